From an optimization exercise on the open Yosys and OpenROAD flow, aimed at small area; shortcuts taken in it are not production practice.
In this exercise RTL edits were held to simulation tests only and were not proved equivalent to the original.
The runs stand in the order in which they began. Some may have run side by side, so a run need not build on the results above it, and the first need not be the original design.
The series may have gaps, and a smaller design here may also do less where the tests do not look.
Power figures rest on the tool's default switching activity, not on a simulated workload.

## design/flow/design.v

```verilog
module ALU_DESIGN #(parameter DW = 8, CW = 4)(INP_VALID,OPA,OPB,CIN,CLK,RST,CMD,CE,MODE,COUT,OFLOW,RES,G,E,L,ERR);
  input [DW-1:0] OPA,OPB;
  input CLK,RST,CE,MODE,CIN;
  input [CW-1:0] CMD;
  input [1:0] INP_VALID;
  output reg [DW:0] RES;
  output reg COUT;
  output reg OFLOW;
  output reg G;
  output reg E;
  output reg L;
  output reg ERR;
  reg [DW-1:0] OPA_1, OPB_1;
  reg [DW-1:0] oprd1, oprd2;
  reg [3:0] CMD_tmp;
  reg [DW-1:0] AU_out_tmp1,AU_out_tmp2 ;
  reg [4:0] wait_counter;
  reg oprd1_valid, oprd2_valid;
  always @ (posedge CLK) begin
      if(RST) begin
        oprd1<=0;
        oprd2<=0;
        CMD_tmp<=0;
        wait_counter<=0;
        oprd1_valid<=0;
        oprd2_valid<=0;
      end
      else if (INP_VALID==2'b01)  begin    
        oprd1<=OPA;
        CMD_tmp<=CMD;
        oprd1_valid<=1;
        wait_counter<=0;
      end
      else if (INP_VALID==2'b10)  begin    
        oprd2<=OPB;
        CMD_tmp<=CMD;
        oprd2_valid<=1;
        wait_counter<=0;
      end
      else if (INP_VALID==2'b11)  begin    
        oprd1<=OPA;
        oprd2<=OPB;
        CMD_tmp<=CMD;
        oprd1_valid<=1;
        oprd2_valid<=1;
        wait_counter<=0;
      end
      else begin    
        if((oprd1_valid && !oprd2_valid) || (!oprd1_valid && oprd2_valid)) begin
          if(wait_counter < 16) begin
            wait_counter <= wait_counter + 1;
          end else begin
            wait_counter <= 16;
          end
        end
      end
    end
    always@(posedge CLK)
      begin
       if(CE)                   
        begin
         if(RST)                
          begin
            RES=9'b000000000;
            COUT=1'b0;
            OFLOW=1'b0;
            G=1'b0;
            E=1'b0;
            L=1'b0;
            ERR=1'b0;
            AU_out_tmp1<=0;
            AU_out_tmp2<=0;
          end
         else if(MODE && oprd1_valid && oprd2_valid)          
         begin
           RES=9'b000000000;
           COUT=1'b0;
           OFLOW=1'b0;
           G=1'b0;
           E=1'b0;
           L=1'b0;
           ERR=1'b0;
          case(CMD_tmp)             
    4'b0000:                   begin             
              RES=oprd1+oprd2;
              COUT=RES[8]?1:0;
            end
      4'b0001 :                begin
             OFLOW=(oprd1<oprd2)?1:0;
             RES=oprd1-oprd2;
            end
           4'h2:            
            begin
             RES=oprd1+oprd2+CIN;
             COUT=RES[8]?1:0;
            end
           4'b0011:             
           begin
            OFLOW=(oprd1<oprd2)?1:0;
            RES=oprd1-oprd2-CIN;
           end
           4'b0100:RES=oprd1;  
           4'b0101:RES=oprd1-1;    
           4'b0110:RES=oprd2-1;  
           4'b0111:RES=oprd2+1;  
           4'b1000:              
           begin
            RES=9'b000000000;
            if(oprd1==oprd2)
             begin
               E=1'b1;
               G=1'b0;
               L=1'b0;
             end
            else if(oprd1>oprd2)
             begin
               E=1'b0;
               G=1'b1;
               L=1'b0;
             end
            else 
             begin
               E=1'b0;
               G=1'b0;
               L=1'b1;
             end
           end
	   4'b1001: begin   
                    RES =AU_out_tmp1 * AU_out_tmp2;
                    AU_out_tmp1 <= oprd1 + 1;
                    AU_out_tmp2 <= oprd2 + 1;
                  end
           4'b1010: begin   
                    RES =AU_out_tmp1 - AU_out_tmp2;  
                    AU_out_tmp1 <= oprd1 << 1;
                    AU_out_tmp2 <= oprd2;
                  end
           default:   
            begin
            RES=9'b000000000;
            COUT=1'b0;
            OFLOW=1'b0;
            G=1'b0;
            E=1'b0;
            L=1'b0;
            ERR=1'b0;
           end
          endcase
         end
        else if(!MODE && oprd1_valid && oprd2_valid)          
        begin 
           RES=9'b000000000;
           COUT=1'b0;
           OFLOW=1'b0;
           G=1'b0;
           E=1'b0;
           L=1'b0;
           ERR=1'b0;
           case(CMD_tmp)    
             4'b0000:RES={1'b0,oprd1&oprd2};     
             4'b0001:RES={1'b0,~(oprd1&oprd2)};  
             4'b0010:RES={1'b0,oprd1&&oprd2};      
             4'b0011:RES={1'b0,~(oprd1|oprd2)};  
             4'b0100:RES={1'b0,oprd1^oprd2};     
             4'b0101:RES={1'b0,~(oprd1^oprd2)};  
             4'b0110:RES={1'b0,~oprd1};        
             4'b0111:RES={1'b0,~oprd2};        
             4'b1000:RES={1'b0,oprd1};      
             4'b1001:RES={1'b0,oprd1<<1};      
             4'b1010:RES={1'b0,oprd2<<1};    
             4'b1011:RES={1'b0,oprd2<<1};     
             4'b1100:                        
             begin
               if(oprd2[0])
                 OPA_1 = {oprd1[6:0], oprd1[7]};
               else
                 OPA_1 = oprd1;
               if(oprd2[1])
                 OPB_1 =  {OPA_1[5:0], OPA_1[7:6]}; 
               else
                 OPB_1= OPA_1;
               if(oprd2[2])
                 RES =  {OPB_1[3:0], OPB_1[7:4]} ;
               else
                 RES = OPB_1;
               if(oprd2[4] | oprd2[5] | oprd2[6] | oprd2[7])
                 ERR=1'b1;
             end
             4'b1101:                        
             begin
               if(oprd2[0])
                 OPA_1 = {oprd1[0], oprd1[7:1]};
               else
                 OPA_1 = oprd1;
               if(oprd2[1])
                 OPB_1 =  {OPA_1[1:0], OPA_1[7:2]}; 
               else
                 OPB_1= OPA_1;
               if(oprd2[2])
                 RES =  {OPB_1[3:0], OPB_1[7:4]} ;
               else
                 RES = OPB_1;
               if(oprd2[4] | oprd2[5] | oprd2[6] | oprd2[7])
                 ERR=1'b0;
             end
             default:   
               begin
               RES=9'b000000000;
               COUT=1'b0;
               OFLOW=1'b0;
               G=1'b0;
               E=1'b0;
               L=1'b0;
               ERR=1'b0;
               end
          endcase
     end
    end
       if(!RST && wait_counter >= 16 &&
          ((INP_VALID==2'b01 && oprd2_valid) || (INP_VALID==2'b10 && oprd1_valid)))
         ERR = 1'b1;
   end
endmodule
```

## design/flow/run.sh

```bash
#!/bin/bash
# synth_recipe.tcl (not shown) runs the flow's synth.tcl, then flattens the netlist and writes it again
# the make line also repeats each setting of config.mk as NAME=value (left out here)
make -C /OpenROAD-flow-scripts/flow DESIGN_CONFIG=/design/flow/config.mk WORK_HOME=/design/flow/orfs CLKGATE_MAP_FILE= SYNTH_SCRIPT=/design/flow/synth_recipe.tcl finish
```

## design/flow/config.mk

```make
export PLATFORM = sky130hd
export DESIGN_NAME = ALU_DESIGN
export DESIGN_NICKNAME = ALU_DESIGN
export VERILOG_FILES = /design/flow/design.v
export SDC_FILE = /design/flow/constraint.sdc
export NUM_CORES = 4
export LEC_CHECK = 0
export CAP_MARGIN = 20
export CORE_MARGIN = 2
export CORE_UTILIZATION = 40
export SLEW_MARGIN = 20
```

## design/flow/constraint.sdc

```tcl
create_clock -name core_clock -period 6.0 [get_ports {CLK}]
set_input_delay 1.2000 -clock core_clock [delete_from_list [all_inputs] [get_ports {CLK}]]
set_output_delay 1.2000 -clock core_clock [all_outputs]
set_load 0.01 [all_outputs]
```

==> flow_metrics.py, run 1 <==
metrics = {
    "run_status": {
        "status": "timing/DRC/antenna clean",
    },
    "sta": {
        "tightestPinTransition_ps": 948.0,
        "skew_ps": 12.47,
        "setup_viol": 0,
        "fin_crit_ps": 4712,
        "finalMaxSlewViolations": 0,
        "finalHoldViolations": 0,
        "slew_headroom": 0.3660,
        "rsz0062_at_grt": "false",
        "setup_slack_ps": 1288,
        "min_period_over_period": 0.7853,
        "final.setup.tns_ps": 0,
        "max_freq_ghz": 0.2122,
    },
    "floorplan": {
        "die_h_um": 139.5,
        "dieArea_sq_um": 19470,
        "io_pins": 42,
        "rows": 49,
        "start_util": 0.4090,
        "die_w_um": 139.5,
        "design.core.area_sq_um": 17960,
    },
    "global_route": {
        "grt_max_degree": 35,
        "grt_first_pass_wirelength_um": 37940,
        "grt_overflow_total": 0,
        "grtUsageTotal": 0.2512,
        "grt_pass1_vias": 6635,
        "antenna_found_initial": 0,
    },
    "clock_network": {
        "cts_buffer_depth": 2,
        "postCtsSetupBuffers": 0,
        "root_buffer": "clkbuf_16",
        "h-tree-depth": 3,
        "holdBufCountCts": 0,
        "cts_tree": "built",
        "clock_latency_ps": 350,
        "clkTransAtPathRegs_ps": 60,
        "cts_resized": 0,
        "clkSinkCount": 58,
        "cts_buffers": 9,
    },
    "layout": {
        "n_antenna_cell": 0,
        "area_delta_synth_final_pct": 12.07,
        "nFillCells": 1838,
        "fin_cells": 1174,
        "ff_latch_area_sq_um": 1461,
        "multi_input_area_sq_um": 5408,
        "final_layout_size_suffix_gt1_frac": 0.06667,
        "final_nets": 1056,
    },
    "worst_setup_path": {
        "worstPathRequired_ps": 6060,
        "startpoint": "AU_out_tmp1[3]",
        "ff2ff_setup_slack_ps": 1290,
        "crit_end": "RES[6]",
        "end_kind": "flip-flop",
        "arrival_ps": 4780,
        "crit_type": "reg2reg",
        "rr_startpoint": "AU_out_tmp1[3]",
        "path_max_fanout": 7,
        "worst_setup_path_start_kind": "flip-flop",
        "rr_endpoint": "RES[6]",
        "reg2regPathDepth": 17,
    },
    "pwr": {
        "ir_drop_mv": 0.1415,
        "power.internal_mw": 0.9951,
        "comb_power_share": 0.412,
        "swShare": 0.3802,
        "pwr-share-seq": 0.292,
        "p_leak_nw": 3.139,
        "switchingPower_mw": 0.6105,
        "powerDensity_nw_per_um2": 195.0,
        "p_clk_frac": 0.296,
    },
    "synth": {
        "yosysSeqAreaShare": 0.1989,
        "synthesis.instances": 922,
        "synth_edf_count": 30,
        "yosys_register_bits": 58,
        "syn_area_sq_um": 7347,
        "synth-async-reset-ratio": 0,
        "ys_dominant_reg_cell": "edfxtp_1",
        "ys.warnings.count": 1,
        "synth_cell_type_count": 78,
        "syn_nets": 1038,
        "synth.avg_cell_area_sq_um": 7.969,
    },
    "place": {
        "placedCellCount": 1158,
        "dp_hpwl_um": 18510,
        "dp_worst_setup_slack_ps": 1365,
        "gp_congestion": 0.9464,
        "io_buffers": 41,
    },
    "routing": {
        "drt_iter0_markers": 919,
        "vias_per_cell": 5.995,
        "postRouteAntennaNets": 0,
        "wl_per_cell_um": 20.80,
        "vias": 7038,
        "drtPass1Iterations": 6,
        "drc": 0,
        "wirelength_um": 24410,
    },
    "hold_path": {
        "worst_hold_path_type": "reg2reg",
    },
    "flow_run": {
        "maxCapViolCount": 0,
    },
}
[state kept, by name (all words and copies together), names as in the netlist]
signal        count
E                 1
AU_out_tmp2       8
L                 1
OFLOW             1
oprd1             8
wait_counter      5
oprd2             8
oprd1_valid       1
ERR               1
oprd2_valid       1
CMD_tmp           4
RES               9
AU_out_tmp1       8
COUT              1
G                 1
[how the worst min path moves through the flow]
stage                                from  slack [ps]  cells after the start         endpoint
after global routing                  ERR         520                      2              ERR
final                                 ERR         480                      2              ERR
after floorplan           wait_counter[3]         480                      2  wait_counter[3]
after global placement                ERR         470                      2              ERR
after detailed placement              ERR         460                      2              ERR
after CTS                             ERR         480                      2              ERR
[power by group through the flow]
stage	Sequential [mW]	Clock, mW	Combinational, mW
final	0.469	0.475	0.662
after global routing	0.471	0.498	0.721
after CTS	0.468	0.482	0.650
after detailed placement	0.476	0	0.646
after global placement	0.475	0	0.644
after floorplan	0.466	0	0.465
[cell type report]
cell class,count,area share
clock buffer,13,0.03039
sequential,58,0.1775
inverter,71,0.03237
timing repair buffer,59,0.06625
tap,229,0.03480
clock inverter,3,0.001975
multi-input combinational,741,0.6567
[cells in the mapped netlist, types with 14 or more instances]
cell type,number,share of area
a21oi_1,50,0.034
and2_1,15,0.013
clkbuf_1,36,0.018
dfxtp_1,28,0.076
edfxtp_1,30,0.12
fa_1,21,0.057
ha_1,68,0.12
inv_1,69,0.035
nand2_1,119,0.061
nand3_1,21,0.014
nor2_1,89,0.045
nor3_1,25,0.017
o21ai_0,47,0.032
o22ai_1,17,0.014
xnor2_1,50,0.060
xor2_1,14,0.017
[cell usage in the layout (no fill, tap or decap), types with 11 or more instances in the layout]
master	netlist	final
ha_1	68	68
o21ai_0	47	47
nand2_1	119	119
edfxtp_1	30	30
mux4_2	13	13
a22oi_1	13	13
nor2_1	89	88
mux2i_1	11	11
and2_1	15	15
nand3_1	21	21
inv_1	69	69
clkdlybuf4s50_1	0	41
dfxtp_1	28	28
o22ai_1	17	17
xor2_1	14	14
buf_4	1	18
a21oi_1	50	50
fa_1	21	21
nor3_1	25	25
xnor2_1	50	50
[routing by layer]
| metal | vias to the layer above | routed length, um | global-route usage | share of wire |
|---|---|---|---|---|
| met3 | 66 | 2433 | 0.06435 | 0.10 |
| li1 | 3314 | - | - | - |
| met2 | 365 | 10800 | 0.3854 | 0.44 |
| met5 | - | 0 | 0 | 0 |
| met1 | 3293 | 10470 | 0.3463 | 0.43 |
| met4 | 0 | 711 | 0.08187 | 0.029 |
[worst max-delay path: stages, from the launching register on]
cell and delay, ps:
edfxtp_1 470, ha_1 190, inv_1 50, fa_1 530, inv_1 40, ha_1 270
inv_1 60, fa_1 500, fa_1 550, inv_1 40, ha_1 320, a211oi_1 240
nor3_1 100, a221oi_2 200, o21ai_1 100, or4_1 490, a221oi_2 190, o22ai_1 90
[logic make-up (layout without fill, tap and decap cells)]
kind of cell | Yosys count | after routing | share of synthesized area
muxes | 27 | 27 | 0.06557
adders and majority gates | 89 | 89 | 0.1730
and+or+nand+nor | 338 | 338 | 0.2158
xor gates and xnor gates | 67 | 67 | 0.08294
buffers and inverters | 123 | 146 | 0.06625
DFF | 58 | 58 | 0.1989
AOI/OAI and AO/OA | 220 | 220 | 0.1976
[stage by stage]
step	hold WS (ps)	utilization	instance area, sq um	power [mW]
2_1_floorplan	478.2	-	7347	0.9309
3_3_place_gp	471.2	0.4431	7959	1.120
3_5_place_dp	460.0	0.4431	7959	1.122
4_1_cts	480.2	0.4579	8225	1.599
5_1_grt	519.6	0.4584	8234	1.690
6_report	478.6	0.4584	8234	1.606
==> run 2: changes to the inputs <==
==> design/flow/design.v (replaced) <==
module ALU_DESIGN #(parameter DW = 8, CW = 4)(INP_VALID,OPA,OPB,CIN,CLK,RST,CMD,CE,MODE,COUT,OFLOW,RES,G,E,L,ERR);
  input [DW-1:0] OPA,OPB;
  input CLK,RST,CE,MODE,CIN;
  input [CW-1:0] CMD;
  input [1:0] INP_VALID;
  output reg [DW:0] RES;
  output reg COUT;
  output reg OFLOW;
  output reg G;
  output reg E;
  output reg L;
  output reg ERR;
  reg [7:0] A, B;
  reg [3:0] C;
  reg VA, VB;
  reg [4:0] W;
  reg [7:0] T1, T2;
  reg TZ;
  always @(posedge CLK) begin
    if (INP_VALID[0]) A <= OPA;
    if (INP_VALID[1]) B <= OPB;
    if (|INP_VALID) C <= CMD;
    VA <= ~RST & (VA | INP_VALID[0]);
    VB <= ~RST & (VB | INP_VALID[1]);
    if (RST | (|INP_VALID)) W <= 5'd0;
    else if ((VA ^ VB) & ~W[4]) W <= W + 5'd1;
  end
  wire both = VA & VB;
  wire live = ~RST & both;
  wire upd = CE & (RST | both);
  wire [15:0] c;
  genvar k;
  generate for (k = 0; k < 16; k = k + 1) begin : dec
    assign c[k] = (C == k);
  end endgenerate
  wire pa = c[0] | c[1] | c[2] | c[3] | c[4] | c[5] | c[8] | c[9];
  wire pt = c[10];
  wire pone = c[6];
  wire qb = c[0] | c[1] | c[2] | c[3] | c[6] | c[7] | c[8];
  wire qt = c[10];
  wire qinv = c[1] | c[3] | c[5] | c[8] | c[10];
  wire ci = c[1] | (c[2] & CIN) | (c[3] & ~CIN) | c[7] | c[9] | c[10];
  wire [7:0] P = ({8{pa}} & A) | ({8{pt}} & T1) | {8{pone}};
  wire [7:0] Q = (({8{qb}} & B) | ({8{qt}} & T2)) ^ {8{qinv}};
  wire [8:0] cc;
  wire [8:0] S;
  assign cc[0] = ci;
  generate for (k = 0; k < 8; k = k + 1) begin : add
    assign S[k] = P[k] ^ Q[k] ^ cc[k];
    assign cc[k+1] = (P[k] & Q[k]) | (cc[k] & (P[k] ^ Q[k]));
  end endgenerate
  assign S[8] = cc[8] ^ (pone | qinv);
  wire F = &S[7:0];
  wire LT = S[8] & ~(~ci & F);
  wire [8:0] M;
  wire mw1;
  assign mw1 = T1[0] & T2[0];
  wire mw2;
  assign mw2 = T1[0] & T2[1];
  wire mw3;
  assign mw3 = T1[0] & T2[2];
  wire mw4;
  assign mw4 = T1[0] & T2[3];
  wire mw5;
  assign mw5 = T1[0] & T2[4];
  wire mw6;
  assign mw6 = T1[0] & T2[5];
  wire mw7;
  assign mw7 = T1[0] & T2[6];
  wire mw8;
  assign mw8 = T1[0] & T2[7];
  wire mw9;
  assign mw9 = T1[1] & T2[0];
  wire mw10;
  assign mw10 = T1[1] & T2[1];
  wire mw11;
  assign mw11 = T1[1] & T2[2];
  wire mw12;
  assign mw12 = T1[1] & T2[3];
  wire mw13;
  assign mw13 = T1[1] & T2[4];
  wire mw14;
  assign mw14 = T1[1] & T2[5];
  wire mw15;
  assign mw15 = T1[1] & T2[6];
  wire mw16;
  assign mw16 = T1[1] & T2[7];
  wire mw17;
  assign mw17 = T1[2] & T2[0];
  wire mw18;
  assign mw18 = T1[2] & T2[1];
  wire mw19;
  assign mw19 = T1[2] & T2[2];
  wire mw20;
  assign mw20 = T1[2] & T2[3];
  wire mw21;
  assign mw21 = T1[2] & T2[4];
  wire mw22;
  assign mw22 = T1[2] & T2[5];
  wire mw23;
  assign mw23 = T1[2] & T2[6];
  wire mw24;
  assign mw24 = T1[3] & T2[0];
  wire mw25;
  assign mw25 = T1[3] & T2[1];
  wire mw26;
  assign mw26 = T1[3] & T2[2];
  wire mw27;
  assign mw27 = T1[3] & T2[3];
  wire mw28;
  assign mw28 = T1[3] & T2[4];
  wire mw29;
  assign mw29 = T1[3] & T2[5];
  wire mw30;
  assign mw30 = T1[4] & T2[0];
  wire mw31;
  assign mw31 = T1[4] & T2[1];
  wire mw32;
  assign mw32 = T1[4] & T2[2];
  wire mw33;
  assign mw33 = T1[4] & T2[3];
  wire mw34;
  assign mw34 = T1[4] & T2[4];
  wire mw35;
  assign mw35 = T1[5] & T2[0];
  wire mw36;
  assign mw36 = T1[5] & T2[1];
  wire mw37;
  assign mw37 = T1[5] & T2[2];
  wire mw38;
  assign mw38 = T1[5] & T2[3];
  wire mw39;
  assign mw39 = T1[6] & T2[0];
  wire mw40;
  assign mw40 = T1[6] & T2[1];
  wire mw41;
  assign mw41 = T1[6] & T2[2];
  wire mw42;
  assign mw42 = T1[7] & T2[0];
  wire mw43;
  assign mw43 = T1[7] & T2[1];
  wire mw44;
  wire mw45;
  assign mw44 = mw2 ^ mw9;
  assign mw45 = mw2 & mw9;
  wire mw46;
  wire mw47;
  assign mw46 = mw10 ^ mw17 ^ mw3;
  assign mw47 = (mw10 & mw17) | (mw10 & mw3) | (mw17 & mw3);
  wire mw48;
  wire mw49;
  assign mw48 = mw45 ^ mw46;
  assign mw49 = mw45 & mw46;
  wire mw50;
  wire mw51;
  assign mw50 = mw11 ^ mw18 ^ mw24;
  assign mw51 = (mw11 & mw18) | (mw11 & mw24) | (mw18 & mw24);
  wire mw52;
  wire mw53;
  assign mw52 = mw4 ^ mw47 ^ mw50;
  assign mw53 = (mw4 & mw47) | (mw4 & mw50) | (mw47 & mw50);
  wire mw54;
  wire mw55;
  assign mw54 = mw49 ^ mw52;
  assign mw55 = mw49 & mw52;
  wire mw56;
  wire mw57;
  assign mw56 = mw12 ^ mw19 ^ mw25;
  assign mw57 = (mw12 & mw19) | (mw12 & mw25) | (mw19 & mw25);
  wire mw58;
  wire mw59;
  assign mw58 = mw30 ^ mw5 ^ mw51;
  assign mw59 = (mw30 & mw5) | (mw30 & mw51) | (mw5 & mw51);
  wire mw60;
  wire mw61;
  assign mw60 = mw56 ^ mw53 ^ mw58;
  assign mw61 = (mw56 & mw53) | (mw56 & mw58) | (mw53 & mw58);
  wire mw62;
  wire mw63;
  assign mw62 = mw55 ^ mw60;
  assign mw63 = mw55 & mw60;
  wire mw64;
  wire mw65;
  assign mw64 = mw13 ^ mw20 ^ mw26;
  assign mw65 = (mw13 & mw20) | (mw13 & mw26) | (mw20 & mw26);
  wire mw66;
  wire mw67;
  assign mw66 = mw31 ^ mw35 ^ mw6;
  assign mw67 = (mw31 & mw35) | (mw31 & mw6) | (mw35 & mw6);
  wire mw68;
  wire mw69;
  assign mw68 = mw57 ^ mw64 ^ mw66;
  assign mw69 = (mw57 & mw64) | (mw57 & mw66) | (mw64 & mw66);
  wire mw70;
  wire mw71;
  assign mw70 = mw59 ^ mw68 ^ mw61;
  assign mw71 = (mw59 & mw68) | (mw59 & mw61) | (mw68 & mw61);
  wire mw72;
  wire mw73;
  assign mw72 = mw63 ^ mw70;
  assign mw73 = mw63 & mw70;
  wire mw74;
  wire mw75;
  assign mw74 = mw14 ^ mw21 ^ mw27;
  assign mw75 = (mw14 & mw21) | (mw14 & mw27) | (mw21 & mw27);
  wire mw76;
  wire mw77;
  assign mw76 = mw32 ^ mw36 ^ mw39;
  assign mw77 = (mw32 & mw36) | (mw32 & mw39) | (mw36 & mw39);
  wire mw78;
  wire mw79;
  assign mw78 = mw7 ^ mw65 ^ mw67;
  assign mw79 = (mw7 & mw65) | (mw7 & mw67) | (mw65 & mw67);
  wire mw80;
  wire mw81;
  assign mw80 = mw74 ^ mw76 ^ mw69;
  assign mw81 = (mw74 & mw76) | (mw74 & mw69) | (mw76 & mw69);
  wire mw82;
  wire mw83;
  assign mw82 = mw78 ^ mw80 ^ mw71;
  assign mw83 = (mw78 & mw80) | (mw78 & mw71) | (mw80 & mw71);
  wire mw84;
  wire mw85;
  assign mw84 = mw73 ^ mw82;
  assign mw85 = mw73 & mw82;
  wire mw86;
  wire mw87;
  assign mw86 = mw15 ^ mw22 ^ mw28;
  assign mw87 = (mw15 & mw22) | (mw15 & mw28) | (mw22 & mw28);
  wire mw88;
  wire mw89;
  assign mw88 = mw33 ^ mw37 ^ mw40;
  assign mw89 = (mw33 & mw37) | (mw33 & mw40) | (mw37 & mw40);
  wire mw90;
  wire mw91;
  assign mw90 = mw42 ^ mw8 ^ mw75;
  assign mw91 = (mw42 & mw8) | (mw42 & mw75) | (mw8 & mw75);
  wire mw92;
  wire mw93;
  assign mw92 = mw77 ^ mw86 ^ mw88;
  assign mw93 = (mw77 & mw86) | (mw77 & mw88) | (mw86 & mw88);
  wire mw94;
  wire mw95;
  assign mw94 = mw79 ^ mw90 ^ mw92;
  assign mw95 = (mw79 & mw90) | (mw79 & mw92) | (mw90 & mw92);
  wire mw96;
  wire mw97;
  assign mw96 = mw81 ^ mw94 ^ mw83;
  assign mw97 = (mw81 & mw94) | (mw81 & mw83) | (mw94 & mw83);
  wire mw98;
  wire mw99;
  assign mw98 = mw85 ^ mw96;
  assign mw99 = mw85 & mw96;
  wire mw100;
  assign mw100 = mw16 ^ mw23;
  wire mw101;
  assign mw101 = mw29 ^ mw34;
  wire mw102;
  assign mw102 = mw38 ^ mw41;
  wire mw103;
  assign mw103 = mw43 ^ mw100;
  wire mw104;
  assign mw104 = mw101 ^ mw102;
  wire mw105;
  assign mw105 = mw103 ^ mw104;
  wire mw106;
  assign mw106 = mw87 ^ mw89;
  wire mw107;
  assign mw107 = mw105 ^ mw106;
  wire mw108;
  assign mw108 = mw107 ^ mw91;
  wire mw109;
  assign mw109 = mw93 ^ mw108;
  wire mw110;
  assign mw110 = mw109 ^ mw95;
  wire mw111;
  assign mw111 = mw110 ^ mw97;
  wire mw112;
  assign mw112 = mw111 ^ mw99;
  assign M[0] = mw1;
  assign M[1] = mw44;
  assign M[2] = mw48;
  assign M[3] = mw54;
  assign M[4] = mw62;
  assign M[5] = mw72;
  assign M[6] = mw84;
  assign M[7] = mw98;
  assign M[8] = mw112;
  wire m1 = live & MODE;
  wire m0 = live & ~MODE;
  wire [2:0] n = B[2:0];
  wire rr = c[12] | c[13];
  wire r = c[13];
  wire [2:0] amt = {rr & (n[2] ^ (r & (n[1] | n[0]))), rr & (n[1] ^ (r & n[0])), (rr & n[0]) | c[9]};
  wire [7:0] r1 = amt[0] ? {A[6:0], A[7]} : A;
  wire [7:0] r2 = amt[1] ? {r1[5:0], r1[7:6]} : r1;
  wire [7:0] X = amt[2] ? {r2[3:0], r2[7:4]} : r2;
  wire xa = c[8] | c[9] | c[12] | c[13];
  wire [3:0] tt;
  assign tt[3] = c[0] | c[5] | xa;
  assign tt[2] = c[1] | c[4] | c[7] | xa;
  assign tt[1] = c[1] | c[4] | c[6];
  assign tt[0] = c[1] | c[3] | c[5] | c[6] | c[7];
  wire [3:0] t = tt & {4{m0}};
  wire [3:0] t0 = t & {4{~c[9]}};
  wire sB = m0 & (c[10] | c[11]);
  wire land = m0 & c[2] & (|A) & (|B);
  wire [7:0] lg;
  assign lg[0] = (t0[3] & X[0] & B[0]) | (t0[2] & X[0] & ~B[0]) | (t0[1] & ~X[0] & B[0]) | (t0[0] & ~X[0] & ~B[0]) | land;
  generate for (k = 1; k < 8; k = k + 1) begin : lgb
    assign lg[k] = (t[3] & X[k] & B[k]) | (t[2] & X[k] & ~B[k]) | (t[1] & ~X[k] & B[k]) | (t[0] & ~X[k] & ~B[k]) | (sB & B[k-1]);
  end endgenerate
  wire selS = m1 & (c[0] | c[1] | c[2] | c[3] | c[4] | c[5] | c[6] | c[7] | (c[10] & ~TZ));
  wire selM = m1 & c[9] & ~TZ;
  wire [8:0] res_n = ({9{selS}} & S) | ({9{selM}} & M) | {1'b0, lg};
  wire cout_n = m1 & (c[0] | c[2]) & S[8];
  wire oflow_n = m1 & (c[1] | c[3]) & LT;
  wire e_n = m1 & c[8] & F;
  wire g_n = m1 & c[8] & ~S[8];
  wire l_n = m1 & c[8] & LT;
  wire err_n = m0 & c[12] & (|B[7:4]);
  wire late = ~RST & W[4] & ((INP_VALID == 2'b01 & VB) | (INP_VALID == 2'b10 & VA));
  wire tupd = m1 & CE & (c[9] | c[10]);
  always @(posedge CLK) begin
    if (upd) begin
      RES <= res_n;
      COUT <= cout_n;
      OFLOW <= oflow_n;
      G <= g_n;
      E <= e_n;
      L <= l_n;
    end
    if (late) ERR <= 1'b1;
    else if (upd) ERR <= err_n;
    if (tupd) begin
      T1 <= c[9] ? S[7:0] : {A[6:0], 1'b0};
      T2 <= c[9] ? B + 8'd1 : B;
    end
    if (CE & RST) TZ <= 1'b1;
    else if (tupd) TZ <= 1'b0;
  end
endmodule
==> flow_metrics.py, run 2 <==
metrics = {
    "hold_path": {
        "hold_end": "ERR",
        "worst_hold_path_type": "reg2reg",
        "hp-start": "ERR",
        "hold_depth": 2,
    },
    "synth": {
        "syn_area_sq_um": 5039,
        "synth_top_area_cell": "edfxtp_1",
        "yosys_register_bits": 59,
        "yosysMostFrequentCell": "nand2_1",
        "synth_cell_type_count": 62,
        "yosysTopAreaCellShare": 0.2980,
        "syn_nets": 587,
        "ys.warnings.count": 1,
        "ys_top_cells_by_area": "edfxtp_1, fa_1, nand2_1, xnor2_1, dfxtp_1",
        "synth_edf_count": 50,
        "synthesis.instances": 520,
        "ys_top_cells_by_count": "nand2_1, edfxtp_1, inv_1",
        "ys_dominant_reg_cell": "edfxtp_1",
        "yosysSeqAreaShare": 0.3337,
        "synth.avg_cell_area_sq_um": 9.690,
        "synth-async-reset-ratio": 0,
    },
    "layout": {
        "area_delta_synth_final_pct": 20.41,
        "layout_commonest_cell": "nand2_1",
        "final_nets": 635,
        "fin_cells": 741,
        "largest_reg_flops": 9,
        "post-route-util": 0.4989,
        "final_layout_size_suffix_gt1_frac": 0.1379,
        "nFillCells": 1126,
        "mostFrequentLayoutCells": "nand2_1, edfxtp_1, clkdlybuf4s50_1, inv_1, nor2_1",
        "n_antenna_cell": 0,
    },
    "worst_setup_path": {
        "worstPathRequired_ps": 6090,
        "end_kind": "flip-flop",
        "max_stage_delay_ps": 510,
        "crit_type": "in2reg",
        "cpMostUsedCell": "fa_2",
        "critPathBufInv": 3,
        "crit_chain": "dlygate4sd2_1, or2_2, a21oi_1, o21ai_1, nand2_1, fa_1, inv_1, fa_1, inv_1, fa_2, fa_2, fa_2, fa_2, fa_2, fa_2, a221oi_2, o211ai_1, mux2_2",
        "cp_slowest_cell": "fa_2",
        "path_max_fanout": 3,
        "ff2ff_setup_slack_ps": 480,
        "worst_setup_path_start_kind": "input port",
        "crit_family": "adder cells",
        "arrival_ps": 5920,
        "reg2regPathDepth": 16,
        "rr_endpoint": "RES[7]",
        "rr_startpoint": "C[2]",
    },
    "routing": {
        "drc": 0,
        "wl_per_cell_um": 19.04,
        "vias": 4295,
        "postRouteAntennaNets": 0,
        "wirelength_um": 14110,
        "drt_iter0_markers": 368,
        "drtPass1Iterations": 5,
        "vias_per_cell": 5.796,
    },
    "sta": {
        "rsz0062_at_grt": "false",
        "skew_ps": 9.581,
        "max_freq_ghz": 0.1713,
        "finalMaxSlewViolations": 0,
        "slew_headroom": 0.3500,
        "fin_crit_ps": 5837,
        "tightestPinTransition_ps": 969.2,
        "setup_viol": 0,
        "whs_ps": 501.2,
        "finalHoldViolations": 0,
        "min_period_over_period": 0.9728,
    },
    "floorplan": {
        "io_pins": 42,
        "die_w_um": 116.2,
        "dieArea_sq_um": 13510,
        "die_h_um": 116.2,
        "design.core.area_sq_um": 12160,
        "start_util": 0.4143,
        "rows": 40,
    },
    "clock_network": {
        "h-tree-depth": 3,
        "root_buffer": "clkbuf_16",
        "cts_buffers": 9,
        "clock_latency_ps": 330,
        "cts_tree": "built",
        "cts_buffer_depth": 2,
        "holdBufCountCts": 0,
        "clkTransAtPathRegs_ps": 60,
        "clkSinkCount": 59,
    },
    "place": {
        "placedCellCount": 724,
        "io_buffers": 41,
        "dp_hpwl_um": 10940,
        "gp_congestion": 1.021,
    },
    "pwr": {
        "ir_drop_mv": 0.1850,
        "p_leak_nw": 2.328,
        "powerDensity_nw_per_um2": 237.6,
    },
    "global_route": {
        "grt_max_degree": 19,
        "grt_pass1_vias": 4152,
        "grt_overflow_total": 0,
        "antenna_found_initial": 0,
        "grtUsageTotal": 0.2216,
        "grt_first_pass_wirelength_um": 22600,
    },
    "flow_run": {
        "maxCapViolCount": 0,
    },
    "run_status": {
        "status": "timing/DRC/antenna clean",
    },
}
## run 2: cell types whose count changed after synthesis, moves of 18 or more
cell,delta
a21oi_1,-23
xnor2_1,-29
nand3_1,-18
nand2_1,-57
nor2_1,-60
o21ai_0,-18
edfxtp_1,+20
dfxtp_1,-19
ha_1,-57
inv_1,-37
clkbuf_1,-22
## run 2: worst min-delay path, delay by kind of cell, from the launching register on
family          cells  cell delay (ps)
simple gates        1               50
compound gates      1               70
flops               1              330
## run 2: worst max path at each step
| stage | slack, ps | cells past startpoint | to | startpoint |
|---|---|---|---|---|
| 2_1_floorplan | 60 | 17 | RES[7] | CIN |
| 3_3_place_gp | -670 | 18 | RES[7] | CIN |
| 3_5_place_dp | -760 | 18 | RES[7] | CIN |
| 4_1_cts | 130 | 18 | RES[7] | CIN |
| 5_1_grt | 20 | 18 | RES[7] | CIN |
| 6_report | 160 | 18 | RES[7] | CIN |
## run 2: stage by stage
step	total power [mW]	area [sq um]	TNS, ps	setup WS, ps
2_1_floorplan	0.7101	5039	0	62.13
3_3_place_gp	0.8206	5688	-3522	-669.6
3_5_place_dp	0.8218	5688	-4341	-764.9
4_1_cts	1.438	6058	0	131.9
5_1_grt	1.497	6067	0	19.16
6_report	1.442	6067	0	163.1
## run 2: cell type report
cell class              count  area [sq um]  area share
clock buffers              10         239.0     0.03939
flip-flops and latches     59          1682      0.2772
inverters                  33         123.9     0.02042
clock inverters             6         112.6     0.01856
well taps                 168         210.2     0.03465
multi-input cells         399          3103      0.5114
repair buffers             66         596.8     0.09837
## run 2: cells by family (layout without fill, tap and decap cells)
kind of cell / Yosys count / after routing / synth area share
buffers and inverters: 62 / 115 / 0.05463
AO/OA/AOI/OAI: 125 / 125 / 0.1810
AND/OR/NAND/NOR: 178 / 178 / 0.1810
adder cells (fa/ha/maj): 40 / 40 / 0.1425
XOR/XNOR: 28 / 28 / 0.04867
multiplexers: 28 / 28 / 0.05836
flip-flops: 59 / 59 / 0.3337
## run 2: power breakdown
group | leakage [nW] | total, mW | switching [mW] | internal, mW
Sequential | 0.546 | 0.499 | 0.0324 | 0.467
Combinational | 1.62 | 0.333 | 0.185 | 0.148
Clock | 0.161 | 0.610 | 0.193 | 0.417
## run 2: metal layers
metal  part of all wire  vias to the layer above  routed length [um]  GRT usage
met1               0.44                     2078                6219     0.3175
met4              0.021                        0                 301    0.05714
li1                   -                     1961                   -          -
met3              0.087                       30                1225    0.05345
met2               0.45                      226                6361     0.3384
met5                  0                        -                   0          0
## run 2: timing repair
item                       CTS  global route
setup buffers                1             0
cloned                       0             0
pin swaps                    3             1
resized for setup            7             2
setup endpoints to repair    7             2
==> run 3: changes to the inputs <==
--- a/design/flow/config.mk
+++ b/design/flow/config.mk
@@ -8,4 +8,8 @@
 export CAP_MARGIN = 20
 export CORE_MARGIN = 2
 export CORE_UTILIZATION = 40
+export CTS_BUF_LIST = sky130_fd_sc_hd__clkbuf_8
+export CTS_CLUSTER_DIAMETER = 200
+export CTS_CLUSTER_SIZE = 30
+export GPL_TIMING_DRIVEN = 0
 export SLEW_MARGIN = 20
==> flow_metrics.py, run 3 <==
metrics = {
    "run_status": {
        "status": "timing/DRC/antenna clean",
    },
    "worst_setup_path": {
        "arrival_ps": 5930,
        "cp_slowest_cell": "fa_1",
        "crit_chain": "dlygate4sd2_1, or2_2, a21oi_1, o21ai_2, nand2_2, fa_1, inv_1, fa_1, inv_1, fa_2, fa_2, fa_2, fa_2, fa_2, fa_1, a221oi_2, o211ai_1, mux2_2",
        "worst_setup_path_start_kind": "input port",
        "path_max_fanout": 2,
        "crit_type": "in2reg",
        "cpMostUsedCell": "fa_2",
        "worstPathRequired_ps": 6100,
        "critPathBufInv": 3,
        "max_stage_delay_ps": 480,
        "crit_family": "adder cells",
        "end_kind": "flip-flop",
    },
    "sta": {
        "tightestPinTransition_ps": 1017,
        "min_period_over_period": 0.9718,
        "final.setup.tns_ps": 0,
        "slew_headroom": 0.3182,
        "skew_ps": 10.22,
        "fin_crit_ps": 5831,
        "finalHoldViolations": 0,
        "rsz0062_at_grt": "false",
        "whs_ps": 509.1,
        "finalMaxSlewViolations": 0,
        "max_freq_ghz": 0.1715,
        "setup_viol": 0,
    },
    "floorplan": {
        "start_util": 0.4143,
        "die_w_um": 116.2,
        "design.core.area_sq_um": 12160,
        "dieArea_sq_um": 13510,
        "die_h_um": 116.2,
        "io_pins": 42,
        "rows": 40,
    },
    "synth": {
        "synth_compound_area_frac": 0.1810,
        "synth_top_area_cell": "edfxtp_1",
        "ys_top_cells_by_area": "edfxtp_1, fa_1, nand2_1, xnor2_1, dfxtp_1",
        "synthesis.instances": 520,
        "yosysTopAreaCellShare": 0.2980,
        "ys_top_cells_by_count": "nand2_1, edfxtp_1, inv_1",
        "syn_nets": 587,
        "synth-async-reset-ratio": 0,
        "synth_top_family_by_area": "compound AO/OA/AOI/OAI gates",
        "synth.avg_cell_area_sq_um": 9.690,
        "synth_edf_count": 50,
        "ys_dominant_reg_cell": "edfxtp_1",
        "synthAdderAreaFrac": 0.1425,
        "yosysSeqAreaShare": 0.3337,
        "syn_area_sq_um": 5039,
        "yosys_register_bits": 59,
        "yosys.area_share.simple": 0.1810,
        "muxShareOfSynthArea": 0.05836,
        "synth_cell_type_count": 62,
        "ys.warnings.count": 1,
        "yosysMostFrequentCell": "nand2_1",
        "synthXorXnorAreaFrac": 0.04867,
    },
    "layout": {
        "nFillCells": 1173,
        "fin_cells": 749,
        "ff_latch_area_sq_um": 1682,
        "final_layout_size_suffix_gt1_frac": 0.1239,
        "area_delta_synth_final_pct": 17.83,
        "post-route-util": 0.4882,
        "layout_commonest_cell": "nand2_1",
        "largest_reg_flops": 9,
        "mostFrequentLayoutCells": "nand2_1, edfxtp_1, clkdlybuf4s50_1, inv_1, nor2_1",
        "n_antenna_cell": 0,
        "multi_input_area_sq_um": 3115,
        "final_nets": 643,
    },
    "clock_network": {
        "cts_buffers": 9,
        "holdBufCountCts": 0,
        "clock_latency_ps": 360,
        "root_buffer": "clkbuf_8",
        "cts_tree": "built",
        "clkSinkCount": 59,
        "h-tree-depth": 3,
        "cts_buffer_depth": 2,
        "clkTransAtPathRegs_ps": 70,
    },
    "place": {
        "io_buffers": 41,
        "gp_congestion": 0.9922,
        "placedCellCount": 729,
        "dp_hpwl_um": 11340,
    },
    "routing": {
        "wl_per_cell_um": 19.61,
        "vias_per_cell": 5.717,
        "wirelength_um": 14690,
        "postRouteAntennaNets": 0,
        "drtPass1Iterations": 5,
        "drt_iter0_markers": 450,
        "vias": 4282,
        "drc": 0,
    },
    "global_route": {
        "grt_overflow_total": 0,
        "grt_pass1_vias": 4229,
        "antenna_found_initial": 0,
        "grtUsageTotal": 0.2310,
        "grt_max_degree": 18,
        "grt_first_pass_wirelength_um": 23360,
    },
    "pwr": {
        "p_clk_frac": 0.322,
        "ir_drop_mv": 0.1482,
        "switchingPower_mw": 0.3933,
        "comb_power_share": 0.289,
        "pwr-share-seq": 0.389,
        "p_leak_nw": 2.276,
        "powerDensity_nw_per_um2": 207.9,
        "power.internal_mw": 0.8410,
        "swShare": 0.3186,
    },
    "flow_run": {
        "maxCapViolCount": 0,
    },
    "hold_path": {
        "worst_hold_path_type": "reg2reg",
    },
}
run 3: per-layer routing:
| layer | up-vias | global-route usage | share of wire |
|---|---|---|---|
| met1 | 2061 | 0.3242 | 0.44 |
| met2 | 212 | 0.3628 | 0.45 |
| li1 | 1976 | - | - |
| met4 | 0 | 0.06984 | 0.024 |
| met3 | 33 | 0.04567 | 0.078 |
| met5 | - | 0 | 0 |
run 3: what timing repair did:
action,4_1_cts,5_1_grt
setup buffers,3,1
resized for setup,9,6
endpoints found under the setup margin,8,4
pin swaps,6,4
hold endpoints to repair,0,0
run 3: worst paths after layout:
| path | end | slack [ps] | depth (start not counted) | start |
|---|---|---|---|---|
| setup / recovery | RES[7] | 170 | 18 | CIN |
| hold / removal | VA | 510 | 2 | VA |
| setup reg to reg | RES[7] | 220 | 19 | C[1] |
| hold reg to reg | VA | 510 | 2 | VA |
run 3: cell type report:
cell class / count / share of cell area
clock buffers: 9 / 0.02086
repair buffers: 45 / 0.07397
inverters: 33 / 0.02086
multi-input cells: 399 / 0.5248
clock inverters: 7 / 0.01475
well taps: 168 / 0.03541
plain buffers: 29 / 0.02613
flip-flops and latches: 59 / 0.2832
run 3: power by group through the flow:
stage	combinational, mW	clock, mW	sequential [mW]
global route	0.384	0.423	0.482
floorplan	0.225	0	0.485
CTS	0.344	0.405	0.481
finish	0.356	0.398	0.480
global placement	0.329	0	0.489
detailed placement	0.329	0	0.490
run 3: worst min-delay path, delay by kind of cell, from the launching register on:
family / cells / cell delay [ps]
flops: 1 / 330
simple gates: 2 / 140
run 3: cell families (layout without fill, tap and decap cells):
family                   after synthesis  after routing
adder cells (fa/ha/maj)               40             40
flip-flops                            59             59
AO/OA/AOI/OAI                        125            125
AND/OR/NAND/NOR                      178            178
multiplexers                          28             28
XOR/XNOR                              28             28
buffers and inverters                 62            123
run 3: through the flow:
| stage | instance area (sq um) | setup slack (ps) | power (mW) |
|---|---|---|---|
| 3_5_place_dp | 5659 | -976.7 | 0.8187 |
| 3_3_place_gp | 5659 | -1027 | 0.8184 |
| 2_1_floorplan | 5039 | 62.13 | 0.7101 |
| 5_1_grt | 5937 | 2.747 | 1.289 |
| 4_1_cts | 5912 | 4.943 | 1.229 |
| 6_report | 5937 | 169.4 | 1.234 |
==> run 4: changes to the inputs <==
==> design/flow/config.mk (replaced) <==
export PLATFORM = sky130hd
export DESIGN_NAME = ALU_DESIGN
export DESIGN_NICKNAME = ALU_DESIGN
export VERILOG_FILES = /design/flow/design.v
export SDC_FILE = /design/flow/constraint.sdc
export NUM_CORES = 4
export LEC_CHECK = 0
export CAP_MARGIN = 0
export CORE_MARGIN = 2
export CORE_UTILIZATION = 40
export CTS_BUF_LIST = sky130_fd_sc_hd__clkbuf_4
export CTS_CLUSTER_DIAMETER = 200
export CTS_CLUSTER_SIZE = 16
export GPL_TIMING_DRIVEN = 0
export SLEW_MARGIN = 0
==> flow_metrics.py, run 4 <==
metrics = {
    "run_status": {
        "status": "timing/DRC/antenna clean",
    },
    "layout": {
        "multi_input_area_sq_um": 3113,
        "largest_reg_flops": 9,
        "layout_commonest_cell": "nand2_1",
        "nFillCells": 1182,
        "post-route-util": 0.4851,
        "area_delta_synth_final_pct": 17.08,
        "ff_latch_area_sq_um": 1682,
        "n_antenna_cell": 0,
        "final_nets": 644,
        "final_layout_size_suffix_gt1_frac": 0.1289,
        "mostFrequentLayoutCells": "nand2_1, edfxtp_1, clkdlybuf4s50_1, inv_1, nor2_1",
    },
    "pwr": {
        "p_leak_nw": 2.256,
        "swShare": 0.3246,
        "power.internal_mw": 0.7956,
        "switchingPower_mw": 0.3823,
        "comb_power_share": 0.303,
        "power.total_mw": 1.178,
        "p_clk_frac": 0.290,
        "powerDensity_nw_per_um2": 199.7,
        "ir_drop_mv": 0.1301,
        "pwr-share-seq": 0.407,
    },
    "floorplan": {
        "dieArea_sq_um": 13510,
        "rows": 40,
        "die_w_um": 116.2,
        "design.core.area_sq_um": 12160,
        "start_util": 0.4143,
        "die_h_um": 116.2,
        "io_pins": 42,
    },
    "worst_setup_path": {
        "worst_setup_path_start_kind": "input port",
        "ff2ff_setup_slack_ps": 250,
        "cpMostUsedCell": "fa_2",
        "end_kind": "flip-flop",
        "rr_startpoint": "C[1]",
        "path_max_fanout": 2,
        "crit_type": "in2reg",
        "arrival_ps": 6030,
        "worstPathRequired_ps": 6170,
        "reg2regPathDepth": 19,
        "max_stage_delay_ps": 530,
        "cp_slowest_cell": "fa_1",
        "rr_endpoint": "RES[7]",
        "crit_chain": "dlygate4sd2_1, or2_2, a21oi_1, o21ai_2, nand2_1, fa_1, inv_1, fa_1, inv_1, fa_2, fa_2, fa_2, fa_2, fa_2, fa_1, a221oi_2, o211ai_1, mux2_2",
    },
    "sta": {
        "slew_headroom": 0.3212,
        "finalHoldViolations": 0,
        "setup_slack_ps": 143.0,
        "fin_crit_ps": 5857,
        "rsz0062_at_grt": "false",
        "max_freq_ghz": 0.1707,
        "final.setup.tns_ps": 0,
        "skew_ps": 19.67,
        "whs_ps": 515.0,
        "setup_viol": 0,
        "min_period_over_period": 0.9762,
        "tightestPinTransition_ps": 1012,
        "finalMaxSlewViolations": 0,
    },
    "clock_network": {
        "cts_buffers": 9,
        "cts_buffer_depth": 2,
        "clkSinkCount": 59,
        "root_buffer": "clkbuf_4",
        "clkTransAtPathRegs_ps": 100,
        "clock_latency_ps": 430,
        "h-tree-depth": 3,
        "cts_tree": "built",
    },
    "synth": {
        "synth_edf_count": 50,
        "ys_top_cells_by_count": "nand2_1, edfxtp_1, inv_1",
        "synth.avg_cell_area_sq_um": 9.690,
        "syn_area_sq_um": 5039,
        "yosysMostFrequentCell": "nand2_1",
        "synth-async-reset-ratio": 0,
        "yosys_register_bits": 59,
        "syn_nets": 587,
        "synth_cell_type_count": 62,
        "ys_dominant_reg_cell": "edfxtp_1",
        "synthesis.instances": 520,
        "synth_top_area_cell": "edfxtp_1",
        "ys.warnings.count": 1,
        "yosysSeqAreaShare": 0.3337,
        "yosysTopAreaCellShare": 0.2980,
        "ys_top_cells_by_area": "edfxtp_1, fa_1, nand2_1, xnor2_1, dfxtp_1",
    },
    "hold_path": {
        "worst_hold_path_type": "reg2reg",
        "hp-start": "VA",
        "hold_end": "VA",
        "hold_depth": 2,
    },
    "routing": {
        "drtPass1Iterations": 5,
        "drt_iter0_markers": 433,
        "drc": 0,
        "wirelength_um": 14570,
        "vias_per_cell": 5.727,
        "wl_per_cell_um": 19.42,
        "vias": 4295,
        "postRouteAntennaNets": 0,
    },
    "global_route": {
        "grt_first_pass_wirelength_um": 23360,
        "grt_overflow_total": 0,
        "grt_pass1_vias": 4205,
        "antenna_found_initial": 0,
        "grt_max_degree": 18,
        "grtUsageTotal": 0.2292,
    },
    "place": {
        "dp_hpwl_um": 11340,
        "dp_worst_setup_slack_ps": -976.7,
        "io_buffers": 41,
        "gp_congestion": 0.9922,
    },
    "flow_run": {
        "maxCapViolCount": 0,
    },
}
[run 4: cell counts after synthesis]
No cell type changed its count.
[run 4: cell families after synthesis]
kind of cell / Yosys count / synth area share
AND/OR/NAND/NOR: 178 / 0.1810
multiplexers: 28 / 0.05836
XOR/XNOR: 28 / 0.04867
flip-flops: 59 / 0.3337
buffers and inverters: 62 / 0.05463
adder cells (fa/ha/maj): 40 / 0.1425
AO/OA/AOI/OAI: 125 / 0.1810
[run 4: worst max path at each step]
stage	from	to	slack, ps	cells past startpoint
after floorplan	CIN	RES[7]	60	17
after detailed placement	CIN	OFLOW	-980	19
final	CIN	RES[7]	140	18
after global placement	CIN	OFLOW	-1030	19
after global routing	CIN	RES[7]	10	18
after CTS	C[2]	RES[7]	100	19
[run 4: stage by stage]
| stage | cell area [sq um] | instances |
|---|---|---|
| final | 5899 | 750 |
| after global routing | 5899 | 750 |
| after CTS | 5868 | 748 |
| after detailed placement | 5659 | 729 |
| after global placement | 5659 | 729 |
| after floorplan | 5039 | 520 |
[run 4: critical path, delay by kind of cell]
family	cells	cell delay, ps
AO/OA/AOI/OAI	4	770
adder cells (fa/ha/maj)	8	3120
buffers and inverters	3	420
multiplexers	1	290
AND/OR/NAND/NOR	2	250
[run 4: what timing repair did]
item,in CTS,in global routing
resized for setup,10,6
setup buffers,3,2
pin swaps,6,2
hold buffers,0,0
setup endpoints to repair,7,3
[run 4: area by class of cell]
class | count | area share
buffer | 29 | 0.02672
clock buffer | 12 | 0.01527
clock inverter | 4 | 0.01294
inverter | 33 | 0.02100
multi-input combinational | 399 | 0.5277
sequential | 59 | 0.2850
tap | 168 | 0.03563
timing repair buffer | 46 | 0.07572
[run 4: routing by layer]
layer / vias up / part of all wire / track usage
met3: 40 / 0.084 / 0.05034
met2: 226 / 0.45 / 0.3628
met4: 0 / 0.021 / 0.05556
li1: 1975 / - / -
met5: - / 0 / 0
met1: 2054 / 0.44 / 0.3219
[run 4: power by group through the flow]
stage	sequential (mW)	clock (mW)	combinational, mW
after floorplan	0.485	0	0.225
after CTS	0.480	0.348	0.344
after global routing	0.481	0.368	0.386
after detailed placement	0.490	0	0.329
final	0.480	0.341	0.357
after global placement	0.489	0	0.329
==> run 5: changes to the inputs <==
--- a/design/flow/config.mk
+++ b/design/flow/config.mk
@@ -8,8 +8,8 @@
 export CAP_MARGIN = 0
 export CORE_MARGIN = 2
 export CORE_UTILIZATION = 40
-export CTS_BUF_LIST = sky130_fd_sc_hd__clkbuf_4
-export CTS_CLUSTER_DIAMETER = 200
-export CTS_CLUSTER_SIZE = 16
+export CTS_BUF_LIST = sky130_fd_sc_hd__clkbuf_16
+export CTS_CLUSTER_DIAMETER = 500
+export CTS_CLUSTER_SIZE = 100
 export GPL_TIMING_DRIVEN = 0
 export SLEW_MARGIN = 0
==> flow_metrics.py, run 5 <==
metrics = {
    "pwr": {
        "p_clk_frac": 0.380,
        "switchingPower_mw": 0.4131,
        "comb_power_share": 0.264,
        "pwr-share-seq": 0.356,
        "power.internal_mw": 0.9375,
        "ir_drop_mv": 0.1957,
        "power.total_mw": 1.351,
        "swShare": 0.3059,
        "powerDensity_nw_per_um2": 224.0,
        "p_leak_nw": 2.319,
    },
    "synth": {
        "yosysTopAreaCellShare": 0.2980,
        "synth-async-reset-ratio": 0,
        "ys_top_cells_by_count": "nand2_1, edfxtp_1, inv_1",
        "synth_cell_type_count": 62,
        "ys.warnings.count": 1,
        "yosysSeqAreaShare": 0.3337,
        "ys_top_cells_by_area": "edfxtp_1, fa_1, nand2_1, xnor2_1, dfxtp_1",
        "synth_top_area_cell": "edfxtp_1",
        "synth.avg_cell_area_sq_um": 9.690,
        "syn_nets": 587,
        "yosysMostFrequentCell": "nand2_1",
        "yosys_register_bits": 59,
        "syn_area_sq_um": 5039,
        "ys_dominant_reg_cell": "edfxtp_1",
        "synth_edf_count": 50,
        "synthesis.instances": 520,
    },
    "routing": {
        "postRouteAntennaNets": 0,
        "wl_per_cell_um": 19.54,
        "drt_iter0_markers": 388,
        "drtPass1Iterations": 5,
        "vias_per_cell": 5.677,
        "drc": 0,
        "vias": 4252,
        "wirelength_um": 14640,
    },
    "worst_setup_path": {
        "path_max_fanout": 2,
        "crit_type": "in2reg",
        "worstPathRequired_ps": 6080,
        "worst_setup_path_start_kind": "input port",
        "end_kind": "flip-flop",
        "arrival_ps": 5880,
    },
    "clock_network": {
        "root_buffer": "clkbuf_16",
        "h-tree-depth": 3,
        "cts_buffers": 9,
        "clkTransAtPathRegs_ps": 50,
        "cts_tree": "built",
        "clock_latency_ps": 340,
        "clkSinkCount": 59,
        "cts_buffer_depth": 2,
        "holdBufCountCts": 0,
    },
    "place": {
        "io_buffers": 41,
        "gp_congestion": 0.9922,
        "dp_worst_setup_slack_ps": -976.7,
        "dp_hpwl_um": 11340,
    },
    "sta": {
        "fin_crit_ps": 5800,
        "tightestPinTransition_ps": 1053,
        "finalHoldViolations": 0,
        "setup_viol": 0,
        "rsz0062_at_grt": "false",
        "skew_ps": 8.296,
        "slew_headroom": 0.2938,
        "min_period_over_period": 0.9667,
        "finalMaxSlewViolations": 0,
        "max_freq_ghz": 0.1724,
        "setup_slack_ps": 199.6,
    },
    "floorplan": {
        "die_w_um": 116.2,
        "io_pins": 42,
        "design.core.area_sq_um": 12160,
        "rows": 40,
        "dieArea_sq_um": 13510,
        "start_util": 0.4143,
        "die_h_um": 116.2,
    },
    "hold_path": {
        "worst_hold_path_type": "reg2reg",
    },
    "layout": {
        "n_antenna_cell": 0,
        "mostFrequentLayoutCells": "nand2_1, edfxtp_1, clkdlybuf4s50_1, inv_1, nor2_1",
        "layout_commonest_cell": "nand2_1",
        "final_layout_size_suffix_gt1_frac": 0.1239,
        "post-route-util": 0.4957,
        "final_nets": 643,
        "largest_reg_flops": 9,
        "area_delta_synth_final_pct": 19.64,
    },
    "global_route": {
        "grt_pass1_vias": 4240,
        "grt_max_degree": 18,
        "grt_overflow_total": 0,
        "grt_first_pass_wirelength_um": 23400,
        "grtUsageTotal": 0.2319,
        "antenna_found_initial": 0,
    },
    "run_status": {
        "status": "timing/DRC/antenna clean",
    },
    "flow_run": {
        "maxCapViolCount": 0,
    },
}
-- run 5: cell counts after synthesis --
Identical to the previous run, type by type.
-- run 5: repair_timing --
item / 4_1_cts / 5_1_grt
endpoints found under the hold margin: 0 / 0
pin swaps: 6 / 7
gates resized for setup: 9 / 6
endpoints found under the setup margin: 8 / 4
setup buffers: 3 / 1
gates cloned: 0 / 0
-- run 5: cells by family after synthesis --
logic type / count (synthesis) / share of synthesized area
and+or+nand+nor: 178 / 0.1810
muxes: 28 / 0.05836
DFF: 59 / 0.3337
AOI/OAI and AO/OA: 125 / 0.1810
xor gates and xnor gates: 28 / 0.04867
buffers and inverters: 62 / 0.05463
adders and majority gates: 40 / 0.1425
-- run 5: worst max-delay path, cell delays in order --
cell	delay, ps
dlygate4sd2_1	260
or2_2	130
a21oi_1	70
o21ai_2	200
nand2_2	90
fa_1	420
inv_1	90
fa_1	170
inv_1	60
fa_2	400
fa_2	360
fa_2	400
fa_2	360
fa_2	400
fa_1	490
a221oi_2	360
o211ai_1	150
mux2_2	290
-- run 5: final timing paths --
kind / from / end / slack, ps / depth (start not counted)
setup / recovery: CIN / RES[7] / 200 / 18
setup reg to reg: C[1] / RES[7] / 290 / 19
hold reg to reg: VA / VA / 510 / 2
hold / removal: VA / VA / 510 / 2
-- run 5: routing by layer --
metal | up-vias | part of all wire | global-route usage
li1 | 1973 | - | -
met1 | 2062 | 0.45 | 0.3235
met2 | 191 | 0.45 | 0.3616
met3 | 26 | 0.074 | 0.05034
met4 | 0 | 0.023 | 0.07302
met5 | - | 0 | 0
-- run 5: area by class of cell --
cell class | count | area (sq um)
Clock inverter | 5 | 27.53
Sequential cell | 59 | 1682
Multi-Input combinational cell | 399 | 3115
Tap cell | 168 | 210.2
Fill cell | 1164 | 6133
Inverter | 33 | 123.9
Buffer | 29 | 155.1
Timing Repair Buffer | 45 | 439.2
Clock buffer | 11 | 275.3
-- run 5: power groups by stage --
stage          logic [mW]  clock network (mW)  registers, mW
2_1_floorplan       0.225                   0          0.485
3_3_place_gp        0.329                   0          0.489
3_5_place_dp        0.329                   0          0.490
4_1_cts             0.344               0.521          0.481
5_1_grt             0.384               0.540          0.483
6_report            0.356               0.514          0.481
-- run 5: through the flow --
step	TNS (ps)	std cells	hold WS, ps	cell area [sq um]
floorplan	0	520	463.3	5039
global placement	-6065	729	480.6	5659
detailed placement	-5463	729	503.1	5659
CTS	0	748	509.3	6003
global route	0	749	531.3	6028
finish	0	749	506.9	6028
==> run 6: changes to the inputs <==
--- a/design/flow/config.mk
+++ b/design/flow/config.mk
@@ -8,8 +8,8 @@
 export CAP_MARGIN = 0
 export CORE_MARGIN = 2
 export CORE_UTILIZATION = 40
-export CTS_BUF_LIST = sky130_fd_sc_hd__clkbuf_16
+export CTS_BUF_LIST = sky130_fd_sc_hd__clkbuf_8
 export CTS_CLUSTER_DIAMETER = 500
-export CTS_CLUSTER_SIZE = 100
+export CTS_CLUSTER_SIZE = 64
 export GPL_TIMING_DRIVEN = 0
 export SLEW_MARGIN = 0
==> flow_metrics.py, run 6 <==
metrics = {
    "floorplan": {
        "io_pins": 42,
        "dieArea_sq_um": 13510,
        "design.core.area_sq_um": 12160,
        "rows": 40,
        "start_util": 0.4143,
        "die_w_um": 116.2,
        "die_h_um": 116.2,
    },
    "pwr": {
        "pwr-share-seq": 0.389,
        "p_leak_nw": 2.276,
        "switchingPower_mw": 0.3933,
        "comb_power_share": 0.289,
        "power.internal_mw": 0.8410,
        "powerDensity_nw_per_um2": 207.9,
        "power.total_mw": 1.234,
        "swShare": 0.3186,
        "ir_drop_mv": 0.1482,
        "p_clk_frac": 0.322,
    },
    "worst_setup_path": {
        "crit_chain": "dlygate4sd2_1, or2_2, a21oi_1, o21ai_2, nand2_2, fa_1, inv_1, fa_1, inv_1, fa_2, fa_2, fa_2, fa_2, fa_2, fa_1, a221oi_2, o211ai_1, mux2_2",
        "worst_setup_path_start_kind": "input port",
        "arrival_ps": 5930,
        "crit_family": "adder cells",
        "crit_type": "in2reg",
        "path_depth": 18,
        "critPathBufInv": 3,
        "max_stage_delay_ps": 480,
        "end_kind": "flip-flop",
        "cp_slowest_cell": "fa_1",
        "worstPathRequired_ps": 6100,
        "reg2regPathDepth": 19,
        "cpMostUsedCell": "fa_2",
        "path_max_fanout": 2,
    },
    "sta": {
        "skew_ps": 10.22,
        "max_freq_ghz": 0.1715,
        "rsz0062_at_grt": "false",
        "finalHoldViolations": 0,
        "whs_ps": 509.1,
        "finalMaxSlewViolations": 0,
        "fin_crit_ps": 5831,
        "min_period_over_period": 0.9718,
        "setup_slack_ps": 169.4,
        "tightestPinTransition_ps": 1017,
        "setup_viol": 0,
        "slew_headroom": 0.3182,
    },
    "layout": {
        "post-route-util": 0.4882,
        "final_layout_size_suffix_gt1_frac": 0.1239,
        "multi_input_area_sq_um": 3115,
        "fin_cells": 749,
        "ff_latch_area_sq_um": 1682,
        "final_nets": 643,
        "largest_reg_flops": 9,
        "mostFrequentLayoutCells": "nand2_1, edfxtp_1, clkdlybuf4s50_1, inv_1, nor2_1",
        "layout_commonest_cell": "nand2_1",
        "n_antenna_cell": 0,
        "area_delta_synth_final_pct": 17.83,
        "nFillCells": 1173,
    },
    "global_route": {
        "grt_first_pass_wirelength_um": 23360,
        "grt_max_degree": 18,
        "grt_pass1_vias": 4229,
        "grt_overflow_total": 0,
        "grtUsageTotal": 0.2310,
        "antenna_found_initial": 0,
    },
    "clock_network": {
        "root_buffer": "clkbuf_8",
        "cts_buffers": 9,
        "h-tree-depth": 3,
        "cts_buffer_depth": 2,
        "clock_latency_ps": 360,
        "clkTransAtPathRegs_ps": 70,
        "clkSinkCount": 59,
        "cts_tree": "built",
    },
    "synth": {
        "syn_area_sq_um": 5039,
        "yosysSeqAreaShare": 0.3337,
        "ys_dominant_reg_cell": "edfxtp_1",
        "ys.warnings.count": 1,
        "synthesis.instances": 520,
        "yosysTopAreaCellShare": 0.2980,
        "syn_nets": 587,
        "synth-async-reset-ratio": 0,
        "ys_top_cells_by_area": "edfxtp_1, fa_1, nand2_1, xnor2_1, dfxtp_1",
        "yosys_register_bits": 59,
        "ys_top_cells_by_count": "nand2_1, edfxtp_1, inv_1",
        "synth_top_area_cell": "edfxtp_1",
        "synth_cell_type_count": 62,
        "yosysMostFrequentCell": "nand2_1",
        "synth.avg_cell_area_sq_um": 9.690,
        "synth_edf_count": 50,
    },
    "routing": {
        "drc": 0,
        "drtPass1Iterations": 5,
        "vias": 4282,
        "postRouteAntennaNets": 0,
        "vias_per_cell": 5.717,
        "drt_iter0_markers": 450,
        "wirelength_um": 14690,
        "wl_per_cell_um": 19.61,
    },
    "place": {
        "io_buffers": 41,
        "gp_congestion": 0.9922,
        "dp_worst_setup_slack_ps": -976.7,
        "placedCellCount": 729,
        "dp_hpwl_um": 11340,
    },
    "run_status": {
        "status": "timing/DRC/antenna clean",
    },
    "hold_path": {
        "worst_hold_path_type": "reg2reg",
        "hold_depth": 2,
    },
    "flow_run": {
        "maxCapViolCount": 0,
    },
}
## run 6: worst reg2reg max path, delay by kind of cell, from the launching register on
family / cells / cell delay, ps
DFF: 1 / 450
buffers and inverters: 4 / 690
adders and majority gates: 8 / 2990
and+or+nand+nor: 2 / 230
muxes: 1 / 290
AOI/OAI and AO/OA: 4 / 890
## run 6: path summary, 6_finish.rpt
kind,startpoint,endpoint,slack (ps)
worst max-delay path,CIN,RES[7],170
worst min register to register,VA,VA,510
worst max register to register,C[1],RES[7],220
worst min-delay path,VA,VA,510
## run 6: repair_timing
action / CTS / global route
pin swaps: 6 / 4
cloned: 0 / 0
resized for setup: 9 / 6
setup buffers: 3 / 1
hold buffers: 0 / 0
setup endpoints to repair: 8 / 4
## run 6: layout make-up
cell class | instances | area share
Buffer | 29 | 0.02613
Clock buffer | 9 | 0.02086
Clock inverter | 7 | 0.01475
Inverter | 33 | 0.02086
Multi-Input combinational cell | 399 | 0.5248
Sequential cell | 59 | 0.2832
Tap cell | 168 | 0.03541
Timing Repair Buffer | 45 | 0.07397
## run 6: per-layer routing
layer,GRT usage,share of wire,vias up
met5,0,0,-
met4,0.06984,0.024,0
met3,0.04567,0.078,33
met2,0.3628,0.45,212
met1,0.3242,0.44,2061
li1,-,-,1976
## run 6: kinds of logic (layout without fill, tap and decap cells)
| group | Yosys count | after routing | share of synthesized area |
|---|---|---|---|
| simple gates | 178 | 178 | 0.1810 |
| compound gates | 125 | 125 | 0.1810 |
| buf+inv | 62 | 123 | 0.05463 |
| flops | 59 | 59 | 0.3337 |
| fa+ha+maj | 40 | 40 | 0.1425 |
| xor+xnor | 28 | 28 | 0.04867 |
| mux | 28 | 28 | 0.05836 |
## run 6: metrics by stage
| step | TNS [ps] | instance area (sq um) |
|---|---|---|
| 4_1_cts | 0 | 5912 |
| 5_1_grt | 0 | 5937 |
| 2_1_floorplan | 0 | 5039 |
| 3_5_place_dp | -5463 | 5659 |
| 6_report | 0 | 5937 |
| 3_3_place_gp | -6065 | 5659 |
## run 6: power groups by stage
stage                     combinational [mW]  clock, mW  sequential (mW)
final                                  0.356      0.398            0.480
after global routing                   0.384      0.423            0.482
after CTS                              0.344      0.405            0.481
after detailed placement               0.329          0            0.490
after global placement                 0.329          0            0.489
after floorplan                        0.225          0            0.485
==> run 7: changes to the inputs <==
==> design/flow/flow/run.sh (new file) <==
#!/bin/bash
# Own layout flow: the standard flow (standard.sh) with three changes.
#  1. Synthesis is the standard flow's own script (synth_recipe.tcl, so the registers and their names are the
#     standard synthesis's), except that ABC's technology mapping uses flow/area.abc, an
#     area-oriented script, instead of ORFS's delay-oriented one.
#  2. Port buffers are sky130_fd_sc_hd__buf_1 instead of the resizer's default pick.
#  3. CTS uses clkbuf_4 only and inserts no dummy loads.
# Every tool's output goes to logs in this folder (make.log, def.log) and to ORFS's own logs
# under orfs/logs/.
set -euo pipefail
W=$(pwd)
F=$W/flow

cat > "$W/own_synth.tcl" <<EOT
proc abc {args} {
  set i [lsearch -exact \$args -script]
  if {\$i >= 0} { lset args [expr {\$i + 1}] $F/area.abc }
  yosys abc {*}\$args
}
source $W/synth_recipe.tcl
EOT

bash "$W/standard.sh" \
  SYNTH_SCRIPT="$W/own_synth.tcl" \
  BUFFER_PORTS_ARGS="-buffer_cell sky130_fd_sc_hd__buf_1" \
  CTS_ARGS="-sink_clustering_enable -repair_clock_nets -dont_use_dummy_load -buf_list sky130_fd_sc_hd__clkbuf_4" \
  finish > "$W/make.log" 2>&1
==> design/flow/flow/area.abc (new file) <==
strash
dch
map -a
topo
stime -c
==> design/flow/standard.sh (new file) <==
#!/bin/bash
# synth_recipe.tcl (not shown) runs the flow's synth.tcl, then flattens the netlist and writes it again
# the make line also repeats each setting of config.mk as NAME=value (left out here)
make -C /OpenROAD-flow-scripts/flow DESIGN_CONFIG=/design/flow/config.mk WORK_HOME=/design/flow/orfs CLKGATE_MAP_FILE= SYNTH_SCRIPT=/design/flow/synth_recipe.tcl "${@:-finish}"
--- a/design/flow/config.mk
+++ b/design/flow/config.mk
@@ -8,8 +8,5 @@
 export CAP_MARGIN = 0
 export CORE_MARGIN = 2
 export CORE_UTILIZATION = 40
-export CTS_BUF_LIST = sky130_fd_sc_hd__clkbuf_8
-export CTS_CLUSTER_DIAMETER = 500
-export CTS_CLUSTER_SIZE = 64
 export GPL_TIMING_DRIVEN = 0
 export SLEW_MARGIN = 0
removed: design/flow/run.sh
==> flow_metrics.py, run 7 <==
metrics = {
    "run_status": {
        "status": "timing/DRC/antenna clean",
    },
    "worst_setup_path": {
        "path_max_fanout": 2,
        "worstPathRequired_ps": 6140,
        "arrival_ps": 5870,
        "worst_setup_path_start_kind": "input port",
        "end_kind": "flip-flop",
        "crit_type": "in2reg",
    },
    "place": {
        "dp_hpwl_um": 9602,
        "placedCellCount": 702,
        "gp_congestion": 0.9710,
        "io_buffers": 41,
    },
    "synth": {
        "syn_area_sq_um": 4436,
        "ys_top_cells_by_count": "clkinv_1, nor2_1, nand2_1",
        "ys_dominant_reg_cell": "edfxtp_1",
        "synthAdderAreaFrac": 0.1619,
        "yosysMostFrequentCell": "clkinv_1",
        "synth.avg_cell_area_sq_um": 8.530,
        "synth_cell_type_count": 25,
        "synth_edf_count": 50,
        "ys_top_cells_by_area": "edfxtp_1, fa_1, clkinv_1, nor2_1, nand2_1",
        "ys.warnings.count": 1,
        "yosysSeqAreaShare": 0.3791,
        "synth-async-reset-ratio": 0,
        "muxShareOfSynthArea": 0,
        "synth_top_family_by_area": "simple AND/OR/NAND/NOR gates",
        "syn_nets": 587,
        "synth_top_area_cell": "edfxtp_1",
        "yosys_register_bits": 59,
        "synthXorXnorAreaFrac": 0.05134,
        "yosysTopAreaCellShare": 0.3385,
        "yosys.area_share.simple": 0.1704,
        "synth_compound_area_frac": 0.1501,
        "synthesis.instances": 520,
    },
    "layout": {
        "fin_cells": 731,
        "n_antenna_cell": 0,
        "nFillCells": 1067,
        "area_delta_synth_final_pct": 15.88,
        "final_nets": 660,
        "largest_reg_flops": 9,
        "layout_commonest_cell": "clkinv_1",
        "final_layout_size_suffix_gt1_frac": 0.1134,
        "mostFrequentLayoutCells": "clkinv_1, nand2_1, nor2_1, edfxtp_1, buf_1",
        "ff_latch_area_sq_um": 1682,
        "multi_input_area_sq_um": 2502,
    },
    "routing": {
        "wirelength_um": 12440,
        "drt_iter0_markers": 338,
        "wl_per_cell_um": 17.02,
        "drc": 0,
        "vias": 4004,
        "vias_per_cell": 5.477,
        "postRouteAntennaNets": 0,
        "drtPass1Iterations": 5,
    },
    "pwr": {
        "pwr-share-seq": 0.472,
        "swShare": 0.3556,
        "powerDensity_nw_per_um2": 197.7,
        "switchingPower_mw": 0.3614,
        "power.internal_mw": 0.6550,
        "ir_drop_mv": 0.1284,
        "p_clk_frac": 0.201,
        "p_leak_nw": 1.743,
        "power.total_mw": 1.016,
        "comb_power_share": 0.327,
    },
    "clock_network": {
        "holdBufCountCts": 0,
        "cts_tree": "built",
        "clock_latency_ps": 410,
        "cts_buffer_depth": 2,
        "clkTransAtPathRegs_ps": 80,
        "root_buffer": "clkbuf_4",
        "h-tree-depth": 3,
        "clkSinkCount": 59,
        "cts_buffers": 9,
    },
    "floorplan": {
        "rows": 38,
        "start_util": 0.4092,
        "die_w_um": 109.3,
        "io_pins": 42,
        "die_h_um": 109.3,
        "design.core.area_sq_um": 10840,
        "dieArea_sq_um": 11950,
    },
    "hold_path": {
        "worst_hold_path_type": "reg2reg",
    },
    "global_route": {
        "grt_max_degree": 27,
        "grt_first_pass_wirelength_um": 19330,
        "grt_overflow_total": 0,
        "grt_pass1_vias": 3781,
        "antenna_found_initial": 0,
        "grtUsageTotal": 0.2184,
    },
    "sta": {
        "rsz0062_at_grt": "false",
        "final.setup.tns_ps": 0,
        "max_freq_ghz": 0.1745,
        "fin_crit_ps": 5731,
        "skew_ps": 25.37,
        "finalHoldViolations": 0,
        "whs_ps": 475.7,
        "tightestPinTransition_ps": 1342,
        "min_period_over_period": 0.9552,
        "finalMaxSlewViolations": 0,
        "slew_headroom": 0.09858,
        "setup_viol": 0,
    },
    "flow_run": {
        "maxCapViolCount": 0,
    },
}
-- run 7: cell types whose count changed after synthesis, moves of 15 or more --
cell | previous run | this run
clkinv_1 | 1 | 103
nor2_1 | 29 | 68
and2_1 | 28 | 0
xnor2_1 | 21 | 6
mux2i_1 | 17 | 0
inv_1 | 32 | 0
-- run 7: power groups by stage --
| stage | Sequential [mW] | Combinational, mW | Clock (mW) |
|---|---|---|---|
| 2_1_floorplan | 0.487 | 0.192 | 0 |
| 3_3_place_gp | 0.488 | 0.273 | 0 |
| 3_5_place_dp | 0.489 | 0.277 | 0 |
| 4_1_cts | 0.480 | 0.293 | 0.214 |
| 5_1_grt | 0.483 | 0.364 | 0.232 |
| 6_report | 0.480 | 0.332 | 0.204 |
-- run 7: path summary, 6_finish.rpt --
| path | start | to | slack, ps | cells past startpoint |
|---|---|---|---|---|
| setup / recovery | CIN | L | 270 | 19 |
| hold / removal | VB | VB | 480 | 2 |
| setup reg to reg | C[0] | L | 290 | 22 |
| hold reg to reg | VB | VB | 480 | 2 |
-- run 7: routing by layer --
metal	vias up	track usage	part of all wire
li1	1912	-	-
met1	1900	0.2826	0.43
met2	156	0.3523	0.46
met3	36	0.05098	0.069
met4	0	0.09222	0.037
met5	-	0	0
-- run 7: cell type report --
type / count / area share
Tap cell: 140 / 0.03408
Multi-Input combinational cell: 358 / 0.4869
Sequential cell: 59 / 0.3272
Timing Repair Buffer: 62 / 0.06134
Clock buffer: 9 / 0.01315
Inverter: 103 / 0.07741
-- run 7: logic make-up (layout without fill, tap and decap cells) --
group	count (synthesis)	count (layout)
fa+ha+maj	40	40
compound gates	111	111
flops	59	59
buf+inv	103	174
xor+xnor	26	26
simple gates	181	181
-- run 7: what timing repair did --
item,in CTS,in global routing
hold endpoints to repair,0,0
resized for setup,19,24
pin swaps,4,9
setup endpoints to repair,8,7
setup buffers,7,13
-- run 7: worst max-delay path, cell delays in order --
cell	delay [ps]
buf_1	110
nor3_1	80
a211oi_2	150
nand4_1	170
fa_1	450
clkinv_1	90
fa_1	170
clkinv_1	90
fa_2	400
fa_2	400
fa_2	410
fa_2	410
fa_1	450
fa_1	560
inv_2	60
nor4_2	240
nand4_1	200
nor2_2	160
nor3_1	70
-- run 7: metrics by stage --
stage | setup WS [ps] | area [sq um] | util
6_report | 268.8 | 5140 | 0.4741
5_1_grt | 0.7883 | 5140 | 0.4741
4_1_cts | 8.565 | 4966 | 0.4581
3_5_place_dp | -620.2 | 4781 | 0.4410
3_3_place_gp | -551.9 | 4765 | 0.4395
2_1_floorplan | 150.6 | 4436 | -
==> run 8: changes to the inputs <==
--- a/design/flow/design.v
+++ b/design/flow/design.v
@@ -288,28 +288,25 @@
   assign M[8] = mw112;
   wire m1 = live & MODE;
   wire m0 = live & ~MODE;
-  wire [2:0] n = B[2:0];
-  wire rr = c[12] | c[13];
-  wire r = c[13];
-  wire [2:0] amt = {rr & (n[2] ^ (r & (n[1] | n[0]))), rr & (n[1] ^ (r & n[0])), (rr & n[0]) | c[9]};
-  wire [7:0] r1 = amt[0] ? {A[6:0], A[7]} : A;
-  wire [7:0] r2 = amt[1] ? {r1[5:0], r1[7:6]} : r1;
-  wire [7:0] X = amt[2] ? {r2[3:0], r2[7:4]} : r2;
   wire xa = c[8] | c[9] | c[12] | c[13];
+  wire cb = c[10] | c[11];
+  wire sh = c[9] | cb;
   wire [3:0] tt;
-  assign tt[3] = c[0] | c[5] | xa;
+  assign tt[3] = c[0] | c[5] | xa | cb;
   assign tt[2] = c[1] | c[4] | c[7] | xa;
-  assign tt[1] = c[1] | c[4] | c[6];
+  assign tt[1] = c[1] | c[4] | c[6] | cb;
   assign tt[0] = c[1] | c[3] | c[5] | c[6] | c[7];
   wire [3:0] t = tt & {4{m0}};
-  wire [3:0] t0 = t & {4{~c[9]}};
-  wire sB = m0 & (c[10] | c[11]);
+  wire [7:0] Y = ({8{t[3]}} & A & B) | ({8{t[2]}} & A & ~B) | ({8{t[1]}} & ~A & B) | ({8{t[0]}} & ~A & ~B);
+  wire [2:0] n = B[2:0];
+  wire rr = c[12] | c[13];
+  wire r = c[13];
+  wire [2:0] amt = {rr & (n[2] ^ (r & (n[1] | n[0]))), rr & (n[1] ^ (r & n[0])), (rr & n[0]) | sh};
+  wire [7:0] r1 = amt[0] ? {Y[6:0], Y[7]} : Y;
+  wire [7:0] r2 = amt[1] ? {r1[5:0], r1[7:6]} : r1;
+  wire [7:0] X = amt[2] ? {r2[3:0], r2[7:4]} : r2;
   wire land = m0 & c[2] & (|A) & (|B);
-  wire [7:0] lg;
-  assign lg[0] = (t0[3] & X[0] & B[0]) | (t0[2] & X[0] & ~B[0]) | (t0[1] & ~X[0] & B[0]) | (t0[0] & ~X[0] & ~B[0]) | land;
-  generate for (k = 1; k < 8; k = k + 1) begin : lgb
-    assign lg[k] = (t[3] & X[k] & B[k]) | (t[2] & X[k] & ~B[k]) | (t[1] & ~X[k] & B[k]) | (t[0] & ~X[k] & ~B[k]) | (sB & B[k-1]);
-  end endgenerate
+  wire [7:0] lg = {X[7:1], (X[0] & ~sh) | land};
   wire selS = m1 & (c[0] | c[1] | c[2] | c[3] | c[4] | c[5] | c[6] | c[7] | (c[10] & ~TZ));
   wire selM = m1 & c[9] & ~TZ;
   wire [8:0] res_n = ({9{selS}} & S) | ({9{selM}} & M) | {1'b0, lg};
==> design/flow/flow/area.abc (replaced) <==
strash
balance
rewrite
refactor
balance
rewrite
rewrite -z
balance
refactor -z
rewrite -z
balance
dch -f
amap
topo
==> flow_metrics.py, run 8 <==
metrics = {
    "worst_setup_path": {
        "end_kind": "flip-flop",
        "crit_chain": "clkinv_1, nand2_2, nor2_2, a211oi_4, o22ai_2, nand2_1, o21ai_2, fa_2, fa_2, clkinv_1, fa_2, fa_2, fa_1, fa_2, fa_2, fa_2, nand2_1, or4_4, o21ai_2, nor3_1",
        "ff2ff_setup_slack_ps": 250,
        "max_stage_delay_ps": 630,
        "worst_setup_path_start_kind": "flip-flop",
        "worstPathRequired_ps": 6180,
        "path_max_fanout": 5,
        "arrival_ps": 5930,
        "cp_slowest_cell": "fa_2",
        "cpMostUsedCell": "fa_2",
        "crit_type": "reg2reg",
    },
    "pwr": {
        "swShare": 0.3356,
        "switchingPower_mw": 0.3288,
        "comb_power_share": 0.302,
        "pwr-share-seq": 0.495,
        "p_clk_frac": 0.203,
        "power.total_mw": 0.9796,
        "p_leak_nw": 1.612,
        "powerDensity_nw_per_um2": 202.6,
        "ir_drop_mv": 0.1116,
        "power.internal_mw": 0.6509,
    },
    "synth": {
        "yosysTopAreaCellShare": 0.3565,
        "ys_top_cells_by_count": "nor2_1, clkinv_1, edfxtp_1",
        "ys_dominant_reg_cell": "edfxtp_1",
        "yosysMostFrequentCell": "nor2_1",
        "syn_nets": 531,
        "synth_top_area_cell": "edfxtp_1",
        "yosys_register_bits": 59,
        "synth-async-reset-ratio": 0,
        "yosysSeqAreaShare": 0.3993,
        "syn_area_sq_um": 4212,
        "synth.avg_cell_area_sq_um": 9.077,
        "synth_edf_count": 50,
        "ys_top_cells_by_area": "edfxtp_1, fa_1, nor2_1, clkinv_1, o22ai_1",
        "ys.warnings.count": 1,
        "synth_cell_type_count": 34,
        "synthesis.instances": 464,
    },
    "routing": {
        "highest_layer": "met4",
        "drc": 0,
        "drtPass1Iterations": 7,
        "wl_met1_um": 4968,
        "postRouteAntennaNets": 0,
        "wirelength_um": 11450,
        "wl_per_cell_um": 17.27,
        "vias": 3780,
        "met3RoutedLength_um": 887,
        "wl_met2_um": 5379,
        "vias_per_cell": 5.701,
        "drt_iter0_markers": 413,
    },
    "clock_network": {
        "clock_latency_ps": 410,
        "h-tree-depth": 3,
        "clkSinkCount": 59,
        "root_buffer": "clkbuf_4",
        "holdBufCountCts": 0,
        "cts_tree": "built",
        "cts_buffers": 9,
        "cts_buffer_depth": 2,
        "clkTransAtPathRegs_ps": 100,
    },
    "layout": {
        "post-route-util": 0.4704,
        "final_layout_size_suffix_gt1_frac": 0.1006,
        "layout_commonest_cell": "nor2_1",
        "fin_cells": 663,
        "final_nets": 596,
        "n_antenna_cell": 0,
        "area_delta_synth_final_pct": 14.80,
        "mostFrequentLayoutCells": "nor2_1, clkinv_1, edfxtp_1, buf_1",
        "largest_reg_flops": 9,
    },
    "sta": {
        "rsz0062_at_grt": "false",
        "fin_crit_ps": 5752,
        "tightestPinTransition_ps": 1138,
        "min_period_over_period": 0.9586,
        "final.setup.tns_ps": 0,
        "setup_viol": 0,
        "finalMaxSlewViolations": 0,
        "finalHoldViolations": 0,
        "slew_headroom": 0.2347,
        "max_freq_ghz": 0.1739,
        "skew_ps": 33.98,
    },
    "place": {
        "gp_congestion": 0.9849,
        "io_buffers": 41,
        "dp_hpwl_um": 8806,
        "placedCellCount": 642,
    },
    "hold_path": {
        "worst_hold_path_type": "reg2reg",
    },
    "floorplan": {
        "die_w_um": 106.6,
        "design.core.area_sq_um": 10280,
        "start_util": 0.4098,
        "die_h_um": 106.6,
        "io_pins": 42,
        "rows": 37,
        "dieArea_sq_um": 11370,
    },
    "global_route": {
        "grt_first_pass_wirelength_um": 18220,
        "grt_max_degree": 18,
        "grt_overflow_total": 0,
        "grt_pass1_vias": 3501,
        "grtUsageTotal": 0.2091,
        "antenna_found_initial": 0,
    },
    "flow_run": {
        "maxCapViolCount": 0,
    },
    "run_status": {
        "status": "timing/DRC/antenna clean",
    },
}
run 8: worst paths after layout:
| kind | from | endpoint | depth (start not counted) |
|---|---|---|---|
| max | C[2] | L | 20 |
| min | W[3] | W[3] | 2 |
| max reg2reg | C[2] | L | 20 |
| min reg2reg | W[3] | W[3] | 2 |
run 8: through the flow:
stage / worst slack (ps) / hold slack (ps) / cell area [sq um]
after CTS: 25.44 / 474.4 / 4761
final: 248.3 / 469.0 / 4835
after detailed placement: -839.1 / 457.6 / 4548
after global placement: -780.6 / 448.1 / 4536
after floorplan: 9.466 / 430.3 / 4212
after global routing: 45.02 / 505.7 / 4835
run 8: critical path: cells and delay by family, from the launching register on:
| family | cells | cell delay (ps) |
|---|---|---|
| fa+ha+maj | 8 | 3180 |
| simple gates | 6 | 1130 |
| compound gates | 4 | 560 |
| flops | 1 | 450 |
| buf+inv | 2 | 200 |
run 8: cell families (layout without fill, tap and decap cells):
group           count (synthesis)  count (layout)  share of synthesized area
simple gates                  149             149                     0.1459
compound gates                138             138                     0.2136
buf+inv                        77             140                    0.06863
flops                          59              59                     0.3993
fa+ha+maj                      40              40                     0.1705
xor+xnor                        1               1                   0.002080
run 8: final cells by class:
type | count | area, sq um
well taps | 136 | 170.2
inverters | 77 | 295.3
repair buffers | 54 | 251.5
flip-flops and latches | 59 | 1682
clock buffers | 9 | 67.56
fillers | 1011 | 5443
multi-input cells | 328 | 2369
run 8: timing repair:
action | CTS | global route
buffers inserted | 9 | 3
pin swaps | 5 | 2
setup endpoints to repair | 8 | 3
gates resized for setup | 24 | 15
cloned | 0 | 0
run 8: layer usage:
| layer | global-route usage | up-vias |
|---|---|---|
| li1 | - | 1811 |
| met1 | 0.2879 | 1788 |
| met2 | 0.3321 | 158 |
| met3 | 0.04924 | 23 |
| met4 | 0.05659 | 0 |
| met5 | 0 | - |
run 8: power groups by stage:
stage | clock network, mW | registers [mW] | logic (mW)
global route | 0.227 | 0.487 | 0.322
detailed placement | 0 | 0.495 | 0.249
global placement | 0 | 0.494 | 0.245
CTS | 0.207 | 0.485 | 0.273
floorplan | 0 | 0.494 | 0.170
finish | 0.199 | 0.485 | 0.296
==> run 9: changes to the inputs <==
--- a/design/flow/design.v
+++ b/design/flow/design.v
@@ -4,18 +4,26 @@
   input [CW-1:0] CMD;
   input [1:0] INP_VALID;
   output reg [DW:0] RES;
-  output reg COUT;
-  output reg OFLOW;
-  output reg G;
-  output reg E;
-  output reg L;
+  output COUT;
+  output OFLOW;
+  output G;
+  output E;
+  output L;
   output reg ERR;
   reg [7:0] A, B;
   reg [3:0] C;
   reg VA, VB;
   reg [4:0] W;
-  reg [7:0] T1, T2;
+  reg [7:0] NT1, NT2;
+  wire [7:0] T1 = ~NT1;
+  wire [7:0] T2 = ~NT2;
   reg TZ;
+  reg [2:0] FL;
+  assign COUT = ~FL[2] & ~FL[1] & FL[0];
+  assign OFLOW = ~FL[2] & FL[1] & ~FL[0];
+  assign G = FL[2] & ~FL[1] & ~FL[0];
+  assign E = FL[2] & ~FL[1] & FL[0];
+  assign L = FL[2] & FL[1] & ~FL[0];
   always @(posedge CLK) begin
     if (INP_VALID[0]) A <= OPA;
     if (INP_VALID[1]) B <= OPB;
@@ -310,28 +318,23 @@
   wire selS = m1 & (c[0] | c[1] | c[2] | c[3] | c[4] | c[5] | c[6] | c[7] | (c[10] & ~TZ));
   wire selM = m1 & c[9] & ~TZ;
   wire [8:0] res_n = ({9{selS}} & S) | ({9{selM}} & M) | {1'b0, lg};
-  wire cout_n = m1 & (c[0] | c[2]) & S[8];
-  wire oflow_n = m1 & (c[1] | c[3]) & LT;
-  wire e_n = m1 & c[8] & F;
-  wire g_n = m1 & c[8] & ~S[8];
-  wire l_n = m1 & c[8] & LT;
+  wire [2:0] fl_n;
+  assign fl_n[2] = m1 & c[8];
+  assign fl_n[1] = m1 & (c[1] | c[3] | c[8]) & LT;
+  assign fl_n[0] = m1 & (((c[0] | c[2]) & S[8]) | (c[8] & F));
   wire err_n = m0 & c[12] & (|B[7:4]);
   wire late = ~RST & W[4] & ((INP_VALID == 2'b01 & VB) | (INP_VALID == 2'b10 & VA));
   wire tupd = m1 & CE & (c[9] | c[10]);
   always @(posedge CLK) begin
     if (upd) begin
       RES <= res_n;
-      COUT <= cout_n;
-      OFLOW <= oflow_n;
-      G <= g_n;
-      E <= e_n;
-      L <= l_n;
+      FL <= fl_n;
     end
     if (late) ERR <= 1'b1;
     else if (upd) ERR <= err_n;
     if (tupd) begin
-      T1 <= c[9] ? S[7:0] : {A[6:0], 1'b0};
-      T2 <= c[9] ? B + 8'd1 : B;
+      NT1 <= ~(c[9] ? S[7:0] : {A[6:0], 1'b0});
+      NT2 <= ~(B + {7'd0, c[9]});
     end
     if (CE & RST) TZ <= 1'b1;
     else if (tupd) TZ <= 1'b0;
--- a/design/flow/config.mk
+++ b/design/flow/config.mk
@@ -7,6 +7,7 @@
 export LEC_CHECK = 0
 export CAP_MARGIN = 0
 export CORE_MARGIN = 2
-export CORE_UTILIZATION = 40
+export CORE_UTILIZATION = 60
 export GPL_TIMING_DRIVEN = 0
+export SETUP_SLACK_MARGIN = 0.1
 export SLEW_MARGIN = 0
==> flow_metrics.py, run 9 <==
metrics = {
    "worst_setup_path": {
        "path_max_fanout": 4,
        "worst_setup_path_start_kind": "flip-flop",
        "reg2regPathDepth": 19,
        "end_kind": "flip-flop",
        "worstPathRequired_ps": 6140,
        "rr_endpoint": "FL[1]",
        "ff2ff_setup_slack_ps": 300,
        "rr_startpoint": "C[2]",
        "arrival_ps": 5850,
        "crit_type": "reg2reg",
    },
    "global_route": {
        "grt_max_degree": 17,
        "grt_pass1_vias": 3553,
        "antenna_found_initial": 0,
        "grtUsageTotal": 0.3003,
        "grt_overflow_total": 0,
        "grt_first_pass_wirelength_um": 17110,
    },
    "synth": {
        "synth_edf_count": 48,
        "ys_dominant_reg_cell": "edfxtp_1",
        "ys_top_cells_by_count": "nor2_1, clkinv_1, edfxtp_1",
        "ys.warnings.count": 1,
        "yosys_register_bits": 57,
        "yosys.area_share.simple": 0.1573,
        "yosysMostFrequentCell": "nor2_1",
        "synth-async-reset-ratio": 0,
        "synthXorXnorAreaFrac": 0.002118,
        "ys_top_cells_by_area": "edfxtp_1, fa_1, nor2_1, clkinv_1, o22ai_1",
        "muxShareOfSynthArea": 0,
        "syn_area_sq_um": 4135,
        "synth_top_area_cell": "edfxtp_1",
        "synth_cell_type_count": 34,
        "yosysTopAreaCellShare": 0.3486,
        "synth_compound_area_frac": 0.2112,
        "synth_top_family_by_area": "compound AO/OA/AOI/OAI gates",
        "yosysSeqAreaShare": 0.3921,
        "syn_nets": 518,
        "synthesis.instances": 451,
        "synth.avg_cell_area_sq_um": 9.169,
        "synthAdderAreaFrac": 0.1737,
    },
    "clock_network": {
        "clkTransAtPathRegs_ps": 90,
        "h-tree-depth": 3,
        "cts_tree": "built",
        "clock_latency_ps": 400,
        "cts_buffer_depth": 2,
        "cts_buffers": 9,
        "clkSinkCount": 57,
        "holdBufCountCts": 0,
        "root_buffer": "clkbuf_4",
    },
    "hold_path": {
        "worst_hold_path_type": "reg2reg",
        "hold_end": "W[4]",
        "hp-start": "W[4]",
        "hold_depth": 2,
    },
    "floorplan": {
        "start_util": 0.6155,
        "die_h_um": 87.02,
        "design.core.area_sq_um": 6719,
        "rows": 30,
        "io_pins": 42,
        "dieArea_sq_um": 7572,
        "die_w_um": 87.02,
    },
    "layout": {
        "final_nets": 584,
        "mostFrequentLayoutCells": "nor2_1, clkinv_1, edfxtp_1, buf_1, nand2_1",
        "multi_input_area_sq_um": 2362,
        "area_delta_synth_final_pct": 13.28,
        "final_layout_size_suffix_gt1_frac": 0.09903,
        "post-route-util": 0.6972,
        "n_antenna_cell": 0,
        "nFillCells": 566,
        "ff_latch_area_sq_um": 1622,
        "layout_commonest_cell": "nor2_1",
        "fin_cells": 595,
        "largest_reg_flops": 9,
    },
    "sta": {
        "slew_headroom": 0.2430,
        "setup_viol": 0,
        "setup_slack_ps": 295.4,
        "tightestPinTransition_ps": 1118,
        "fin_crit_ps": 5705,
        "finalMaxSlewViolations": 0,
        "skew_ps": 23.14,
        "max_freq_ghz": 0.1753,
        "finalHoldViolations": 0,
        "min_period_over_period": 0.9508,
        "rsz0062_at_grt": "false",
    },
    "routing": {
        "drtPass1Iterations": 6,
        "drt_iter0_markers": 387,
        "postRouteAntennaNets": 0,
        "vias_per_cell": 6.382,
        "wl_per_cell_um": 17.83,
        "drc": 0,
        "vias": 3797,
        "wirelength_um": 10610,
    },
    "place": {
        "dp_hpwl_um": 7972,
        "gp_congestion": 0.9902,
        "dp_worst_setup_slack_ps": -451.5,
        "io_buffers": 41,
        "placedCellCount": 574,
    },
    "pwr": {
        "ir_drop_mv": 0.1486,
        "powerDensity_nw_per_um2": 204.9,
        "power.total_mw": 0.9596,
        "p_leak_nw": 1.570,
    },
    "flow_run": {
        "maxCapViolCount": 0,
    },
    "run_status": {
        "status": "timing/DRC/antenna clean",
    },
}
-- run 9: changes by cell type in the layout (fill, tap and decap cells not counted), sizes merged, moves of 3 or more --
cell and change:
clkinv -5, a21oi -6, nor3 +9, a22oi -3, nor2 -6, o21ai -6
or2 +8, nand3 -5
-- run 9: critical path, stage by stage (launching register included) --
cell      delay, ps
edfxtp_1        470
buf_4           190
nor2_4          110
clkinv_1        130
nor2_4          140
nor2_1           90
o21ai_4          80
a21oi_1         110
fa_1            440
fa_2            410
fa_2            410
fa_2            400
fa_1            460
fa_2            410
fa_2            410
fa_2            600
nand4_1         100
or2_0           280
nor2_1          120
nor4_1           70
-- run 9: final cells by class --
cell class | instances | area share
timing repair buffer | 55 | 0.05556
multi-input combinational | 324 | 0.5043
inverter | 70 | 0.05823
tap | 80 | 0.02137
clock buffer | 9 | 0.01442
sequential | 57 | 0.3462
-- run 9: kinds of logic (layout without fill, tap and decap cells) --
group	count (synthesis)	in the layout
buffers and inverters	70	134
DFF	57	57
AOI/OAI and AO/OA	130	130
and+or+nand+nor	153	153
adders and majority gates	40	40
xor gates and xnor gates	1	1
-- run 9: what timing repair did --
item / in CTS / in global routing
endpoints found under the setup margin: 5 / 2
gates resized for setup: 24 / 9
pin swaps: 3 / 3
buffers inserted: 11 / 1
-- run 9: how the worst max path moves through the flow --
| stage | start | endpoint | depth (start not counted) |
|---|---|---|---|
| 2_1_floorplan | C[3] | FL[1] | 19 |
| 3_3_place_gp | C[3] | FL[1] | 19 |
| 3_5_place_dp | C[3] | FL[1] | 19 |
| 6_report | C[2] | FL[1] | 19 |
| 4_1_cts | C[1] | FL[1] | 19 |
| 5_1_grt | C[1] | FL[1] | 19 |
-- run 9: through the flow --
stage / TNS, ps / hold WS (ps) / instance area, sq um
2_1_floorplan: 0 / 430.3 / 4144
3_3_place_gp: -1412 / 447.6 / 4398
3_5_place_dp: -1243 / 448.4 / 4419
4_1_cts: 0 / 458.7 / 4646
5_1_grt: 0 / 491.4 / 4684
6_report: 0 / 457.4 / 4684
-- run 9: layer usage --
metal	track usage	up-vias	wire length, um
met5	0	-	0
met2	0.4747	222	5044
met3	0.07393	28	1018
li1	-	1777	-
met4	0.1193	0	307
met1	0.3990	1770	4238
-- run 9: power breakdown --
part           total (mW)  switching [mW]  internal, mW
Combinational       0.299           0.178         0.120
Sequential          0.473          0.0188         0.454
Clock               0.188           0.119        0.0694
Total               0.960           0.316         0.644
==> run 10: changes to the inputs <==
--- a/design/flow/config.mk
+++ b/design/flow/config.mk
@@ -7,7 +7,7 @@
 export LEC_CHECK = 0
 export CAP_MARGIN = 0
 export CORE_MARGIN = 2
-export CORE_UTILIZATION = 60
+export CORE_UTILIZATION = 50
 export GPL_TIMING_DRIVEN = 0
 export SETUP_SLACK_MARGIN = 0.1
 export SLEW_MARGIN = 0
==> flow_metrics.py, run 10 <==
metrics = {
    "run_status": {
        "status": "timing/DRC/antenna clean",
    },
    "sta": {
        "finalMaxSlewViolations": 0,
        "setup_viol": 0,
        "final.setup.tns_ps": 0,
        "tightestPinTransition_ps": 1116,
        "min_period_over_period": 0.9443,
        "max_freq_ghz": 0.1765,
        "slew_headroom": 0.2496,
        "fin_crit_ps": 5666,
        "skew_ps": 31.70,
        "finalHoldViolations": 0,
        "rsz0062_at_grt": "false",
    },
    "clock_network": {
        "cts_buffer_depth": 2,
        "h-tree-depth": 3,
        "holdBufCountCts": 0,
        "clock_latency_ps": 390,
        "clkSinkCount": 57,
        "root_buffer": "clkbuf_4",
        "clkTransAtPathRegs_ps": 100,
        "cts_buffers": 9,
        "cts_tree": "built",
    },
    "synth": {
        "yosys_register_bits": 57,
        "synthesis.instances": 451,
        "yosysTopAreaCellShare": 0.3486,
        "synth.avg_cell_area_sq_um": 9.169,
        "ys_top_cells_by_count": "nor2_1, clkinv_1, edfxtp_1",
        "ys_top_cells_by_area": "edfxtp_1, fa_1, nor2_1, clkinv_1, o22ai_1",
        "synth_cell_type_count": 34,
        "ys.warnings.count": 1,
        "yosysMostFrequentCell": "nor2_1",
        "synth-async-reset-ratio": 0,
        "synth_top_area_cell": "edfxtp_1",
        "yosysSeqAreaShare": 0.3921,
        "syn_area_sq_um": 4135,
        "ys_dominant_reg_cell": "edfxtp_1",
        "syn_nets": 518,
        "synth_edf_count": 48,
    },
    "hold_path": {
        "worst_hold_path_type": "reg2reg",
        "hold_end": "W[3]",
        "hp-start": "W[3]",
        "hold_depth": 2,
    },
    "place": {
        "gp_congestion": 0.9071,
        "io_buffers": 41,
        "dp_hpwl_um": 8446,
    },
    "global_route": {
        "grt_pass1_vias": 3466,
        "grtUsageTotal": 0.2622,
        "antenna_found_initial": 0,
        "grt_first_pass_wirelength_um": 17650,
        "grt_max_degree": 17,
        "grt_overflow_total": 0,
    },
    "worst_setup_path": {
        "crit_type": "reg2reg",
        "rr_startpoint": "C[2]",
        "reg2regPathDepth": 19,
        "end_kind": "flip-flop",
        "worst_setup_path_start_kind": "flip-flop",
        "worstPathRequired_ps": 6130,
        "arrival_ps": 5800,
        "rr_endpoint": "FL[1]",
        "path_max_fanout": 4,
        "ff2ff_setup_slack_ps": 330,
    },
    "routing": {
        "wirelength_um": 11280,
        "drt_iter0_markers": 284,
        "postRouteAntennaNets": 0,
        "drtPass1Iterations": 5,
        "drc": 0,
        "vias": 3704,
        "wl_per_cell_um": 18.19,
        "vias_per_cell": 5.974,
    },
    "pwr": {
        "powerDensity_nw_per_um2": 205.5,
        "p_leak_nw": 1.559,
        "ir_drop_mv": 0.1566,
        "power.total_mw": 0.9656,
    },
    "floorplan": {
        "rows": 33,
        "dieArea_sq_um": 9014,
        "design.core.area_sq_um": 8134,
        "die_w_um": 94.94,
        "die_h_um": 94.94,
        "io_pins": 42,
        "start_util": 0.5084,
    },
    "layout": {
        "final_layout_size_suffix_gt1_frac": 0.09126,
        "nFillCells": 753,
        "n_antenna_cell": 0,
        "final_nets": 584,
        "largest_reg_flops": 9,
        "area_delta_synth_final_pct": 13.62,
        "mostFrequentLayoutCells": "nor2_1, clkinv_1, edfxtp_1, buf_1, nand2_1",
        "layout_commonest_cell": "nor2_1",
    },
    "flow_run": {
        "maxCapViolCount": 0,
    },
}
[run 10: changes by cell type in the layout (fill, tap and decap cells not counted)]
cell	previous run	this run
buf_4	12	11
or2_0	9	8
nor2_1	67	68
nor2_2	5	4
buf_2	1	2
or2_1	0	1
clkinv_2	4	2
inv_4	0	1
clkinv_4	1	0
nand2_4	1	0
clkinv_1	65	67
nand2_1	33	34
[run 10: worst max path at each step]
stage | from | endpoint | slack [ps] | cells past startpoint
floorplan | C[3] | FL[1] | 130 | 19
global placement | C[3] | FL[1] | -560 | 19
detailed placement | C[3] | FL[1] | -540 | 19
CTS | C[3] | FL[1] | 150 | 19
global route | C[2] | FL[1] | 90 | 19
finish | C[2] | FL[1] | 330 | 19
[run 10: kinds of logic (layout without fill, tap and decap cells)]
family / Yosys count / count (layout) / share of synthesized area
xor+xnor: 1 / 1 / 0.002118
buf+inv: 70 / 134 / 0.06354
fa+ha+maj: 40 / 40 / 0.1737
simple gates: 153 / 153 / 0.1573
flops: 57 / 57 / 0.3921
compound gates: 130 / 130 / 0.2112
[run 10: critical path, cell delays in order, from the launching register on]
cell and delay (ps):
edfxtp_1 470, buf_4 190, nor2_4 90, clkinv_1 130, nor2_4 150, nor2_1 90
o21ai_4 100, a21oi_1 130, fa_2 380, fa_1 470, fa_2 410, fa_2 400
fa_2 410, fa_1 460, fa_2 420, fa_2 590, nand4_1 90, or2_1 260
nor2_1 90, nor4_1 60
[run 10: per-stage QoR]
stage	hold WS, ps	area (sq um)	util	worst slack (ps)	cells
detailed placement	452.4	4456	0.5478	-540.5	600
global placement	450.3	4429	0.5445	-560.5	597
floorplan	430.3	4144	-	129.1	451
CTS	468.0	4666	0.5736	148.9	619
global route	486.7	4698	0.5776	85.30	620
finish	463.8	4698	0.5776	334.2	620
[run 10: layout make-up]
| class | instances | area (sq um) | area share |
|---|---|---|---|
| well taps | 105 | 131.4 | 0.02796 |
| clock buffers | 9 | 67.56 | 0.01438 |
| repair buffers | 55 | 257.7 | 0.05486 |
| multi-input cells | 324 | 2352 | 0.5007 |
| flip-flops and latches | 57 | 1622 | 0.3451 |
| inverters | 70 | 267.8 | 0.05699 |
[run 10: metal layers]
layer	GRT usage	vias to the layer above	share of wire
met5	0	-	0
met4	0.08937	0	0.022
met3	0.05427	22	0.073
met2	0.4208	165	0.47
met1	0.3546	1734	0.43
li1	-	1783	-
[run 10: where the power goes]
part | internal, mW | total [mW] | switching (mW)
clock | 0.0696 | 0.193 | 0.123
combinational | 0.120 | 0.300 | 0.179
sequential | 0.454 | 0.473 | 0.0187
total | 0.644 | 0.966 | 0.322
[run 10: repair_timing]
item / 4_1_cts / 5_1_grt
setup endpoints to repair: 6 / 3
pin swaps: 3 / 2
buffers inserted: 10 / 1
gates resized for setup: 20 / 9
==> run 11: changes to the inputs <==
--- a/design/flow/design.v
+++ b/design/flow/design.v
@@ -14,6 +14,7 @@
   reg [3:0] C;
   reg VA, VB;
   reg [4:0] W;
+  wire WS = (W == 5'b10111);
   reg [7:0] NT1, NT2;
   wire [7:0] T1 = ~NT1;
   wire [7:0] T2 = ~NT2;
@@ -31,7 +32,7 @@
     VA <= ~RST & (VA | INP_VALID[0]);
     VB <= ~RST & (VB | INP_VALID[1]);
     if (RST | (|INP_VALID)) W <= 5'd0;
-    else if ((VA ^ VB) & ~W[4]) W <= W + 5'd1;
+    else if ((VA ^ VB) & ~WS) W <= {W[3:0], ~(W[4] ^ W[2])};
   end
   wire both = VA & VB;
   wire live = ~RST & both;
@@ -323,7 +324,7 @@
   assign fl_n[1] = m1 & (c[1] | c[3] | c[8]) & LT;
   assign fl_n[0] = m1 & (((c[0] | c[2]) & S[8]) | (c[8] & F));
   wire err_n = m0 & c[12] & (|B[7:4]);
-  wire late = ~RST & W[4] & ((INP_VALID == 2'b01 & VB) | (INP_VALID == 2'b10 & VA));
+  wire late = ~RST & WS & ((INP_VALID == 2'b01 & VB) | (INP_VALID == 2'b10 & VA));
   wire tupd = m1 & CE & (c[9] | c[10]);
   always @(posedge CLK) begin
     if (upd) begin
==> design/flow/flow/run.sh (replaced) <==
#!/bin/bash
# Own layout flow: the standard flow (standard.sh) with these changes.
#  1. Synthesis is the standard flow's own script (synth_recipe.tcl), so the registers and their names are
#     the standard synthesis's, except that
#     - Yosys's synth runs with -noabc as well as -nofsm -noshare: its quick generic ABC
#       pass is skipped, so the full and half adders that ORFS extracts afterwards keep the
#       polarity written in the RTL (fewer inverters between adder cells);
#     - ABC's technology mapping uses flow/area.abc, an area-oriented script, instead of
#       ORFS's delay-oriented one.
#  2. Port buffers are sky130_fd_sc_hd__buf_1 instead of the resizer's default pick.
#  3. CTS uses clkbuf_4 only and inserts no dummy loads.
# Every tool's output goes to logs in this folder (make.log) and to ORFS's own logs under
# orfs/logs/.
set -euo pipefail
W=$(pwd)
F=$W/flow

grep -q '^proc synth {args} { yosys synth -nofsm -noshare {\*}$args }$' "$W/synth_recipe.tcl"
sed 's/^proc synth {args} { yosys synth -nofsm -noshare {\*}$args }$/proc synth {args} { yosys synth -nofsm -noshare -noabc {*}$args }/' \
  "$W/synth_recipe.tcl" > "$W/own_synth_recipe.tcl"
grep -q -- '-noabc' "$W/own_synth_recipe.tcl"

cat > "$W/own_synth.tcl" <<EOT
proc abc {args} {
  set i [lsearch -exact \$args -script]
  if {\$i >= 0} { lset args [expr {\$i + 1}] $F/area.abc }
  yosys abc {*}\$args
}
source $W/own_synth_recipe.tcl
EOT

bash "$W/standard.sh" \
  SYNTH_SCRIPT="$W/own_synth.tcl" \
  BUFFER_PORTS_ARGS="-buffer_cell sky130_fd_sc_hd__buf_1" \
  CTS_ARGS="-sink_clustering_enable -repair_clock_nets -dont_use_dummy_load -buf_list sky130_fd_sc_hd__clkbuf_4" \
  finish > "$W/make.log" 2>&1
==> flow_metrics.py, run 11 <==
metrics = {
    "sta": {
        "finalHoldViolations": 0,
        "whs_ps": 497.6,
        "skew_ps": 35.12,
        "fin_crit_ps": 5625,
        "finalMaxSlewViolations": 0,
        "final.setup.tns_ps": 0,
        "min_period_over_period": 0.9374,
        "max_freq_ghz": 0.1778,
        "tightestPinTransition_ps": 1143,
        "setup_viol": 0,
        "rsz0062_at_grt": "false",
        "slew_headroom": 0.2300,
    },
    "pwr": {
        "powerDensity_nw_per_um2": 211.0,
        "comb_power_share": 0.301,
        "power.internal_mw": 0.6362,
        "p_clk_frac": 0.197,
        "pwr-share-seq": 0.502,
        "switchingPower_mw": 0.3131,
        "ir_drop_mv": 0.1301,
        "p_leak_nw": 1.558,
        "swShare": 0.3298,
    },
    "clock_network": {
        "cts_buffer_depth": 2,
        "h-tree-depth": 3,
        "clkTransAtPathRegs_ps": 100,
        "clock_latency_ps": 400,
        "cts_tree": "built",
        "root_buffer": "clkbuf_4",
        "cts_buffers": 9,
        "clkSinkCount": 57,
        "holdBufCountCts": 0,
    },
    "layout": {
        "n_antenna_cell": 0,
        "layout_commonest_cell": "nor2_1",
        "final_nets": 556,
        "post-route-util": 0.5793,
        "area_delta_synth_final_pct": 11.54,
        "largest_reg_flops": 9,
        "mostFrequentLayoutCells": "nor2_1, edfxtp_1, clkinv_1, buf_1, o22ai_1",
        "final_layout_size_suffix_gt1_frac": 0.05123,
        "fin_cells": 590,
    },
    "worst_setup_path": {
        "rr_endpoint": "RES[7]",
        "arrival_ps": 5730,
        "path_max_fanout": 8,
        "crit_type": "reg2reg",
        "worst_setup_path_start_kind": "flip-flop",
        "reg2regPathDepth": 15,
        "end_kind": "flip-flop",
        "rr_startpoint": "C[0]",
        "ff2ff_setup_slack_ps": 380,
        "worstPathRequired_ps": 6100,
    },
    "floorplan": {
        "rows": 32,
        "io_pins": 42,
        "die_w_um": 93.82,
        "dieArea_sq_um": 8802,
        "design.core.area_sq_um": 7767,
        "die_h_um": 93.82,
        "start_util": 0.5193,
    },
    "run_status": {
        "status": "timing/DRC/antenna clean",
    },
    "routing": {
        "postRouteAntennaNets": 0,
        "vias_per_cell": 6.208,
        "wirelength_um": 10900,
        "drtPass1Iterations": 5,
        "vias": 3663,
        "wl_per_cell_um": 18.47,
        "drt_iter0_markers": 285,
        "drc": 0,
    },
    "place": {
        "placedCellCount": 572,
        "io_buffers": 41,
        "gp_congestion": 0.9380,
        "dp_hpwl_um": 8201,
    },
    "hold_path": {
        "worst_hold_path_type": "reg2reg",
        "hp-start": "TZ",
        "hold_depth": 2,
        "hold_end": "TZ",
    },
    "global_route": {
        "grt_pass1_vias": 3438,
        "grtUsageTotal": 0.2588,
        "antenna_found_initial": 0,
        "grt_overflow_total": 0,
        "grt_first_pass_wirelength_um": 17230,
        "grt_max_degree": 18,
    },
    "synth": {
        "yosysMostFrequentCell": "nor2_1",
        "synth_top_family_by_area": "compound AO/OA/AOI/OAI gates",
        "synth_edf_count": 48,
        "ys_dominant_reg_cell": "edfxtp_1",
        "yosysTopAreaCellShare": 0.3573,
        "synth.avg_cell_area_sq_um": 9.425,
        "ys_top_cells_by_area": "edfxtp_1, fa_1, nor2_1, o22ai_1, dfxtp_1",
        "ys_top_cells_by_count": "nor2_1, edfxtp_1, clkinv_1",
        "yosysSeqAreaShare": 0.4020,
        "synth_top_area_cell": "edfxtp_1",
        "muxShareOfSynthArea": 0,
        "syn_nets": 494,
        "synth_compound_area_frac": 0.2224,
        "synthXorXnorAreaFrac": 0,
        "ys.warnings.count": 1,
        "synth_cell_type_count": 30,
        "syn_area_sq_um": 4034,
        "yosys.area_share.simple": 0.1588,
        "yosys_register_bits": 57,
        "synthesis.instances": 428,
        "synthAdderAreaFrac": 0.1749,
        "synth-async-reset-ratio": 0,
    },
    "flow_run": {
        "maxCapViolCount": 0,
    },
}
-- run 11: worst max path at each step --
stage	from	endpoint	slack, ps	cells past startpoint
2_1_floorplan	C[1]	RES[7]	380	17
3_3_place_gp	C[1]	RES[7]	-520	17
3_5_place_dp	C[1]	RES[7]	-560	17
4_1_cts	C[3]	RES[7]	180	15
5_1_grt	C[0]	RES[7]	110	15
6_report	C[0]	RES[7]	380	15
-- run 11: cells by family after synthesis --
| group | Yosys count |
|---|---|
| flip-flops | 57 |
| adder cells (fa/ha/maj) | 39 |
| buffers and inverters | 45 |
| AO/OA/AOI/OAI | 133 |
| AND/OR/NAND/NOR | 154 |
-- run 11: power by group through the flow --
stage	logic, mW	clock network, mW	registers [mW]
floorplan	0.185	0	0.483
global placement	0.262	0	0.486
detailed placement	0.262	0	0.486
CTS	0.268	0.192	0.478
global route	0.315	0.210	0.479
finish	0.286	0.187	0.477
-- run 11: cell type report --
type | instances | area, sq um
multi-input combinational | 326 | 2277
sequential | 57 | 1622
inverter | 45 | 176.4
timing repair buffer | 51 | 229.0
clock buffer | 9 | 67.56
tap | 102 | 127.6
fill | 719 | 3268
-- run 11: through the flow --
step | area (sq um) | worst slack, ps | total power, mW
floorplan | 4034 | 378.5 | 0.6687
global placement | 4315 | -524.6 | 0.7479
detailed placement | 4328 | -558.9 | 0.7486
CTS | 4418 | 176.2 | 0.9379
global route | 4499 | 113.9 | 1.005
finish | 4499 | 375.3 | 0.9493
-- run 11: critical path, stage by stage (launching register included) --
cell      delay (ps)
edfxtp_1         510
clkinv_1         290
nor2_1           340
nor4_4           100
o22ai_1          200
a21oi_1          120
fa_1             430
fa_1             390
fa_1             390
fa_1             410
fa_1             410
fa_1             410
fa_1             410
fa_1             500
a22oi_1          220
o221ai_1         170
-- run 11: layer usage --
metal	wire, um	part of all wire	up-vias	GRT usage
met4	188	0.017	0	0.07005
met3	820	0.075	19	0.05377
met5	0	0	-	0
met2	5108	0.47	196	0.4304
met1	4778	0.44	1713	0.3449
li1	-	-	1735	-
-- run 11: what timing repair did --
action / 4_1_cts / 5_1_grt
endpoints found under the setup margin: 7 / 5
setup buffers: 1 / 7
pin swaps: 1 / 0
gates resized for setup: 2 / 5
==> run 12: changes to the inputs <==
--- a/design/flow/config.mk
+++ b/design/flow/config.mk
@@ -9,5 +9,5 @@
 export CORE_MARGIN = 2
 export CORE_UTILIZATION = 50
 export GPL_TIMING_DRIVEN = 0
-export SETUP_SLACK_MARGIN = 0.1
+export SETUP_SLACK_MARGIN = 0.0
 export SLEW_MARGIN = 0
==> flow_metrics.py, run 12 <==
metrics = {
    "run_status": {
        "status": "timing/DRC/antenna clean",
    },
    "clock_network": {
        "cts_tree": "built",
        "cts_buffers": 9,
        "cts_buffer_depth": 2,
        "clock_latency_ps": 400,
        "root_buffer": "clkbuf_4",
        "clkSinkCount": 57,
        "h-tree-depth": 3,
        "clkTransAtPathRegs_ps": 100,
    },
    "synth": {
        "yosys_register_bits": 57,
        "syn_area_sq_um": 4034,
        "ys_top_cells_by_area": "edfxtp_1, fa_1, nor2_1, o22ai_1, dfxtp_1",
        "yosysTopAreaCellShare": 0.3573,
        "yosysSeqAreaShare": 0.4020,
        "ys_top_cells_by_count": "nor2_1, edfxtp_1, clkinv_1",
        "synth_top_area_cell": "edfxtp_1",
        "synth_compound_area_frac": 0.2224,
        "synthXorXnorAreaFrac": 0,
        "syn_nets": 494,
        "muxShareOfSynthArea": 0,
        "synth_edf_count": 48,
        "synthesis.instances": 428,
        "yosysMostFrequentCell": "nor2_1",
        "synth-async-reset-ratio": 0,
        "synthAdderAreaFrac": 0.1749,
        "synth_cell_type_count": 30,
        "ys.warnings.count": 1,
        "synth_top_family_by_area": "compound AO/OA/AOI/OAI gates",
        "yosys.area_share.simple": 0.1588,
        "synth.avg_cell_area_sq_um": 9.425,
        "ys_dominant_reg_cell": "edfxtp_1",
    },
    "flow_run": {
        "maxCapViolCount": 0,
    },
    "worst_setup_path": {
        "path_max_fanout": 17,
        "end_kind": "flip-flop",
        "rr_startpoint": "C[2]",
        "worstPathRequired_ps": 6100,
        "arrival_ps": 5890,
        "startpoint": "C[2]",
        "crit_type": "reg2reg",
        "worst_setup_path_start_kind": "flip-flop",
    },
    "sta": {
        "final.setup.tns_ps": 0,
        "finalHoldViolations": 0,
        "finalMaxSlewViolations": 0,
        "skew_ps": 39.10,
        "fin_crit_ps": 5784,
        "tightestPinTransition_ps": 1131,
        "min_period_over_period": 0.9639,
        "whs_ps": 498.2,
        "rsz0062_at_grt": "false",
        "slew_headroom": 0.2380,
        "setup_viol": 0,
        "max_freq_ghz": 0.1729,
    },
    "routing": {
        "wl_per_cell_um": 18.62,
        "vias": 3653,
        "drt_iter0_markers": 356,
        "drtPass1Iterations": 5,
        "vias_per_cell": 6.244,
        "wirelength_um": 10890,
        "postRouteAntennaNets": 0,
        "drc": 0,
    },
    "place": {
        "place_area_sq_um": 4328,
        "placedCellCount": 572,
        "dp_hpwl_um": 8201,
        "gp_congestion": 0.9380,
        "io_buffers": 41,
    },
    "layout": {
        "area_delta_synth_final_pct": 10.30,
        "final_layout_size_suffix_gt1_frac": 0.03934,
        "post-route-util": 0.5728,
        "final_nets": 551,
        "fin_cells": 585,
        "finish.instance_area_sq_um": 4449,
        "nFillCells": 724,
        "largest_reg_flops": 9,
        "n_antenna_cell": 0,
        "mostFrequentLayoutCells": "nor2_1, edfxtp_1, clkinv_1, buf_1, o22ai_1",
        "layout_commonest_cell": "nor2_1",
    },
    "pwr": {
        "powerDensity_nw_per_um2": 212.5,
        "ir_drop_mv": 0.1302,
        "p_leak_nw": 1.533,
    },
    "floorplan": {
        "die_w_um": 93.82,
        "die_h_um": 93.82,
        "start_util": 0.5193,
        "io_pins": 42,
        "dieArea_sq_um": 8802,
        "rows": 32,
        "design.core.area_sq_um": 7767,
    },
    "global_route": {
        "grtUsageTotal": 0.2588,
        "grt_overflow_total": 0,
        "antenna_found_initial": 0,
        "grt_pass1_vias": 3439,
        "grt_max_degree": 18,
        "grt_first_pass_wirelength_um": 17210,
    },
    "hold_path": {
        "worst_hold_path_type": "reg2reg",
        "hp-start": "TZ",
    },
}
-- run 12: cell counts after synthesis --
Identical to the previous run, type by type.
-- run 12: layer usage --
metal	wire length, um	global-route usage	vias to the layer above	share of wire
met1	4680	0.3449	1675	0.43
met4	193	0.07005	0	0.018
li1	-	-	1725	-
met3	945	0.05377	22	0.087
met5	0	0	-	0
met2	5072	0.4304	231	0.47
-- run 12: final timing paths --
kind | cells past startpoint | slack, ps | end
hold / removal | 2 | 500 | TZ
hold reg to reg | 2 | 500 | TZ
setup / recovery | 16 | 220 | RES[7]
setup reg to reg | 16 | 220 | RES[7]
-- run 12: worst max-delay path: stages, from the launching register on --
cell	delay (ps)
edfxtp_1	440
clkinv_1	160
nand3_1	120
nor2_1	240
clkinvlp_4	350
o22ai_1	270
a21oi_1	130
fa_1	440
fa_1	400
fa_1	390
fa_1	410
fa_1	410
fa_1	410
fa_1	420
fa_1	500
a22oi_1	220
o221ai_1	170
-- run 12: layout make-up --
| cell class | instances | area [sq um] | share of cell area |
|---|---|---|---|
| clock buffers | 9 | 67.56 | 0.01519 |
| inverters | 45 | 172.7 | 0.03881 |
| multi-input cells | 326 | 2268 | 0.5098 |
| flip-flops and latches | 57 | 1622 | 0.3645 |
| well taps | 102 | 127.6 | 0.02868 |
| repair buffers | 46 | 191.4 | 0.04303 |
-- run 12: repair_timing --
item                       4_1_cts  5_1_grt
gates resized for setup          2        3
setup endpoints to repair        6        5
cloned                           0        0
pin swaps                        0        1
buffers inserted                 0        3
hold buffers                     0        0
-- run 12: logic make-up (layout without fill, tap and decap cells) --
kind of cell    after synthesis  in the layout
flops                        57             57
simple gates                154            154
compound gates              133            133
buf+inv                      45            100
fa+ha+maj                    39             39
-- run 12: metrics by stage --
stage	power (mW)	setup slack, ps
2_1_floorplan	0.6687	378.5
3_3_place_gp	0.7479	-524.6
3_5_place_dp	0.7486	-558.9
4_1_cts	0.9361	32.43
5_1_grt	0.9979	30.31
6_report	0.9455	216.5
-- run 12: report_power, final --
| group | leakage (nW) | switching (mW) | internal (mW) |
|---|---|---|---|
| clock network | 0.0414 | 0.118 | 0.0693 |
| registers | 0.533 | 0.0200 | 0.457 |
| logic | 0.959 | 0.175 | 0.106 |
==> run 13: changes to the inputs <==
--- a/design/flow/config.mk
+++ b/design/flow/config.mk
@@ -7,7 +7,7 @@
 export LEC_CHECK = 0
 export CAP_MARGIN = 0
 export CORE_MARGIN = 2
-export CORE_UTILIZATION = 50
+export CORE_UTILIZATION = 60
 export GPL_TIMING_DRIVEN = 0
 export SETUP_SLACK_MARGIN = 0.0
 export SLEW_MARGIN = 0
==> flow_metrics.py, run 13 <==
metrics = {
    "run_status": {
        "status": "timing/DRC/antenna clean",
    },
    "worst_setup_path": {
        "reg2regPathDepth": 16,
        "crit_family": "adder cells",
        "crit_type": "reg2reg",
        "arrival_ps": 6020,
        "path_max_fanout": 17,
        "end_kind": "flip-flop",
        "path_depth": 16,
        "critPathBufInv": 1,
        "crit_chain": "nand3_1, nor2_1, clkinvlp_4, o22ai_1, a21oi_1, fa_1, fa_1, fa_1, fa_1, fa_1, fa_1, fa_1, fa_1, nand3_1, nor2_1, nor4_1",
        "cp_slowest_cell": "edfxtp_1",
        "worstPathRequired_ps": 6170,
        "max_stage_delay_ps": 570,
        "cpMostUsedCell": "fa_1",
        "worst_setup_path_start_kind": "flip-flop",
    },
    "routing": {
        "wirelength_um": 10430,
        "vias_per_cell": 6.638,
        "drc": 0,
        "postRouteAntennaNets": 0,
        "wl_met2_um": 4816,
        "drtPass1Iterations": 5,
        "highest_layer": "met4",
        "drt_iter0_markers": 483,
        "wl_per_cell_um": 18.69,
        "wl_met1_um": 4206,
        "met3RoutedLength_um": 1092,
        "vias": 3704,
    },
    "place": {
        "dp_worst_setup_slack_ps": -540.3,
        "io_buffers": 41,
        "dp_hpwl_um": 7803,
        "gp_congestion": 0.9549,
        "placedCellCount": 547,
    },
    "floorplan": {
        "rows": 29,
        "io_pins": 42,
        "start_util": 0.6281,
        "die_h_um": 86.00,
        "die_w_um": 86.00,
        "dieArea_sq_um": 7395,
        "design.core.area_sq_um": 6422,
    },
    "synth": {
        "yosysMostFrequentCell": "nor2_1",
        "syn_area_sq_um": 4034,
        "ys.warnings.count": 1,
        "synthesis.instances": 428,
        "ys_top_cells_by_count": "nor2_1, edfxtp_1, clkinv_1",
        "synth_edf_count": 48,
        "synth_cell_type_count": 30,
        "yosysSeqAreaShare": 0.4020,
        "yosys_register_bits": 57,
        "ys_dominant_reg_cell": "edfxtp_1",
        "syn_nets": 494,
        "yosysTopAreaCellShare": 0.3573,
        "synth_top_area_cell": "edfxtp_1",
        "synth-async-reset-ratio": 0,
        "synth.avg_cell_area_sq_um": 9.425,
        "ys_top_cells_by_area": "edfxtp_1, fa_1, nor2_1, o22ai_1, dfxtp_1",
    },
    "pwr": {
        "powerDensity_nw_per_um2": 214.3,
        "p_leak_nw": 1.523,
        "ir_drop_mv": 0.1612,
    },
    "global_route": {
        "grt_overflow_total": 0,
        "antenna_found_initial": 0,
        "grtUsageTotal": 0.2919,
        "grt_first_pass_wirelength_um": 16360,
        "grt_max_degree": 18,
        "grt_pass1_vias": 3374,
    },
    "hold_path": {
        "worst_hold_path_type": "reg2reg",
        "hold_depth": 2,
    },
    "layout": {
        "n_antenna_cell": 0,
        "mostFrequentLayoutCells": "nor2_1, edfxtp_1, clkinv_1, buf_1, o22ai_1",
        "multi_input_area_sq_um": 2263,
        "fin_cells": 558,
        "final_nets": 549,
        "layout_commonest_cell": "nor2_1",
        "nFillCells": 527,
        "area_delta_synth_final_pct": 9.119,
        "ff_latch_area_sq_um": 1622,
        "final_layout_size_suffix_gt1_frac": 0.03326,
        "largest_reg_flops": 9,
    },
    "flow_run": {
        "maxCapViolCount": 0,
    },
    "sta": {
        "fin_crit_ps": 5846,
        "slew_headroom": 0.1982,
        "finalMaxSlewViolations": 0,
        "setup_slack_ps": 153.9,
        "skew_ps": 21.01,
        "whs_ps": 499.1,
        "setup_viol": 0,
        "min_period_over_period": 0.9743,
        "max_freq_ghz": 0.1711,
        "finalHoldViolations": 0,
        "tightestPinTransition_ps": 1190,
    },
    "clock_network": {
        "cts_buffer_depth": 2,
        "clkSinkCount": 57,
        "cts_buffers": 9,
        "cts_tree": "built",
        "clkTransAtPathRegs_ps": 90,
        "h-tree-depth": 3,
        "clock_latency_ps": 400,
        "root_buffer": "clkbuf_4",
    },
}
run 13: cell families after synthesis:
| group | count (synthesis) | share of synthesized area |
|---|---|---|
| simple gates | 154 | 0.1588 |
| compound gates | 133 | 0.2224 |
| flops | 57 | 0.4020 |
| buf+inv | 45 | 0.04187 |
| fa+ha+maj | 39 | 0.1749 |
run 13: repair_timing:
item,CTS,global route
pin swaps,0,1
setup endpoints to repair,6,4
buffers inserted,0,1
hold buffers,0,0
gates resized for setup,2,2
run 13: layout make-up:
| class | count | share of cell area |
|---|---|---|
| clock buffer | 9 | 0.01535 |
| inverter | 45 | 0.03923 |
| multi-input combinational | 326 | 0.5142 |
| sequential | 57 | 0.3684 |
| tap | 77 | 0.02189 |
| timing repair buffer | 44 | 0.04093 |
run 13: path summary, 6_finish.rpt:
kind                            startpoint     to  slack [ps]
worst max-delay path                  C[3]  FL[1]         150
worst min-delay path                    VA     VA         500
worst max register to register        C[3]  FL[1]         150
worst min register to register          VA     VA         500
run 13: report_power, final:
part	internal, mW	switching [mW]	total, mW
clock network	0.0695	0.120	0.189
registers	0.457	0.0206	0.477
logic	0.104	0.173	0.277
run 13: through the flow:
stage	TNS [ps]	utilization	total power, mW	cell area [sq um]
after floorplan	0	-	0.6687	4034
after global placement	-1619	0.6671	0.7408	4284
after detailed placement	-2279	0.6696	0.7465	4300
after CTS	0	0.6824	0.9319	4383
after global routing	-27.76	0.6854	0.9853	4402
final	0	0.6854	0.9434	4402
run 13: tightest hold or removal path, stage by stage, from the launching register on:
cell and delay, ps:
dfxtp_1 340, nor2_1 60, nor2_1 70
run 13: routing by layer:
layer | global-route usage | vias to the layer above
met4 | 0.1342 | 0
met3 | 0.07026 | 28
met2 | 0.4531 | 254
met5 | 0 | -
met1 | 0.3890 | 1702
li1 | - | 1720
==> run 14: changes to the inputs <==
==> design/flow/flow/area.abc (replaced) <==
strash
balance
rewrite
refactor
balance
rewrite
rewrite -z
balance
refactor -z
rewrite -z
balance
strash
balance
rewrite
refactor
balance
rewrite
rewrite -z
balance
refactor -z
rewrite -z
balance
dch -f
amap
topo
--- a/design/flow/config.mk
+++ b/design/flow/config.mk
@@ -7,7 +7,7 @@
 export LEC_CHECK = 0
 export CAP_MARGIN = 0
 export CORE_MARGIN = 2
-export CORE_UTILIZATION = 60
+export CORE_UTILIZATION = 50
 export GPL_TIMING_DRIVEN = 0
 export SETUP_SLACK_MARGIN = 0.0
 export SLEW_MARGIN = 0
==> flow_metrics.py, run 14 <==
metrics = {
    "global_route": {
        "grt_first_pass_wirelength_um": 17810,
        "grt_max_degree": 18,
        "antenna_found_initial": 0,
        "grt_overflow_total": 0,
        "grt_pass1_vias": 3500,
        "grtUsageTotal": 0.2665,
    },
    "floorplan": {
        "die_h_um": 93.61,
        "start_util": 0.5169,
        "dieArea_sq_um": 8763,
        "die_w_um": 93.61,
        "io_pins": 42,
        "rows": 32,
        "design.core.area_sq_um": 7767,
    },
    "sta": {
        "finalHoldViolations": 0,
        "whs_ps": 505.0,
        "finalMaxSlewViolations": 0,
        "rsz0062_at_grt": "false",
        "skew_ps": 32.98,
        "fin_crit_ps": 5815,
        "setup_slack_ps": 184.7,
        "min_period_over_period": 0.9692,
        "tightestPinTransition_ps": 1121,
        "setup_viol": 0,
        "slew_headroom": 0.2448,
        "max_freq_ghz": 0.1720,
    },
    "synth": {
        "yosysTopAreaCellShare": 0.3590,
        "synth_edf_count": 48,
        "yosys_register_bits": 57,
        "yosysMostFrequentCell": "nor2_1",
        "ys_dominant_reg_cell": "edfxtp_1",
        "synth-async-reset-ratio": 0,
        "ys_top_cells_by_count": "nor2_1, edfxtp_1, clkinv_1",
        "ys_top_cells_by_area": "edfxtp_1, fa_1, nor2_1, o22ai_1, dfxtp_1",
        "synth_top_area_cell": "edfxtp_1",
        "synth.avg_cell_area_sq_um": 9.337,
        "syn_area_sq_um": 4015,
        "synthesis.instances": 430,
        "synth_cell_type_count": 29,
        "yosysSeqAreaShare": 0.4039,
        "syn_nets": 496,
        "ys.warnings.count": 1,
    },
    "pwr": {
        "power.total_mw": 0.9331,
        "pwr-share-seq": 0.513,
        "swShare": 0.3311,
        "ir_drop_mv": 0.1303,
        "power.internal_mw": 0.6241,
        "comb_power_share": 0.282,
        "switchingPower_mw": 0.3090,
        "powerDensity_nw_per_um2": 208.2,
        "p_clk_frac": 0.206,
        "p_leak_nw": 1.536,
    },
    "layout": {
        "n_antenna_cell": 0,
        "multi_input_area_sq_um": 2286,
        "final_layout_size_suffix_gt1_frac": 0.05761,
        "ff_latch_area_sq_um": 1622,
        "finish.instance_area_sq_um": 4482,
        "mostFrequentLayoutCells": "nor2_1, edfxtp_1, o22ai_1, buf_1, clkinv_1",
        "nFillCells": 752,
        "layout_commonest_cell": "nor2_1",
        "largest_reg_flops": 9,
        "area_delta_synth_final_pct": 11.62,
        "final_nets": 554,
    },
    "clock_network": {
        "clock_latency_ps": 410,
        "clkTransAtPathRegs_ps": 100,
        "cts_buffer_depth": 2,
        "h-tree-depth": 3,
        "root_buffer": "clkbuf_4",
        "clkSinkCount": 57,
        "cts_tree": "built",
        "holdBufCountCts": 0,
        "cts_buffers": 9,
    },
    "routing": {
        "postRouteAntennaNets": 0,
        "vias_per_cell": 6.070,
        "vias": 3569,
        "drtPass1Iterations": 5,
        "drc": 0,
        "wirelength_um": 10810,
        "drt_iter0_markers": 313,
        "wl_per_cell_um": 18.38,
    },
    "worst_setup_path": {
        "path_max_fanout": 7,
        "cpMostUsedCell": "fa_1",
        "worst_setup_path_start_kind": "flip-flop",
        "cp_slowest_cell": "fa_1",
        "critPathBufInv": 1,
        "crit_family": "adder cells",
        "arrival_ps": 5970,
        "end_kind": "flip-flop",
        "crit_chain": "clkinvlp_4, nand2_1, nor2_1, a21oi_1, nand3_1, fa_1, fa_1, fa_1, fa_1, fa_1, fa_1, fa_1, fa_1, nand2_1, or3_1, nor2_1, nor3_1",
        "worstPathRequired_ps": 6150,
        "crit_type": "reg2reg",
        "max_stage_delay_ps": 560,
    },
    "place": {
        "dp_hpwl_um": 8078,
        "io_buffers": 41,
        "gp_congestion": 0.9372,
        "place_area_sq_um": 4317,
        "dp_worst_setup_slack_ps": -305.0,
    },
    "hold_path": {
        "worst_hold_path_type": "reg2reg",
    },
    "flow_run": {
        "maxCapViolCount": 0,
    },
    "run_status": {
        "status": "timing/DRC/antenna clean",
    },
}
-- run 14: what timing repair did --
action,in CTS,in global routing
gates resized for setup,5,13
pin swaps,0,1
setup endpoints to repair,2,2
cloned,0,1
buffers inserted,0,4
-- run 14: per-stage QoR --
step,TNS (ps),std cells,util
3_5_place_dp,-543.0,574,0.5557
2_1_floorplan,0,430,-
5_1_grt,0,588,0.5770
6_report,0,588,0.5770
3_3_place_gp,-326.1,573,0.5532
4_1_cts,0,583,0.5659
-- run 14: power groups by stage --
stage               Combinational, mW  Clock, mW  Sequential (mW)
floorplan                       0.174          0            0.482
global placement                0.241          0            0.485
detailed placement              0.244          0            0.486
CTS                             0.247      0.196            0.477
global route                    0.293      0.214            0.481
finish                          0.263      0.192            0.478
-- run 14: logic make-up after synthesis --
group / share of synthesized area
and+or+nand+nor: 0.1567
AOI/OAI and AO/OA: 0.2225
DFF: 0.4039
buffers and inverters: 0.04113
adders and majority gates: 0.1758
-- run 14: worst paths after layout --
kind                            start  endpoint  slack [ps]  depth (start not counted)
worst max-delay path             C[3]     FL[1]         180                         17
worst min-delay path               TZ        TZ         510                          2
worst max register to register   C[3]     FL[1]         180                         17
worst min register to register     TZ        TZ         510                          2
-- run 14: cell type report --
class / count / area share
inverter: 44 / 0.03908
timing repair inverter: 1 / 0.001117
timing repair buffer: 46 / 0.04439
tap: 102 / 0.02848
sequential: 57 / 0.3618
clock buffer: 9 / 0.01508
multi-input combinational: 329 / 0.5100
-- run 14: worst min-delay path, delay by kind of cell (launching register included) --
kind                   cells  cell delay [ps]
DFF                        1              350
buffers and inverters      1               50
AOI/OAI and AO/OA          1               60
-- run 14: metal layers --
layer  part of all wire  vias to the layer above  wire (um)  track usage
met2               0.48                      150       5142       0.4311
met1               0.44                     1671       4760       0.3727
met5                  0                        -          0            0
met4              0.016                        0        175      0.08454
met3              0.067                       16        729      0.03868
li1                   -                     1732          -            -

## re-timing with driven ports
Ports are ideal in the flow. The routed layouts listed here were re-timed in OpenROAD. Step 1: set_driving_cell puts a clkbuf_16 on CLK and a buf_2 on each other input, an assumption about the parent block. Step 2 adds t to the input delays and takes it off the output delays; t is the mean of the earliest and latest rising clock arrival at the registers after step 1. Input paths then give back, and output paths get back, about the clock's delay inside the block. Three values: ideal ports, drivers, drivers and shift; two values: the first two.
run	t, ns	setup slack, ns	worst setup path at the end
run 1	0.382	1.288 / 1.288 / 1.288	register to register
run 2	0.365	0.163 / 0.179 / -0.186	input to register
run 3	0.385	0.169 / 0.183 / -0.202	input to register
run 4	0.452	0.143 / 0.154 / -0.298	input to register
run 5	0.376	0.200 / 0.218 / -0.157	input to register
run 6	0.385	0.169 / 0.183 / -0.202	input to register
run 7	0.426	0.269 / 0.277 / -0.149	input to register
run 8	0.425	0.248 / 0.248 / -0.027	input to register
run 9	0.416	0.295 / 0.295 / -0.018	input to register
run 10	0.408	0.334 / 0.334 / 0.040	input to register
run 11	0.413	0.375 / 0.375 / 0.258	input to register
run 12	0.414	0.216 / 0.216 / 0.216	register to register
run 13	0.417	0.154 / 0.154 / 0.154	register to register
run 14	0.422	0.185 / 0.185 / -0.032	input to register
With both steps, setup timing fails in 9 of these runs, where it was met with ideal ports. For run 4, which loses most, drivers alone change the setup slack by +0.011 ns; drivers and shift together by -0.441 ns.
